Context: an optimization exercise on an open-source flow, tuned for small area. The choices shown serve that exercise and are no tape-out recipe.
RTL that was checked went through simulation tests only; none was proved equivalent to the original.
Order is by start time. A run may have started before the one above it ended, and the first run may already hold edits.
The series may have gaps, and a smaller design here may also do less where the tests do not look.
Only the layout flow was run in runs 4 to 7; the RTL was not checked for function there.

## flow/config.mk

```make
export PLATFORM = sky130hd
export DESIGN_NAME = configure
export DESIGN_NICKNAME = configure
export VERILOG_FILES = /design/flow/design.v
export SDC_FILE = /design/flow/constraint.sdc
export NUM_CORES = 4
export LEC_CHECK = 0
export CAP_MARGIN = 20
export CORE_MARGIN = 2
export CORE_UTILIZATION = 40
export SLEW_MARGIN = 20
```

## flow/run.sh

```bash
#!/bin/bash
# synth_recipe.tcl (not shown) runs the flow's synth.tcl, then flattens the netlist and writes it again
# the make line also repeats each setting of config.mk as NAME=value (left out here)
make -C /OpenROAD-flow-scripts/flow DESIGN_CONFIG=/design/flow/config.mk WORK_HOME=/design/flow/orfs CLKGATE_MAP_FILE= SYNTH_SCRIPT=/design/flow/synth_recipe.tcl finish
```

## flow/constraint.sdc

```tcl
create_clock -name core_clock -period 5.0 [get_ports {ctrl_s_axi_aclk}]
set_input_delay 1.0000 -clock core_clock [delete_from_list [all_inputs] [get_ports {ctrl_s_axi_aclk}]]
set_output_delay 1.0000 -clock core_clock [all_outputs]
set_load 0.01 [all_outputs]
```

## flow/design.v

```verilog
module    configure #(
		parameter	DEFAULT_SND_BUFFER_SIZE	=	32'd8192 ,
		parameter	DEFAULT_REV_BUFFER_SIZE =   32'd8192 ,
		parameter	DEFAULT_FLIGHT_FLAG_SIZE =	32'd256000,
		parameter	MAX_MSSize	= 32'd8000	,
		parameter	MAX_MEMORY_SIZE	=   32'd1024*1024 ,
		parameter	DEFAULT_INIT_SEQ	=	0	,
		parameter	INIT_STATE	=	32'h0000_0000 ,
		parameter	CONNECTING	=	32'h0000_0001 ,
		parameter	CONNECTED	=	32'h0000_0010 ,
		parameter	CLOSING	=	32'h0000_0100	,
		parameter	CLOSED	=	32'h0000_1000	
)(
	input	ctrl_s_axi_aclk,							 
	input   ctrl_s_axi_aresetn,							 
	input	[31:0]	ctrl_s_axi_awaddr,					 
	input	ctrl_s_axi_awvalid,							 
	output	reg	ctrl_s_axi_awready,						 
	input	[31:0]	ctrl_s_axi_wdata,					 
	input	[3:0]	ctrl_s_axi_wstrb,					 
	input	ctrl_s_axi_wvalid,							 
	output	reg	ctrl_s_axi_wready,						 
	output	reg	[1:0]	ctrl_s_axi_bresp,				 
	output	reg	ctrl_s_axi_bvalid,						 
	input	ctrl_s_axi_bready,							 
	input   [31:0]	ctrl_s_axi_araddr,					 
	input	ctrl_s_axi_arvalid,							 
	output	reg	ctrl_s_axi_arready,							 
	output  reg [31:0]	ctrl_s_axi_rdata,					 
	output	reg [1:0]	ctrl_s_axi_rresp,					 
	output	reg	ctrl_s_axi_rvalid,							 
	input	ctrl_s_axi_rready,							 
	input	[31:0]	udt_state ,							 
	input	state_valid,								 
	output	reg	state_ready,							 
	output	reg	Req_Connect ,							 
	input	Res_Connect ,								 
	output	reg	Req_Close	,							 
	input	Res_Close	,								 
	input	Peer_Req_Close ,						
	output	reg	Peer_Res_Close ,
	output	reg	user_valid	,							 
	input	user_ready	,								 
	output	reg	[31:0]	Snd_Buffer_Size ,					 
	output	reg	[31:0]	Rev_Buffer_Size	,					 
	output	reg [31:0]	 FlightFlagSize ,					 
	output	reg [31:0]	MSSize	,							 
	output	reg	[31:0]	INIT_SEQ							 
);
reg	[31:0]	CTRL_state_reg ; 
reg	[31:0]	REG_address ;
(* mark_debug = "TRUE" *)	integer	CTRL_State  ;
(* mark_debug = "TRUE" *)	integer CTRL_Next_State ;
(* mark_debug = "TRUE" *)	integer	READ_CTRL_State ;
(* mark_debug = "TRUE" *)	integer READ_CTRL_Next_State ;
(* mark_debug = "TRUE" *)	reg		init_paramter ;
localparam  CTRL_IDLE = 0 ,  
	CTRL_INIT = 1 ,	CTRL_SEL = 17 ,
	CTRL_CONNECT = 2 , CTRL_CLOSE  = 3 ,
	CTRL_SND_BUFFER = 4 , CTRL_REV_BUFFER = 5 ,CTRL_FLIGHT_SIZE = 6 , CTRL_MSSIZE = 7 , CTRL_INIT_SEQ = 8 ,
	CTRL_UNKOWN = 9 ,
	WRESP_IDLE = 10 , WRESP_OK = 11 ,WRESP_SLVERR = 12 ,WRESP_DECERR = 13 ,
	CTRL_CLOSE2CORE = 14 ,  CTRL_CONNECT2CORE = 15  ,
	CTRL_UDT_STATE  = 16 ;
localparam	READ_IDLE   =  1  , READ_ADDRESS  = 2 ,  READ_OK  = 3 , READ_SLVERR = 4 , READ_DECERR = 5  , RRESP_IDLE = 6;
(* mark_debug = "TRUE" *)	reg	[7:0]	sel ;
(* mark_debug = "TRUE" *)	reg			sel_en	;
(* mark_debug = "TRUE" *)	reg [31:0]	rd_sel ;
parameter	SEL_SND_PARAMETER	=	8'b0000_0001 ;
parameter	SEL_RCV_PARAMETER	=	8'b0000_0010 ;
parameter	SEL_FIGHT_SIZE		=	8'b0000_0100 ;
parameter	SEL_MSSIZE			=	8'b0000_1000 ;
parameter	SEL_INIT_SEQ		=	8'b0001_0000 ;
parameter	SEL_CONNECT			=	8'b0010_0000 ;
parameter	SEL_CLOSE			=	8'b0100_0000 ;
parameter	SEL_UNKNOW			=	8'b1000_0000 ;
always@(posedge ctrl_s_axi_aclk or negedge ctrl_s_axi_aresetn)
begin
	if(!ctrl_s_axi_aresetn)
	begin
		user_valid <= 0 ;
		Peer_Res_Close <= 0 ;
	end
	else	if(Peer_Req_Close || Res_Close ) begin
		user_valid <= 1 ;
		Peer_Res_Close <= 0 ;
	end
	else	if(user_ready) begin
		user_valid <= 0 ;
		Peer_Res_Close <= 1 ;
	end
end
always@(posedge  ctrl_s_axi_aclk or  negedge ctrl_s_axi_aresetn)
begin
	if(!ctrl_s_axi_aresetn)
		READ_CTRL_State  <= READ_IDLE ;
	else
		READ_CTRL_State  <= READ_CTRL_Next_State ;
end
always@(*)
begin
	case(READ_CTRL_State)
		READ_IDLE:
			if(ctrl_s_axi_arvalid)
				READ_CTRL_Next_State =  READ_ADDRESS ;
			else
				READ_CTRL_Next_State =  READ_IDLE ;
		READ_ADDRESS:
			if(ctrl_s_axi_araddr > 32'h0000_0006)
				READ_CTRL_Next_State	=	READ_DECERR	;
			else
				READ_CTRL_Next_State	=	RRESP_IDLE ;
		RRESP_IDLE:
			if(rd_sel == 32'hffff_ffff)
				READ_CTRL_Next_State	=	READ_SLVERR ;
			else
				READ_CTRL_Next_State	=	READ_OK ;
		READ_DECERR:
			READ_CTRL_Next_State =  READ_IDLE ;
		READ_OK:
			READ_CTRL_Next_State =  READ_IDLE ; 
		READ_SLVERR:
			READ_CTRL_Next_State =  READ_IDLE ; 
		default:
			READ_CTRL_Next_State = READ_IDLE ;
	endcase
end
always@(posedge	ctrl_s_axi_aclk or  negedge  ctrl_s_axi_aresetn)
begin
	if(!ctrl_s_axi_aresetn)
	begin
		ctrl_s_axi_arready <= 0 ;
		ctrl_s_axi_rdata	<= 32'h 0;
		ctrl_s_axi_rresp	<= 2'b0;
		ctrl_s_axi_rvalid	<= 1'b0;
		rd_sel <= 0 ;
	end
	else
	begin
		case(READ_CTRL_Next_State)
			READ_IDLE:
			begin
				ctrl_s_axi_arready 	<= 1 ;
				ctrl_s_axi_rdata	<= 32'h 0;
				ctrl_s_axi_rresp	<= 2'b0;
				ctrl_s_axi_rvalid	<=  0;
				rd_sel <= 0 ;
			end
			READ_ADDRESS:
			begin
				case(ctrl_s_axi_araddr)
					32'h0000_0000:
						rd_sel <= MSSize ;
					32'h0000_0001:
						rd_sel <= Snd_Buffer_Size ;
					32'h0000_0002:
						rd_sel <= Rev_Buffer_Size ;
					32'h0000_0003:
						rd_sel <= FlightFlagSize ;
					32'h0000_0004:
						rd_sel <= INIT_SEQ	;
					32'h0000_0005:
						rd_sel <= CTRL_state_reg ;
					32'h0000_0006:
						rd_sel <= CTRL_state_reg ;
					default:
						rd_sel <= 32'hffff_ffff ;	
				endcase
				ctrl_s_axi_arready <= 0 ;
			end
			READ_OK:
			begin
				ctrl_s_axi_rdata <= rd_sel ;
				ctrl_s_axi_rresp <= 2'b00 ;
				ctrl_s_axi_rvalid <= 1 ;
			end
			READ_DECERR:
			begin
				ctrl_s_axi_rdata <= rd_sel ;
				ctrl_s_axi_rresp <= 2'b01 ;
				ctrl_s_axi_rvalid <= 1  ;
			end
			READ_SLVERR:
			begin
				ctrl_s_axi_rdata <= rd_sel ;
				ctrl_s_axi_rresp <= 2'b11 ;
				ctrl_s_axi_rvalid <= 1 ;
			end
		endcase
	end
end
always@(posedge	ctrl_s_axi_aclk or negedge ctrl_s_axi_aresetn)
begin
	if(!ctrl_s_axi_aresetn)
		CTRL_State	<=	CTRL_IDLE ;
	else
		CTRL_State	<=	CTRL_Next_State	;
end		
always@(*)
begin
	case(CTRL_State)
		CTRL_IDLE:
		if(init_paramter == 0 )
			CTRL_Next_State = CTRL_INIT ;
		else	if(ctrl_s_axi_awvalid)
			CTRL_Next_State = CTRL_SEL ;
		else	if(state_valid)
			CTRL_Next_State = CTRL_UDT_STATE ;
		else
			CTRL_Next_State = CTRL_IDLE ;
		CTRL_SEL:
		begin
			if(sel_en && ctrl_s_axi_wvalid)
			begin
				case(sel)
				SEL_SND_PARAMETER:CTRL_Next_State = CTRL_SND_BUFFER ;
				SEL_RCV_PARAMETER:CTRL_Next_State = CTRL_REV_BUFFER ;
				SEL_FIGHT_SIZE:CTRL_Next_State = CTRL_FLIGHT_SIZE ;
				SEL_MSSIZE:CTRL_Next_State = CTRL_MSSIZE ;
				SEL_INIT_SEQ:CTRL_Next_State = CTRL_INIT_SEQ ;
				SEL_CONNECT:CTRL_Next_State = CTRL_CONNECT ;
				SEL_CLOSE:CTRL_Next_State = CTRL_CLOSE ;
				SEL_UNKNOW:CTRL_Next_State = CTRL_UNKOWN ;
				default:CTRL_Next_State = CTRL_SEL ;
				endcase
			end
			else
				CTRL_Next_State =  CTRL_SEL ;
		end
		CTRL_UDT_STATE:
		begin
			CTRL_Next_State = CTRL_IDLE ;
		end
		CTRL_INIT:
		begin
			CTRL_Next_State	=	CTRL_IDLE	;
		end
		CTRL_CONNECT:
		begin
			CTRL_Next_State =	WRESP_IDLE	;
		end
		CTRL_SND_BUFFER:
		begin
				CTRL_Next_State =	WRESP_IDLE	;
		end
		CTRL_REV_BUFFER:
		begin
				CTRL_Next_State =	WRESP_IDLE	;
		end
		CTRL_FLIGHT_SIZE:
		begin
				CTRL_Next_State =	WRESP_IDLE	;
		end
		CTRL_MSSIZE:
		begin
				CTRL_Next_State =	WRESP_IDLE	;
		end
		CTRL_INIT_SEQ:
		begin
				CTRL_Next_State =	WRESP_IDLE	;
		end
		CTRL_CLOSE:
		begin
				CTRL_Next_State =	WRESP_IDLE	;
		end
		CTRL_UNKOWN:
		begin
				CTRL_Next_State =	WRESP_IDLE	;
		end
		WRESP_IDLE:
		begin
			if(sel <  8'b0010_0000 ) begin
				if(sel == SEL_MSSIZE && MSSize <= MAX_MSSize)
					CTRL_Next_State =	WRESP_OK ;
				else	if(	sel == SEL_SND_PARAMETER && (Snd_Buffer_Size << 3) <= MAX_MEMORY_SIZE)
					CTRL_Next_State =	WRESP_OK ;
				else	if(sel == SEL_RCV_PARAMETER &&  (Rev_Buffer_Size << 3) <= MAX_MEMORY_SIZE)
					CTRL_Next_State =	WRESP_OK ;
				else	if(sel == SEL_FIGHT_SIZE && Rev_Buffer_Size < FlightFlagSize )
					CTRL_Next_State =	WRESP_OK ;
				else	if(sel == SEL_INIT_SEQ )
					CTRL_Next_State =	WRESP_OK ;
				else
					CTRL_Next_State =	WRESP_SLVERR ;
			end  else	if(sel == SEL_CONNECT && (CTRL_state_reg == INIT_STATE || CTRL_state_reg == CLOSED))
				CTRL_Next_State =	WRESP_OK ;
			else	if(sel == SEL_CLOSE &&  CTRL_state_reg == CONNECTED )
				CTRL_Next_State = 	WRESP_OK ;
			else	if(sel == SEL_UNKNOW)
				CTRL_Next_State =	WRESP_DECERR ;
			else
				CTRL_Next_State =  WRESP_SLVERR ;
		end
		WRESP_OK:
		begin
			if( sel == SEL_CONNECT &&  ctrl_s_axi_bready)
				CTRL_Next_State = CTRL_CONNECT2CORE ;
			else	if(sel == SEL_CLOSE && ctrl_s_axi_bready)
				CTRL_Next_State = CTRL_CLOSE2CORE	;
			else	if(ctrl_s_axi_bready)
				CTRL_Next_State = CTRL_IDLE ;
			else
				CTRL_Next_State =  WRESP_OK ;
		end
		WRESP_SLVERR:
		begin
			if(ctrl_s_axi_bready)
				CTRL_Next_State = CTRL_IDLE ;
			else
				CTRL_Next_State =  WRESP_SLVERR ;
		end
		WRESP_DECERR:
		begin
			if(ctrl_s_axi_bready)
				CTRL_Next_State = CTRL_IDLE ;
			else
				CTRL_Next_State =  WRESP_DECERR ;
		end
		CTRL_CLOSE2CORE:
		begin
			if(Res_Close)
				CTRL_Next_State = CTRL_IDLE ;
			else
				CTRL_Next_State = CTRL_CLOSE2CORE ;
		end
		CTRL_CONNECT2CORE:
		begin
			if(Res_Connect)
				CTRL_Next_State = CTRL_IDLE ;
			else
				CTRL_Next_State = CTRL_CONNECT2CORE ;
		end
		default:
			CTRL_Next_State = CTRL_IDLE ;
	endcase
end
always@(posedge	ctrl_s_axi_aclk or negedge	ctrl_s_axi_aresetn)
begin
	if(!ctrl_s_axi_aresetn)
	begin
		init_paramter <= 0;
		ctrl_s_axi_awready <= 0 ;
		ctrl_s_axi_wready  <= 0 ;
		ctrl_s_axi_bresp  <= 2'b00 ;
		ctrl_s_axi_bvalid <= 0 ;
		sel <= 8'b0 ;
		Snd_Buffer_Size  <= 32'h0 ;
		Rev_Buffer_Size	<= 32'h0 ;
		FlightFlagSize <= 32'h0 ;
		MSSize <= 32'h0 ;
		INIT_SEQ <= 32'h0 ;
		CTRL_state_reg	<=	INIT_STATE ;
		Req_Close <= 0 ;
		sel_en <= 0 ;
		state_ready <= 0 ;
		Req_Connect <= 0 ;
	end
	else	begin
		case(CTRL_Next_State)
			CTRL_IDLE:
			begin
				sel <= 8'b0 ;
				state_ready <= 0 ;
				if(init_paramter)
					ctrl_s_axi_awready <= 1 ;
				ctrl_s_axi_wready  <= 0 ;
				ctrl_s_axi_bresp  <= 2'b00 ;
				ctrl_s_axi_bvalid <= 0 ;
				Req_Close <= 0 ;
				sel_en <= 0 ;
				Req_Connect <= 0 ;
			end
			CTRL_INIT:
			begin
				init_paramter <= 1 ;
				Snd_Buffer_Size <= DEFAULT_SND_BUFFER_SIZE ;
				Rev_Buffer_Size <= DEFAULT_REV_BUFFER_SIZE ;
				FlightFlagSize <= DEFAULT_FLIGHT_FLAG_SIZE ;
				INIT_SEQ <=  DEFAULT_INIT_SEQ ;
				MSSize <= MAX_MSSize ;
			end
			CTRL_SEL:
			begin
				ctrl_s_axi_wready <= 1 ;
				REG_address	<= ctrl_s_axi_awaddr ;
				if(!sel_en)begin
				case(ctrl_s_axi_awaddr)
					32'h0000_0000:	sel<=SEL_MSSIZE;
					32'h0000_0001:	sel<=SEL_SND_PARAMETER ;
					32'h0000_0002:	sel<=SEL_RCV_PARAMETER ;
					32'h0000_0003:	sel<=SEL_FIGHT_SIZE ;
					32'h0000_0004:	sel<=SEL_INIT_SEQ ;
					32'h0000_0005:	sel<=SEL_CONNECT ;
					32'h0000_0006:	sel<=SEL_CLOSE	;
					default:
						sel	<= SEL_UNKNOW ;
				endcase
				end
				sel_en	<=	1 ;
			end
			CTRL_UDT_STATE:
			begin
				if(CTRL_state_reg != 32'hffff_ffff)
					CTRL_state_reg	<= udt_state ;
				state_ready <= 1 ;
				ctrl_s_axi_awready <= 0 ;
			end
			CTRL_CONNECT: 
			begin
				ctrl_s_axi_wready  <= 0 ;
				ctrl_s_axi_awready <= 0 ;
				sel <= SEL_CONNECT ;
			end
			CTRL_CLOSE:
			begin
				ctrl_s_axi_wready <= 0 ;
				ctrl_s_axi_awready <= 0 ;
			end
			CTRL_MSSIZE:
			begin
				ctrl_s_axi_wready <= 0 ;
				ctrl_s_axi_awready <= 0 ;
				MSSize[31:24] <= ctrl_s_axi_wdata[31:24] & {8{ctrl_s_axi_wstrb[3]}};
				MSSize[23:16] <= ctrl_s_axi_wdata[23:16] & {8{ctrl_s_axi_wstrb[2]}};
				MSSize[15:8]  <= ctrl_s_axi_wdata[15:8] & {8{ctrl_s_axi_wstrb[1]}};
				MSSize[7:0]   <= ctrl_s_axi_wdata[7:0] & {8{ctrl_s_axi_wstrb[0]}};
			end
			CTRL_FLIGHT_SIZE:
			begin
				ctrl_s_axi_wready <= 0 ;
				ctrl_s_axi_awready <= 0 ;
				FlightFlagSize[31:24] <= ctrl_s_axi_wdata[31:24] & {8{ctrl_s_axi_wstrb[3]}};
				FlightFlagSize[23:16] <= ctrl_s_axi_wdata[23:16] & {8{ctrl_s_axi_wstrb[2]}};
				FlightFlagSize[15:8]  <= ctrl_s_axi_wdata[15:8] & {8{ctrl_s_axi_wstrb[1]}};
				FlightFlagSize[7:0]   <= ctrl_s_axi_wdata[7:0] & {8{ctrl_s_axi_wstrb[0]}};
			end
			CTRL_SND_BUFFER:
			begin
				ctrl_s_axi_wready <=  0 ;
				ctrl_s_axi_awready <= 0 ;
				Snd_Buffer_Size[31:24] <= ctrl_s_axi_wdata[31:24] & {8{ctrl_s_axi_wstrb[3]}};
				Snd_Buffer_Size[23:16] <= ctrl_s_axi_wdata[23:16] & {8{ctrl_s_axi_wstrb[2]}};
				Snd_Buffer_Size[15:8]  <= ctrl_s_axi_wdata[15:8] & {8{ctrl_s_axi_wstrb[1]}};
				Snd_Buffer_Size[7:0]   <= ctrl_s_axi_wdata[7:0] & {8{ctrl_s_axi_wstrb[0]}};
			end
			CTRL_REV_BUFFER:
			begin
				ctrl_s_axi_wready <=  0 ;
				ctrl_s_axi_awready <= 0 ;
				Rev_Buffer_Size[31:24] <= ctrl_s_axi_wdata[31:24] & {8{ctrl_s_axi_wstrb[3]}};
				Rev_Buffer_Size[23:16] <= ctrl_s_axi_wdata[23:16] & {8{ctrl_s_axi_wstrb[2]}};
				Rev_Buffer_Size[15:8]  <= ctrl_s_axi_wdata[15:8] & {8{ctrl_s_axi_wstrb[1]}};
				Rev_Buffer_Size[7:0]   <= ctrl_s_axi_wdata[7:0] & {8{ctrl_s_axi_wstrb[0]}};
			end
			CTRL_INIT_SEQ:
			begin
				ctrl_s_axi_wready <=  0 ;
				ctrl_s_axi_awready <= 0 ;
				INIT_SEQ[31:24] <= ctrl_s_axi_wdata[31:24] & {8{ctrl_s_axi_wstrb[3]}};
				INIT_SEQ[23:16] <= ctrl_s_axi_wdata[23:16] & {8{ctrl_s_axi_wstrb[2]}};
				INIT_SEQ[15:8]  <= ctrl_s_axi_wdata[15:8] & {8{ctrl_s_axi_wstrb[1]}};
				INIT_SEQ[7:0]   <= ctrl_s_axi_wdata[7:0] & {8{ctrl_s_axi_wstrb[0]}};
			end
			WRESP_IDLE:
			begin
				sel_en <= 0 ;
				ctrl_s_axi_wready <= 0 ;
			end
			WRESP_OK:
			begin
				sel_en <= 0 ;
				ctrl_s_axi_bvalid <= 1 ;
				ctrl_s_axi_bresp  <= 2'b00 ;
			end
			WRESP_DECERR:
			begin
				sel_en <= 0 ;
				ctrl_s_axi_bvalid <= 1 ;
				ctrl_s_axi_bresp  <= 2'b11 ;
			end
			WRESP_SLVERR:
			begin
				ctrl_s_axi_bvalid <= 1 ;
				ctrl_s_axi_bresp  <= 2'b11 ;
				case(sel)
					SEL_MSSIZE:
					begin
						MSSize <= 32'hffff_ffff ;
					end
					SEL_SND_PARAMETER:
					begin
						Snd_Buffer_Size <= 32'hffff_ffff ;
					end
					SEL_RCV_PARAMETER:
					begin
						Rev_Buffer_Size  <=32'hffff_ffff ;
					end
					SEL_FIGHT_SIZE:
					begin
						FlightFlagSize <=32'hffff_ffff ;
					end
					SEL_INIT_SEQ:
					begin
						INIT_SEQ <=32'hffff_ffff ;
					end
					SEL_CONNECT:
					begin
						CTRL_state_reg <=32'hffff_ffff ;
					end
					SEL_CLOSE:
					begin
						CTRL_state_reg <=32'hffff_ffff ;
					end
				endcase
			end
			CTRL_CLOSE2CORE:
			begin
				ctrl_s_axi_bvalid <= 0 ;
				Req_Close <= 1 ;
				CTRL_state_reg  <= CLOSING ;
			end
			CTRL_CONNECT2CORE:
			begin
				ctrl_s_axi_bvalid <= 0 ;
				Req_Connect <= 1 ;
				CTRL_state_reg  <= CONNECTING ;
			end
		endcase
	end
end
endmodule
```

==> results of run 1 <==
-- stage by stage --
step / std cells / hold slack, ps / util (%) / instance area [µm²]
final: 2135 / 481 / 54.4 / 19900
after global routing: 2134 / 519 / 54.4 / 19900
after CTS: 2134 / 492 / 54.4 / 19900
after detailed placement: 2073 / 473 / 51.3 / 18700
after global placement: 2073 / 467 / 51.3 / 18700
after floorplan: 1333 / 474 / - / 14800
-- placed cells by master (no fill, tap or decap), types with 38 or more instances in the layout --
cell type,Yosys,layout
a221o_1,55,55
nor4_1,41,41
a2bb2oi_1,39,39
dfrtp_1,286,286
o21ai_0,69,69
inv_1,43,43
o221a_2,115,115
nand2_1,103,103
a22o_1,65,65
buf_4,3,41
clkdlybuf4s50_1,0,346
a21oi_1,38,38
-- area by class of cell --
type,instances,area [µm²],area share [%]
Antenna cell,1,2.50,0.0126
Clock buffer,48,985,4.96
Clock inverter,13,148,0.743
Inverter,45,169,0.850
Multi-Input combinational cell,881,6940,34.9
Sequential cell,287,7180,36.2
Tap cell,468,586,2.95
Timing Repair Buffer,392,3850,19.4
-- layer usage --
metal | GRT usage [%] | vias up | part of all wire, %
met2 | 44.1 | 665 | 44
li1 | - | 5946 | -
met1 | 43.6 | 6819 | 45
met4 | 8.59 | 0 | 2.9
met3 | 6.62 | 102 | 8.8
met5 | 0 | - | 0
-- path summary, 6_finish.rpt --
kind | start | to | slack (ps) | cells after the start
max | sel[5] | INIT_SEQ[0] | 800 | 12
min | Req_Close | Req_Close | 480 | 2
max reg2reg | sel[5] | INIT_SEQ[0] | 800 | 12
min reg2reg | Req_Close | Req_Close | 480 | 2
max in group asynchronous | ctrl_s_axi_aresetn | Rev_Buffer_Size[29] | 3330 | 2
min in group asynchronous | ctrl_s_axi_aresetn | Peer_Res_Close | 570 | 1
-- kinds of logic after synthesis --
family / after synthesis / share of synthesized area (%)
xor+xnor: 6 / 0.356
buf+inv: 165 / 4.87
fa+ha+maj: 31 / 2.63
simple gates: 331 / 12.0
mux: 36 / 3.54
compound gates: 477 / 28.0
flops: 287 / 48.6
-- worst max-delay path: cells and delay by family (launching register included) --
kind / cells / cell delay, ps
compound gates: 6 / 2070
simple gates: 4 / 1130
flops: 1 / 550
buf+inv: 2 / 350
==> notes.md, run 1 <==
Initial Utilization 40.4%; Die ar. 38500 µm²; Distinct cells, synth 77; Post-synth EDFFs 0; WP data arrival between 4000 and 5000 ps; clk buf depth 3; Startpoint Class register; worst-skew pair later-pin latency 530 ps; Die W 196 µm; worst slew pin tran 1020 ps; gr usage total 29.8%; status no timing/DRC/antenna violations; post-synthesis register bit count 287; Initial DRT Pass Iterations 6; layout cells sized above 1 between 10% and 20%; Clock Sink Count 287; Synth area leader dfrtp_1; pre-CTS WS about 380 ps; most frequent cells after synthesis dfrtp_1, o221a_2, nand2_1, o21ai_0, clkbuf_1; post-DP HPWL 42200 µm; Critical Path Sink Type register; Synth area leaders dfrtp_1, o221a_2, a22o_1; final setup violation count 0; clock root cell clkbuf_16; Starting DRT DRC Count 1192; clock edge transition at the registers on the reported setup and hold paths about 60 ps; final worst-path cycle share 84.1%; final hold violation count 0; nets 1817; clock buffer count from CTS 35; H-tree depth 2; Post-DRT Antenna Nets 0; count leader, synth dfrtp_1; GP Congestion 0.943; DR vias/cell about 6.3; CP cell instances nor4_4, nand4b_1, a211o_1, a211oi_2, o21a_1, nor2_1, a21oi_2, inv_2, and4_1, a221oi_4, buf_12, o221a_2; top_reg_cell synth dfrtp_1; Seq/Total Area, Yosys 48.6%; Setup Skew 20.4 ps; chip height 196 µm; initial antenna violation count 1; worst hold path type register to register; row cnt 70; WP data required 5450 ps; drt total wl 58000 µm; Slew Limit Headroom between 30% and 40%; global-route wire length before repair 87100 µm; drt wl/cell 27.2 µm; I/O Pins 350; Post-Syn Instances 1333; vias in the first global route 13400; largest net degree at the start of global routing approximately 130; Avg Inst Size Synth about 11 µm²; filler instances 3196; core area 36500 µm²; CP peak stage delay approximately 680 ps; RSZ-0062 raised after global routing false; share of the synthesized area in the top cell type approximately half; Post-synth ARST share 100%; area growth from synthesis to layout 34.5%; post-CTS sizing 0; type of the worst setup path register to register; CTS tree yes; vias between 10000 and 15000; f_max 0.238 GHz; Slew Viols, Final 0; Mapped Nets 1508; Post-CTS Setup Repair Bufs 0; total number of yosys warnings 1; Fin Setup TNS 0 ps; Final WS setup 796 ps; detailed-route DRC error count 0; CP Max Fanout 25; GRT Residual Overflow 0; Mapped Area 14800 µm²; CP max-delay cell a221oi_4; hold_buf cts 0; number of I/O port buffers 348; Max Cap Viol 0; Tmin final between 4000 and 5000 ps
Power of run 1 is not shown: the default activity estimate is doubtful for this run.
==> inputs of run 2 (changes only) <==
==> flow/design.v (replaced) <==
module configure (
	input             ctrl_s_axi_aclk,
	input             ctrl_s_axi_aresetn,
	input      [31:0] ctrl_s_axi_awaddr,
	input             ctrl_s_axi_awvalid,
	output            ctrl_s_axi_awready,
	input      [31:0] ctrl_s_axi_wdata,
	input      [3:0]  ctrl_s_axi_wstrb,
	input             ctrl_s_axi_wvalid,
	output            ctrl_s_axi_wready,
	output     [1:0]  ctrl_s_axi_bresp,
	output            ctrl_s_axi_bvalid,
	input             ctrl_s_axi_bready,
	input      [31:0] ctrl_s_axi_araddr,
	input             ctrl_s_axi_arvalid,
	output            ctrl_s_axi_arready,
	output     [31:0] ctrl_s_axi_rdata,
	output     [1:0]  ctrl_s_axi_rresp,
	output            ctrl_s_axi_rvalid,
	input             ctrl_s_axi_rready,
	input      [31:0] udt_state,
	input             state_valid,
	output            state_ready,
	output            Req_Connect,
	input             Res_Connect,
	output            Req_Close,
	input             Res_Close,
	input             Peer_Req_Close,
	output reg        Peer_Res_Close,
	output reg        user_valid,
	input             user_ready,
	output reg [31:0] Snd_Buffer_Size,
	output reg [31:0] Rev_Buffer_Size,
	output reg [31:0] FlightFlagSize,
	output reg [31:0] MSSize,
	output reg [31:0] INIT_SEQ
);
localparam [31:0] DEF_SND = 32'd8192, DEF_REV = 32'd8192,
                  DEF_FLT = 32'd256000, DEF_MSS = 32'd8000;
localparam [2:0] S_MSS = 3'd0, S_SND = 3'd1, S_REV = 3'd2, S_FLT = 3'd3,
                 S_SEQ = 3'd4, S_CON = 3'd5, S_CLS = 3'd6, S_UNK = 3'd7;
localparam [3:0] W_RST = 4'd0, W_INIT = 4'd1, W_IDLE = 4'd2, W_UPD = 4'd3,
                 W_SEL = 4'd4, W_WR = 4'd5, W_CHK = 4'd6, W_OK = 4'd7,
                 W_ERR = 4'd8, W_CORE = 4'd9;
localparam [2:0] R_RST = 3'd0, R_IDLE = 3'd1, R_ADDR = 3'd2, R_WAIT = 3'd3,
                 R_VAL = 3'd4, R_DEC = 3'd5;
reg [3:0]  ws;
reg [2:0]  sel;
reg [2:0]  rs;
reg [31:0] st;         
reg [31:0] rd_sel;     
wire [2:0] aw_sel = (|ctrl_s_axi_awaddr[31:3]) ? S_UNK : ctrl_s_axi_awaddr[2:0];
wire [2:0] ar_sel = (|ctrl_s_axi_araddr[31:3]) ? S_UNK : ctrl_s_axi_araddr[2:0];
wire st_ff  = &st;
wire sel_ok =
	(sel == S_MSS) ? (MSSize <= DEF_MSS) :
	(sel == S_SND) ? ((Snd_Buffer_Size << 3) <= 32'd1048576) :
	(sel == S_REV) ? ((Rev_Buffer_Size << 3) <= 32'd1048576) :
	(sel == S_FLT) ? (Rev_Buffer_Size < FlightFlagSize) :
	(sel == S_SEQ) ? 1'b1 :
	(sel == S_CON) ? (st == 32'h0 || st == 32'h1000) :
	(sel == S_CLS) ? (st == 32'h10) : 1'b0;
wire wr_go  = (ws == W_SEL) && ctrl_s_axi_wvalid;
wire err_go = (ws == W_CHK) && !sel_ok;
wire [31:0] mwd = ctrl_s_axi_wdata & {{8{ctrl_s_axi_wstrb[3]}}, {8{ctrl_s_axi_wstrb[2]}},
                                      {8{ctrl_s_axi_wstrb[1]}}, {8{ctrl_s_axi_wstrb[0]}}};
always @(posedge ctrl_s_axi_aclk or negedge ctrl_s_axi_aresetn)
	if (!ctrl_s_axi_aresetn)
		ws <= W_RST;
	else
		case (ws)
			W_RST:  ws <= W_INIT;
			W_INIT: ws <= W_IDLE;
			W_IDLE: ws <= ctrl_s_axi_awvalid ? W_SEL : state_valid ? W_UPD : W_IDLE;
			W_UPD:  ws <= W_IDLE;
			W_SEL:  if (ctrl_s_axi_wvalid) ws <= W_WR;
			W_WR:   ws <= W_CHK;
			W_CHK:  ws <= (sel_ok && sel != S_UNK) ? W_OK : W_ERR;
			W_OK:   if (ctrl_s_axi_bready) ws <= (sel == S_CON || sel == S_CLS) ? W_CORE : W_IDLE;
			W_ERR:  if (ctrl_s_axi_bready) ws <= W_IDLE;
			W_CORE: if (sel == S_CON ? Res_Connect : Res_Close) ws <= W_IDLE;
			default: ws <= W_IDLE;
		endcase
always @(posedge ctrl_s_axi_aclk)
	if (ws == W_IDLE)
		sel <= aw_sel;
assign ctrl_s_axi_awready = (ws == W_IDLE) || (ws == W_SEL) ||
	(sel == S_UNK && (ws == W_WR || ws == W_CHK || ws == W_ERR));
assign ctrl_s_axi_wready  = (ws == W_SEL) || (ws == W_WR && sel == S_UNK);
assign ctrl_s_axi_bvalid  = (ws == W_OK) || (ws == W_ERR);
assign ctrl_s_axi_bresp   = {2{ws == W_ERR}};
assign state_ready        = (ws == W_UPD);
assign Req_Connect        = (ws == W_CORE) && (sel == S_CON);
assign Req_Close          = (ws == W_CORE) && (sel == S_CLS);
always @(posedge ctrl_s_axi_aclk or negedge ctrl_s_axi_aresetn)
	if (!ctrl_s_axi_aresetn) begin
		MSSize          <= 32'h0;
		Snd_Buffer_Size <= 32'h0;
		Rev_Buffer_Size <= 32'h0;
		FlightFlagSize  <= 32'h0;
		INIT_SEQ        <= 32'h0;
	end else if (ws == W_RST) begin
		MSSize          <= MSSize | DEF_MSS;
		Snd_Buffer_Size <= Snd_Buffer_Size | DEF_SND;
		Rev_Buffer_Size <= Rev_Buffer_Size | DEF_REV;
		FlightFlagSize  <= FlightFlagSize | DEF_FLT;
	end else begin
		if (wr_go && sel == S_MSS) MSSize          <= mwd;
		if (wr_go && sel == S_SND) Snd_Buffer_Size <= mwd;
		if (wr_go && sel == S_REV) Rev_Buffer_Size <= mwd;
		if (wr_go && sel == S_FLT) FlightFlagSize  <= mwd;
		if (wr_go && sel == S_SEQ) INIT_SEQ        <= mwd;
		if (err_go && sel == S_MSS) MSSize          <= 32'hffff_ffff;
		if (err_go && sel == S_SND) Snd_Buffer_Size <= 32'hffff_ffff;
		if (err_go && sel == S_REV) Rev_Buffer_Size <= 32'hffff_ffff;
		if (err_go && sel == S_FLT) FlightFlagSize  <= 32'hffff_ffff;
		if (err_go && sel == S_SEQ) INIT_SEQ        <= 32'hffff_ffff;
	end
always @(posedge ctrl_s_axi_aclk or negedge ctrl_s_axi_aresetn)
	if (!ctrl_s_axi_aresetn)
		st <= 32'h0;
	else if (ws == W_IDLE && !ctrl_s_axi_awvalid && state_valid && !st_ff)
		st <= udt_state;
	else if (err_go && (sel == S_CON || sel == S_CLS))
		st <= 32'hffff_ffff;
	else if (ws == W_OK && ctrl_s_axi_bready && sel == S_CON)
		st <= 32'h1;
	else if (ws == W_OK && ctrl_s_axi_bready && sel == S_CLS)
		st <= 32'h100;
always @(posedge ctrl_s_axi_aclk or negedge ctrl_s_axi_aresetn)
	if (!ctrl_s_axi_aresetn)
		rs <= R_RST;
	else
		case (rs)
			R_RST, R_IDLE: rs <= ctrl_s_axi_arvalid ? R_ADDR : R_IDLE;
			R_ADDR:        rs <= (ar_sel == S_UNK) ? R_DEC : R_WAIT;
			R_WAIT:        rs <= R_VAL;
			default:       rs <= R_IDLE;
		endcase
always @(posedge ctrl_s_axi_aclk)
	if (rs == R_RST || rs == R_IDLE)
		case (ar_sel)
			S_MSS:   rd_sel <= MSSize;
			S_SND:   rd_sel <= Snd_Buffer_Size;
			S_REV:   rd_sel <= Rev_Buffer_Size;
			S_FLT:   rd_sel <= FlightFlagSize;
			S_SEQ:   rd_sel <= INIT_SEQ;
			S_CON,
			S_CLS:   rd_sel <= st;
			default: rd_sel <= 32'hffff_ffff;
		endcase
assign ctrl_s_axi_arready = (rs == R_IDLE);
assign ctrl_s_axi_rvalid  = (rs == R_VAL) || (rs == R_DEC);
assign ctrl_s_axi_rdata   = ctrl_s_axi_rvalid ? rd_sel : 32'h0;
assign ctrl_s_axi_rresp   = (rs == R_DEC) ? 2'b01 : (rs == R_VAL && &rd_sel) ? 2'b11 : 2'b00;
always @(posedge ctrl_s_axi_aclk or negedge ctrl_s_axi_aresetn)
	if (!ctrl_s_axi_aresetn) begin
		user_valid     <= 1'b0;
		Peer_Res_Close <= 1'b0;
	end else if (Peer_Req_Close || Res_Close) begin
		user_valid     <= 1'b1;
		Peer_Res_Close <= 1'b0;
	end else if (user_ready) begin
		user_valid     <= 1'b0;
		Peer_Res_Close <= 1'b1;
	end
endmodule
--- a/flow/config.mk
+++ b/flow/config.mk
@@ -5,7 +5,8 @@
 export SDC_FILE = /design/flow/constraint.sdc
 export NUM_CORES = 4
 export LEC_CHECK = 0
+export ABC_AREA = 1
 export CAP_MARGIN = 20
 export CORE_MARGIN = 2
-export CORE_UTILIZATION = 40
+export CORE_UTILIZATION = 60
 export SLEW_MARGIN = 20
==> notes.md, run 2 <==
vias in the first global route 14100 (+4.9%); drt total wl 52100 µm (-10%); H-tree depth 1 (-1); vias 14900 (+9.9%); Post-synth EDFFs 35 (+35); CP Capture Point ctrl_s_axi_rresp[0]; count leader, synth nand2_1; Max Cap Viol 0 (unchanged); I/O Pins 350 (unchanged); Clock Sink Count 236 (-18%); Post-DRT Antenna Nets 0 (unchanged); fin util 80.8% (+26 points); R2R cell count 16 (+4); post-DP HPWL 37700 µm (-11%); Post-CTS Setup Repair Bufs 0 (unchanged); nets 2251 (+24%); Fin Setup TNS 0 ps (unchanged); clk buf depth 3 (unchanged); hold_buf cts 0 (unchanged); Starting DRT DRC Count 2164 (+82%); DR vias/cell 6.26 (-1.2%); Initial DRT Pass Iterations 6 (unchanged); chip height 153 µm (-22%); gr usage total 43.7% (+14 points); Mapped Nets 1953 (+30%); worst slew pin tran 988 ps (-27.1 ps); reg-to-reg endpoint FlightFlagSize[12]; commonest non-fill, non-tap cells in the layout nand2_1, clkdlybuf4s50_1, dfrtp_1; Initial Utilization 61.2% (+21 points); Post-synth ARST share 85.2% (-15 points); final worst-path cycle share 74.5% (-9.6 points); worst-skew pair later-pin latency 540 ps (about the same); most frequent cells after synthesis nand2_1, dfrtp_1, inv_1, nand3_1, nor2_1; Tmin final 3720 ps (-481 ps); top_reg_cell synth dfrtp_1; GP Congestion 1.01 (+7.2%); Slew Viols, Final 0 (unchanged); FF-to-FF Start FlightFlagSize[11]; WP data arrival 2720 ps (-1930 ps); Post-Syn Instances 1778 (+33%); final setup violation count 0 (unchanged); Startpoint Class register; post-synthesis register bit count 236 (-18%); area growth from synthesis to layout 32.1%; post-CTS sizing 0 (unchanged); clock root cell clkbuf_16; clock edge transition at the registers on the reported setup and hold paths 60 ps (about the same); CP Max Fanout 33 (+32%); CTS tree yes; type of the worst setup path register to output port; worst hold path type register to register; Synth area leaders dfrtp_1, nand2_1, edfxtp_1; pre-CTS WS 1100 ps (+716 ps); core area 21900 µm² (-40%); Critical Path Sink Type output port; final hold violation count 0 (unchanged); HP Start Peer_Res_Close; Die W 153 µm (-22%); CP startpoint rs[2]; setup slack, reg-to-reg 1470 ps (+670 ps); detailed-route DRC error count 0 (unchanged); commonest non-fill, non-tap cell in the layout nand2_1; Final WS setup 1280 ps (+481 ps); WP data required 4000 ps (-1450 ps); layout cells sized above 1 4.49% (-11 points); GRT Residual Overflow 0 (unchanged); Distinct cells, synth 44 (-43%); share of the synthesized area in the top cell type 37.6% (-11 points); Mapped Area 13400 µm² (-9.3%); clock buffer count from CTS 25 (-29%); worst hold path cell count 1 (-1); row cnt 54 (-23%); Seq/Total Area, Yosys 45.4% (-3.2 points); Synth area leader dfrtp_1; largest net degree at the start of global routing 115 (-8.0%); Setup Skew 11.4 ps (-9.06 ps); Avg Inst Size Synth 7.53 µm² (-32%); Die ar. 23500 µm² (-39%); RSZ-0062 raised after global routing false; f_max 0.269 GHz (+13%); number of I/O port buffers 348 (unchanged); initial antenna violation count 1 (unchanged); total number of yosys warnings 1 (unchanged); global-route wire length before repair 80400 µm (-7.6%); Slew Limit Headroom 34.1% (+1.8 points); status no timing/DRC/antenna violations; drt wl/cell 21.9 µm (-19%)
==> run 2: worst min path at each step <==
stage                endpoint  slack, ps
6_report       Peer_Res_Close        480
3_5_place_dp   Peer_Res_Close        480
5_1_grt        Peer_Res_Close        520
3_3_place_gp   Peer_Res_Close        470
4_1_cts        Peer_Res_Close        480
2_1_floorplan           st[0]        510
==> run 2: cells by family (layout without fill, tap and decap cells) <==
group	Yosys count	count (layout)	synth area share, %
and+or+nand+nor	993	993	32.5
buffers and inverters	305	620	9.43
DFF	236	236	45.4
AOI/OAI and AO/OA	213	213	9.73
adders and majority gates	31	31	2.90
other	0	1	0
==> run 2: metrics by stage <==
| step | area [µm²] | std cells | hold WS (ps) |
|---|---|---|---|
| after floorplan | 13400 | 1778 | 506 |
| after global placement | 16900 | 2329 | 467 |
| after detailed placement | 16900 | 2329 | 478 |
| after CTS | 17700 | 2373 | 480 |
| after global routing | 17700 | 2374 | 520 |
| final | 17700 | 2374 | 476 |
==> run 2: area by class of cell <==
class | count | area (µm²)
Clock inverter | 10 | 76.3
Inverter | 208 | 781
Tap cell | 280 | 350
Fill cell | 1449 | 4200
Sequential cell | 236 | 6080
Timing Repair Buffer | 368 | 3650
Antenna cell | 1 | 2.50
Multi-Input combinational cell | 1237 | 6060
Clock buffer | 34 | 691
==> run 2: layer usage <==
layer	vias to the layer above	GRT usage (%)	routed length, µm
li1	6463	-	-
met1	6813	60.3	19000
met2	1409	65.0	22400
met3	181	14.3	8520
met4	0	16.2	2130
met5	-	0	0
==> run 2: worst max-delay path, cell delays in order, from the launching register on <==
cell,delay (ps)
dfrtp_1,380
inv_1,80
nor2_1,140
inv_1,430
nor2_1,320
nand3_1,130
o22ai_1,160
clkdlybuf4s50_1,570
Power of run 2 is not shown: the default activity estimate is doubtful for this run.
==> inputs of run 3 (changes only) <==
==> flow/flow/run.sh (new file) <==
#!/bin/bash
set -euo pipefail
export BUFFER_PORTS_ARGS="-buffer_cell sky130_fd_sc_hd__buf_1"
bash standard.sh > standard.log 2>&1
==> flow/standard.sh (new file) <==
#!/bin/bash
# synth_recipe.tcl (not shown) runs the flow's synth.tcl, then flattens the netlist and writes it again
# the make line also repeats each setting of config.mk as NAME=value (left out here)
make -C /OpenROAD-flow-scripts/flow DESIGN_CONFIG=/design/flow/config.mk WORK_HOME=/design/flow/orfs CLKGATE_MAP_FILE= SYNTH_SCRIPT=/design/flow/synth_recipe.tcl "${@:-finish}"
removed: flow/run.sh
==> notes.md, run 3 <==
area growth from synthesis to layout 16.8%; nets 2251 (unchanged); WP data required 4000 ps (about the same); total number of yosys warnings 1 (unchanged); Clock Sink Count 236 (unchanged); Max Cap Viol 0 (unchanged); CP cell instances inv_1, nor4_1, nand3_1, o22ai_1, buf_1; DR vias/cell 6.07 (-3.0%); top_reg_cell synth dfrtp_1; count leader, synth nand2_1; Seq/Total Area, Yosys 45.4% (unchanged); Synth area leader dfrtp_1; H-tree depth 1 (unchanged); commonest non-fill, non-tap cells in the layout nand2_1, buf_1, dfrtp_1; Slew Viols, Final 0 (unchanged); initial antenna violation count 1 (unchanged); chip height 153 µm (unchanged); worst slew pin tran 976 ps (-12.6 ps); CTS tree yes; worst hold path type register to register; final worst-path cycle share 66.9% (-7.5 points); Post-synth ARST share 85.2% (unchanged); layout cells sized above 1 4.87% (+0.38 points); Post-DRT Antenna Nets 0 (unchanged); share of the synthesized area in the top cell type 37.6% (unchanged); drt total wl 49600 µm (-4.8%); Top Family by Delay on Critical Path simple AND/OR/NAND/NOR gates; drt wl/cell 20.9 µm (-4.9%); clock edge transition at the registers on the reported setup and hold paths 60 ps (about the same); worst-skew pair later-pin latency 540 ps (about the same); Initial Utilization 61.2% (unchanged); vias 14400 (-2.9%); Post-synth EDFFs 35 (unchanged); Die ar. 23500 µm² (unchanged); Avg Inst Size Synth 7.53 µm² (unchanged); WP data arrival 2350 ps (-370 ps); worst hold path cell count 1 (unchanged); largest net degree at the start of global routing 77 (-33%); status no timing/DRC/antenna violations; Distinct cells, synth 44 (unchanged); R2R cell count 15 (-1); core area 21900 µm² (unchanged); filler instances 1871 (+29%); Post-Syn Instances 1778 (unchanged); Die W 153 µm (unchanged); Slew Limit Headroom 34.9% (+0.77 points); Startpoint Class register; row cnt 54 (unchanged); CP max-delay cell nor4_1; Worst Hold Path EP Peer_Res_Close; type of the worst setup path register to output port; CP Max Fanout 2 (-94%); GP Congestion 1.03 (+1.9%); reg-to-reg endpoint MSSize[0]; Initial DRT Pass Iterations 6 (unchanged); I/O Pins 350 (unchanged); commonest non-fill, non-tap cell in the layout nand2_1; Crit path buffers/inverters 2 (-1); post-synthesis register bit count 236 (unchanged); number of I/O port buffers 348 (unchanged); Mapped Nets 1953 (unchanged); post-CTS sizing 0 (unchanged); most frequent cells after synthesis nand2_1, dfrtp_1, inv_1, nand3_1, nor2_1; final hold violation count 0 (unchanged); Mapped Area 13400 µm² (unchanged); gr usage total 41.3% (-2.4 points); f_max 0.299 GHz (+11%); GRT Residual Overflow 0 (unchanged); Post-CTS Setup Repair Bufs 0 (unchanged); vias in the first global route 13200 (-5.9%); clock buffer count from CTS 26 (+4.0%); CP peak stage delay 700 ps (+130 ps); Setup Skew 17.3 ps (+5.96 ps); RSZ-0062 raised after global routing false; Synth area leaders dfrtp_1, nand2_1, edfxtp_1; hold_buf cts 0 (unchanged); Fin Setup TNS 0 ps (unchanged); Critical Path Sink Type output port; setup slack, reg-to-reg 1780 ps (+310 ps); global-route wire length before repair 75600 µm (-6.0%); HP Start Peer_Res_Close; post-DP HPWL 36300 µm (-3.6%); clock root cell clkbuf_16; clk buf depth 3 (unchanged); detailed-route DRC error count 0 (unchanged); Tmin final 3350 ps (-376 ps); FF-to-FF Start Rev_Buffer_Size[11]; final setup violation count 0 (unchanged); diode count 0 (-1); Starting DRT DRC Count 2017 (-6.8%)
[run 3: how the worst max path moves through the flow]
stage | startpoint | end | slack (ps) | depth (start not counted)
after floorplan | ctrl_s_axi_araddr[11] | rd_sel[13] | 2430 | 9
after global placement | ctrl_s_axi_araddr[11] | rd_sel[6] | 1400 | 10
after detailed placement | ctrl_s_axi_araddr[3] | rd_sel[0] | 1290 | 10
after CTS | ws[1] | ctrl_s_axi_awready | 1710 | 5
after global routing | rs[2] | ctrl_s_axi_rresp[0] | 1470 | 7
final | rd_sel[2] | ctrl_s_axi_rresp[0] | 1650 | 5
[run 3: cells by family after synthesis]
| logic type | count (synthesis) | synth area share, % |
|---|---|---|
| and+or+nand+nor | 993 | 32.5 |
| buffers and inverters | 305 | 9.43 |
| DFF | 236 | 45.4 |
| AOI/OAI and AO/OA | 213 | 9.73 |
| adders and majority gates | 31 | 2.90 |
[run 3: worst register-to-register path: cells and delay by family, from the launching register on]
kind	cells	cell delay, ps
buffers and inverters	1	80
adder cells (fa/ha/maj)	1	360
AO/OA/AOI/OAI	1	160
AND/OR/NAND/NOR	12	2060
flip-flops	1	500
[run 3: final cells by class]
class | count | area (µm²) | area share [%]
sequential | 236 | 6080 | 38.9
multi-input combinational | 1237 | 6060 | 38.7
timing repair buffer | 367 | 1480 | 9.45
clock buffer | 40 | 826 | 5.28
inverter | 208 | 781 | 4.99
tap | 280 | 350 | 2.24
clock inverter | 8 | 68.8 | 0.440
[run 3: per-layer routing]
layer / routed length, µm / part of all wire, % / GRT usage, %
met5: 11 / 0.022 / 0
met3: 7480 / 15 / 12.3
met2: 21000 / 42 / 61.3
met1: 19200 / 39 / 59.0
met4: 1910 / 3.9 / 12.8
[run 3: per-stage QoR]
step / hold WS, ps / instance area (µm²) / worst slack, ps / cells / utilization (%)
2_1_floorplan: 506 / 13400 / 2430 / 1778 / -
3_3_place_gp: 464 / 14700 / 1400 / 2328 / 67.4
3_5_place_dp: 478 / 14700 / 1290 / 2328 / 67.4
4_1_cts: 491 / 15600 / 1710 / 2376 / 71.4
5_1_grt: 516 / 15600 / 1470 / 2376 / 71.4
6_report: 489 / 15600 / 1650 / 2376 / 71.4
Power of run 3 is not shown: the default activity estimate is doubtful for this run.
==> inputs of run 4 (changes only) <==
--- a/flow/design.v
+++ b/flow/design.v
@@ -49,14 +49,27 @@
 reg [2:0]  rs;
 reg [31:0] st;         
 reg [31:0] rd_sel;     
+function lt32;
+	input [31:0] a, b;
+	integer i;
+	begin
+		lt32 = 1'b0;
+		for (i = 0; i < 32; i = i + 1)
+			lt32 = (~a[i] & b[i]) | (~a[i] & lt32) | (b[i] & lt32);
+	end
+endfunction
 wire [2:0] aw_sel = (|ctrl_s_axi_awaddr[31:3]) ? S_UNK : ctrl_s_axi_awaddr[2:0];
 wire [2:0] ar_sel = (|ctrl_s_axi_araddr[31:3]) ? S_UNK : ctrl_s_axi_araddr[2:0];
 wire st_ff  = &st;
+wire mss_ok = ~lt32(DEF_MSS, MSSize);
+wire snd_ok = ~lt32(32'd1048576, Snd_Buffer_Size << 3);
+wire rev_ok = ~lt32(32'd1048576, Rev_Buffer_Size << 3);
+wire flt_ok = lt32(Rev_Buffer_Size, FlightFlagSize);
 wire sel_ok =
-	(sel == S_MSS) ? (MSSize <= DEF_MSS) :
-	(sel == S_SND) ? ((Snd_Buffer_Size << 3) <= 32'd1048576) :
-	(sel == S_REV) ? ((Rev_Buffer_Size << 3) <= 32'd1048576) :
-	(sel == S_FLT) ? (Rev_Buffer_Size < FlightFlagSize) :
+	(sel == S_MSS) ? mss_ok :
+	(sel == S_SND) ? snd_ok :
+	(sel == S_REV) ? rev_ok :
+	(sel == S_FLT) ? flt_ok :
 	(sel == S_SEQ) ? 1'b1 :
 	(sel == S_CON) ? (st == 32'h0 || st == 32'h1000) :
 	(sel == S_CLS) ? (st == 32'h10) : 1'b0;
@@ -92,6 +105,8 @@
 assign state_ready        = (ws == W_UPD);
 assign Req_Connect        = (ws == W_CORE) && (sel == S_CON);
 assign Req_Close          = (ws == W_CORE) && (sel == S_CLS);
+wire [31:0] pv = mwd | {32{ws == W_CHK}};
+wire        pl = wr_go || err_go;
 always @(posedge ctrl_s_axi_aclk or negedge ctrl_s_axi_aresetn)
 	if (!ctrl_s_axi_aresetn) begin
 		MSSize          <= 32'h0;
@@ -104,17 +119,12 @@
 		Snd_Buffer_Size <= Snd_Buffer_Size | DEF_SND;
 		Rev_Buffer_Size <= Rev_Buffer_Size | DEF_REV;
 		FlightFlagSize  <= FlightFlagSize | DEF_FLT;
-	end else begin
-		if (wr_go && sel == S_MSS) MSSize          <= mwd;
-		if (wr_go && sel == S_SND) Snd_Buffer_Size <= mwd;
-		if (wr_go && sel == S_REV) Rev_Buffer_Size <= mwd;
-		if (wr_go && sel == S_FLT) FlightFlagSize  <= mwd;
-		if (wr_go && sel == S_SEQ) INIT_SEQ        <= mwd;
-		if (err_go && sel == S_MSS) MSSize          <= 32'hffff_ffff;
-		if (err_go && sel == S_SND) Snd_Buffer_Size <= 32'hffff_ffff;
-		if (err_go && sel == S_REV) Rev_Buffer_Size <= 32'hffff_ffff;
-		if (err_go && sel == S_FLT) FlightFlagSize  <= 32'hffff_ffff;
-		if (err_go && sel == S_SEQ) INIT_SEQ        <= 32'hffff_ffff;
+	end else if (pl) begin
+		if (sel == S_MSS) MSSize          <= pv;
+		if (sel == S_SND) Snd_Buffer_Size <= pv;
+		if (sel == S_REV) Rev_Buffer_Size <= pv;
+		if (sel == S_FLT) FlightFlagSize  <= pv;
+		if (sel == S_SEQ) INIT_SEQ        <= pv;
 	end
 always @(posedge ctrl_s_axi_aclk or negedge ctrl_s_axi_aresetn)
 	if (!ctrl_s_axi_aresetn)
--- a/flow/config.mk
+++ b/flow/config.mk
@@ -5,8 +5,7 @@
 export SDC_FILE = /design/flow/constraint.sdc
 export NUM_CORES = 4
 export LEC_CHECK = 0
-export ABC_AREA = 1
 export CAP_MARGIN = 20
 export CORE_MARGIN = 2
-export CORE_UTILIZATION = 60
+export CORE_UTILIZATION = 40
 export SLEW_MARGIN = 20
==> notes.md, run 4 <==
status no timing/DRC/antenna violations; nets 1574 (-30%); diode count 0 (unchanged); post-CTS sizing 0 (unchanged); layout cells sized above 1 5.66% (+0.80 points); CP cell instances nand3b_1, buf_4, a211oi_1, nor3_1, o21bai_4, a21oi_2, buf_4, o22a_1; WP data arrival 4070 ps (+1720 ps); multi-input logic area 5050 µm² (-17%); CP max-delay cell a21oi_2; Mapped Area 11600 µm² (-13%); Startpoint Class register; post-synthesis register bit count 236 (unchanged); Max Cap Viol 0 (unchanged); Post-Syn Instances 1124 (-37%); clk buf depth 3 (unchanged); initial antenna violation count 1 (unchanged); Post-synth ARST share 85.2% (unchanged); post-DP HPWL 33600 µm (-7.7%); core area 28600 µm² (+31%); Register Area 6080 µm² (unchanged); Worst path most repeated cell buf_4; count leader, synth dfrtp_1; worst hold path cell count 1 (unchanged); clock root cell clkbuf_16; Seq/Total Area, Yosys 52.5% (+7.1 points); hold_buf cts 0 (unchanged); worst slew pin tran 1050 ps (+72.9 ps); most frequent cells after synthesis dfrtp_1, nand2_1, o22a_1, clkbuf_1, nand3_1; final worst-path cycle share 72.5% (+5.5 points); drt wl/cell 24.9 µm (+20%); RSZ-0062 raised after global routing false; drt total wl 45700 µm (-7.8%); final hold violation count 0 (unchanged); share of the synthesized area in the top cell type 43.4% (+5.9 points); type of the worst setup path register to register; Distinct cells, synth 63 (+43%); Die ar. 30300 µm² (+29%); Critical Path Sink Type register; top_reg_cell synth dfrtp_1; Post-DRT Antenna Nets 0 (unchanged); CTS tree yes; detailed-route DRC error count 0 (unchanged); GRT Residual Overflow 0 (unchanged); Initial Utilization 40.5% (-21 points); WP data required 5450 ps (+1450 ps); GP Congestion 0.931 (-9.7%); Avg Inst Size Synth 10.3 µm² (+37%); Post-CTS Setup Repair Bufs 0 (unchanged); commonest non-fill, non-tap cell in the layout buf_1; row cnt 62 (+15%); f_max 0.276 GHz (-7.6%); H-tree depth 1 (unchanged); Synth area leaders dfrtp_1, o22a_1, edfxtp_1; worst-skew pair later-pin latency 530 ps (about the same); Tmin final 3620 ps (+277 ps); Fin Setup TNS 0 ps (unchanged); Slew Viols, Final 0 (unchanged); Post-synth EDFFs 35 (unchanged); clock buffer count from CTS 27 (+3.8%); I/O Pins 350 (unchanged); filler instances 2819 (+51%); CP peak stage delay 700 ps (about the same); Synth area leader dfrtp_1; Mapped Nets 1268 (-35%); clock edge transition at the registers on the reported setup and hold paths 60 ps (about the same); chip height 174 µm (+14%); Clock Sink Count 236 (unchanged); vias 11300 (-22%); global-route wire length before repair 67100 µm (-11%); Initial DRT Pass Iterations 9 (+3); CP Max Fanout 34 (+32); Die W 174 µm (+14%); largest net degree at the start of global routing 80 (+3.9%); final setup violation count 0 (unchanged); DR vias/cell 6.15 (+1.3%); Starting DRT DRC Count 1352 (-33%); worst hold path type register to register; commonest non-fill, non-tap cells in the layout buf_1, dfrtp_1, nand2_1; Setup Skew 20.6 ps (+3.26 ps); area growth from synthesis to layout 21.0%; number of I/O port buffers 348 (unchanged); total number of yosys warnings 1 (unchanged); vias in the first global route 10600 (-20%); R2R cell count 8 (-7); Slew Limit Headroom 30.0% (-4.9 points); gr usage total 29.0% (-12 points)
[run 4: cell types whose count changed after synthesis, sizes merged, moves of 30 or more]
cell    delta
o22a     +145
nand2    -386
o211ai    +34
a21oi     -49
and2      +34
a221oi    +32
o311ai    -30
nor2     -120
o21ai     -48
inv      -179
ha        -31
nand3    -144
[run 4: metrics by stage]
stage | setup WS (ps) | utilization, % | area [µm²] | std cells | hold slack, ps
after floorplan | 1880 | - | 11600 | 1124 | 456
after global placement | 1310 | 46.2 | 13200 | 1785 | 463
after detailed placement | 1270 | 46.2 | 13200 | 1785 | 492
after CTS | 1430 | 48.9 | 14000 | 1832 | 506
after global routing | 1260 | 49.0 | 14000 | 1832 | 516
final | 1380 | 49.0 | 14000 | 1832 | 495
[run 4: layout make-up]
class	count	share of cell area, %
Clock buffer	40	5.38
Clock inverter	7	0.295
Inverter	28	0.750
Multi-Input combinational cell	767	36.1
Sequential cell	236	43.4
Tap cell	384	3.43
Timing Repair Buffer	370	10.7
[run 4: worst paths after layout]
check                              startpoint                 end  slack [ps]
max in group asynchronous  ctrl_s_axi_aresetn  Snd_Buffer_Size[7]        3440
min in group asynchronous  ctrl_s_axi_aresetn          user_valid         610
hold / removal                 Peer_Res_Close      Peer_Res_Close         500
setup / recovery                       sel[2]   FlightFlagSize[7]        1380
hold reg to reg                Peer_Res_Close      Peer_Res_Close         500
setup reg to reg                       sel[2]   FlightFlagSize[7]        1380
[run 4: routing by layer]
layer  vias to the layer above  share of wire (%)  track usage (%)
met5                         -                  0                0
met4                         0                2.7             8.44
met3                        65                 10             6.04
met2                       660                 45             44.9
met1                      5607                 42             41.2
li1                       4938                  -                -
[run 4: worst max-delay path: cells and delay by family, from the launching register on]
kind / cells / cell delay, ps
AOI/OAI and AO/OA: 4 / 1200
buffers and inverters: 2 / 870
DFF: 1 / 630
and+or+nand+nor: 2 / 830
[run 4: cell families (layout without fill, tap and decap cells)]
logic type      after synthesis  in the layout  share of synthesized area [%]
simple gates                419            419                           17.9
compound gates              342            342                           24.8
fa+ha+maj                     2              2                          0.173
mux                           3              3                          0.259
xor+xnor                      1              1                         0.0756
buf+inv                     121            445                           4.21
flops                       236            236                           52.5
Power of run 4 is not shown: the default activity estimate is doubtful for this run.
==> inputs of run 5 (changes only) <==
--- a/flow/config.mk
+++ b/flow/config.mk
@@ -8,4 +8,5 @@
 export CAP_MARGIN = 20
 export CORE_MARGIN = 2
 export CORE_UTILIZATION = 40
+export CTS_BUF_LIST = sky130_fd_sc_hd__clkbuf_4
 export SLEW_MARGIN = 20
==> notes.md, run 5 <==
Post-DRT Antenna Nets 0 (unchanged); Setup Skew 48.1 ps (+27.5 ps); gr usage total 29.5% (+0.53 points); count leader, synth dfrtp_1; Initial DRT Pass Iterations 9 (unchanged); commonest non-fill, non-tap cell in the layout buf_1; status no timing/DRC/antenna violations; post-CTS sizing 0 (unchanged); Mapped Nets 1268 (unchanged); Initial Utilization 40.5% (unchanged); nets 1615 (+2.6%); I/O Pins 350 (unchanged); Die ar. 30300 µm² (unchanged); Slew Limit Headroom 28.5% (-1.5 points); Post-Syn Instances 1124 (unchanged); clock root cell clkbuf_4; DR vias/cell 6.05 (-1.7%); vias in the first global route 11000 (+3.1%); Synth area leader dfrtp_1; hold_buf cts 0 (unchanged); Clock Sink Count 236 (unchanged); f_max 0.273 GHz (-0.91%); setup slack, reg-to-reg 1340 ps (-30 ps); clk buf depth 3 (unchanged); Post-DP Area 13200 µm² (unchanged); share of the synthesized area in the top cell type 43.4% (unchanged); final setup violation count 0 (unchanged); Mapped Area 11600 µm² (unchanged); Avg Inst Size Synth 10.3 µm² (unchanged); chip height 174 µm (unchanged); worst hold path type input pin to asynchronous set/reset pin; clock edge transition at the registers on the reported setup and hold paths 60 ps (about the same); type of the worst setup path register to register; worst slew pin tran 1070 ps (+22.5 ps); row cnt 62 (unchanged); Seq/Total Area, Yosys 52.5% (unchanged); global-route wire length before repair 67800 µm (+1.1%); R2R cell count 8 (unchanged); Slew Viols, Final 0 (unchanged); filler instances 2864 (+1.6%); RSZ-0062 raised after global routing false; Critical Path Sink Type register; top_reg_cell synth dfrtp_1; clock buffer count from CTS 68 (+150%); area growth from synthesis to layout 22.0%; CP Max Fanout 34 (unchanged); vias 11500 (+2.3%); Startpoint Class register; H-tree depth 3 (+2); drt wl/cell 24.1 µm (-3.3%); post-synthesis register bit count 236 (unchanged); Max Cap Viol 0 (unchanged); Post-CTS Setup Repair Bufs 0 (unchanged); Post-synth ARST share 85.2% (unchanged); total number of yosys warnings 1 (unchanged); GRT Residual Overflow 0 (unchanged); largest net degree at the start of global routing 80 (unchanged); Starting DRT DRC Count 1271 (-6.0%); Synth area leaders dfrtp_1, o22a_1, edfxtp_1; multi-input logic area 5050 µm² (unchanged); detailed-route DRC error count 0 (unchanged); reg-to-reg endpoint FlightFlagSize[19]; Tmin final 3660 ps (+33.2 ps); WP data required 5570 ps (+120 ps); commonest non-fill, non-tap cells in the layout buf_1, dfrtp_1, nand2_1; FF-to-FF Start sel[2]; post-DP HPWL 33600 µm (unchanged); worst-skew pair later-pin latency 670 ps (+140 ps); final worst-path cycle share 73.1% (+0.66 points); final hold violation count 0 (unchanged); CTS tree yes; number of I/O port buffers 348 (unchanged); layout cells sized above 1 10.6% (+4.9 points); initial antenna violation count 2 (+1); Fin Setup TNS 0 ps (unchanged); core area 28600 µm² (unchanged); drt total wl 46000 µm (+0.69%); most frequent cells after synthesis dfrtp_1, nand2_1, o22a_1, clkbuf_1, nand3_1; Distinct cells, synth 63 (unchanged); Post-synth EDFFs 35 (unchanged); Die W 174 µm (unchanged); fin area 14100 µm² (+0.81%); Register Area 6080 µm² (unchanged); WP data arrival 4230 ps (+160 ps); GP Congestion 0.931 (unchanged)
run 5: worst max-delay path, stage by stage (launching register included):
cell,delay [ps]
edfxtp_1,640
nand3b_1,250
buf_4,460
a211oi_1,150
nor3_1,580
o21bai_4,170
a21oi_2,700
buf_4,420
o22a_1,200
run 5: area by class of cell:
type	count	share of cell area [%]
clock inverters	13	0.629
inverters	28	0.744
well taps	384	3.40
repair buffers	370	10.6
multi-input cells	767	35.8
clock buffers	109	5.79
flip-flops and latches	236	43.0
diodes	1	0.0177
run 5: metrics by stage:
step	worst slack (ps)	instances	hold WS [ps]	util (%)
2_1_floorplan	1880	1124	456	-
3_3_place_gp	1310	1785	463	46.2
3_5_place_dp	1270	1785	492	46.2
4_1_cts	1430	1907	455	49.3
5_1_grt	1280	1908	510	49.4
6_report	1340	1908	479	49.4
run 5: logic make-up after synthesis:
group / share of synthesized area (%)
AND/OR/NAND/NOR: 17.9
AO/OA/AOI/OAI: 24.8
flip-flops: 52.5
buffers and inverters: 4.21
multiplexers: 0.259
adder cells (fa/ha/maj): 0.173
XOR/XNOR: 0.0756
run 5: worst max-delay path by stage:
stage	slack [ps]	to	start
after CTS	1430	FlightFlagSize[19]	sel[2]
after floorplan	1880	ctrl_s_axi_arready	rs[2]
after detailed placement	1270	rd_sel[12]	ctrl_s_axi_araddr[6]
final	1340	FlightFlagSize[19]	sel[2]
after global placement	1310	rd_sel[6]	ctrl_s_axi_araddr[6]
after global routing	1280	FlightFlagSize[17]	sel[2]
run 5: layer usage:
metal / up-vias / GRT usage [%] / part of all wire (%)
li1: 5066 / - / -
met1: 5683 / 40.7 / 41
met2: 700 / 45.0 / 45
met4: 0 / 10.7 / 3.0
met5: - / 0 / 0
met3: 85 / 7.76 / 11
Power of run 5 is not shown: the default activity estimate is doubtful for this run.
==> inputs of run 6 (changes only) <==
--- a/flow/config.mk
+++ b/flow/config.mk
@@ -8,5 +8,6 @@
 export CAP_MARGIN = 20
 export CORE_MARGIN = 2
 export CORE_UTILIZATION = 40
-export CTS_BUF_LIST = sky130_fd_sc_hd__clkbuf_4
+export CTS_CLUSTER_DIAMETER = 60
+export CTS_CLUSTER_SIZE = 20
 export SLEW_MARGIN = 20
==> notes.md, run 6 <==
status no timing/DRC/antenna violations; Avg Inst Size Synth 10.3 µm² (unchanged); type of the worst setup path register to register; Die ar. 30300 µm² (unchanged); Slew Viols, Final 0 (unchanged); diode count 0 (-1); initial antenna violation count 1 (-1); Worst Hold Path EP Peer_Res_Close; GRT Residual Overflow 0 (unchanged); Post-DRT Antenna Nets 0 (unchanged); final worst-path cycle share 72.6% (-0.54 points); post-DP HPWL 33600 µm (unchanged); Synth area leaders dfrtp_1, o22a_1, edfxtp_1; WP data required 5450 ps (-120 ps); Initial Utilization 40.5% (unchanged); Mapped Area 11600 µm² (unchanged); layout cells sized above 1 5.42% (-5.1 points); Fin Setup TNS 0 ps (unchanged); Critical Path Sink Type register; post-synthesis register bit count 236 (unchanged); worst-skew pair later-pin latency 530 ps (-140 ps); FF-to-FF Start sel[2]; core area 28600 µm² (unchanged); most frequent cells after synthesis dfrtp_1, nand2_1, o22a_1, clkbuf_1, nand3_1; drt wl/cell 25.0 µm (+3.8%); total number of yosys warnings 1 (unchanged); commonest non-fill, non-tap cell in the layout buf_1; top_reg_cell synth dfrtp_1; fin area 13900 µm² (-1.3%); gr usage total 29.0% (-0.53 points); Post-synth ARST share 85.2% (unchanged); commonest non-fill, non-tap cells in the layout buf_1, dfrtp_1, nand2_1; R2R cell count 8 (unchanged); clock root cell clkbuf_16; Mapped Nets 1268 (unchanged); Clock Sink Count 236 (unchanged); Startpoint Class register; hold_buf cts 0 (unchanged); Post-CTS Setup Repair Bufs 0 (unchanged); vias in the first global route 10500 (-4.0%); Slew Limit Headroom 30.2% (+1.7 points); share of the synthesized area in the top cell type 43.4% (unchanged); Distinct cells, synth 63 (unchanged); DR vias/cell 6.17 (+2.0%); clock buffer count from CTS 21 (-69%); Tmin final 3630 ps (-26.8 ps); CP Max Fanout 34 (unchanged); Post-Syn Instances 1124 (unchanged); drt total wl 45600 µm (-0.85%); GP Congestion 0.931 (unchanged); worst slew pin tran 1050 ps (-25.8 ps); vias 11200 (-2.6%); f_max 0.275 GHz (+0.74%); worst hold path type register to register; Setup Skew 26.9 ps (-21.2 ps); setup slack, reg-to-reg 1370 ps (+30 ps); reg-to-reg endpoint FlightFlagSize[5]; Starting DRT DRC Count 1202 (-5.4%); row cnt 62 (unchanged); final setup violation count 0 (unchanged); cell count after placement 1785 (unchanged); chip height 174 µm (unchanged); filler instances 2838 (-0.91%); number of I/O port buffers 348 (unchanged); RSZ-0062 raised after global routing false; area growth from synthesis to layout 20.4%; global-route wire length before repair 66900 µm (-1.4%); Die W 174 µm (unchanged); Seq/Total Area, Yosys 52.5% (unchanged); HP Start Peer_Res_Close; final hold violation count 0 (unchanged); Layout Cells excl Fill 1822 (-4.5%); CTS tree yes; Initial DRT Pass Iterations 6 (-3); count leader, synth dfrtp_1; H-tree depth 1 (-2); detailed-route DRC error count 0 (unchanged); post-CTS sizing 0 (unchanged); Post-synth EDFFs 35 (unchanged); clock edge transition at the registers on the reported setup and hold paths 70 ps (about the same); largest net degree at the start of global routing 80 (unchanged); worst hold path cell count 1; clk buf depth 3 (unchanged); nets 1568 (-2.9%); I/O Pins 350 (unchanged); Post-DP Area 13200 µm² (unchanged); WP data arrival 4080 ps (-150 ps); Synth area leader dfrtp_1; WHS 497 ps (+17.8 ps); Max Cap Viol 0 (unchanged)
==> run 6: cell counts after synthesis <==
Identical to the previous run, type by type.
==> run 6: how the worst max path moves through the flow <==
stage	cells past startpoint	from	endpoint	slack, ps
detailed placement	9	ctrl_s_axi_araddr[6]	rd_sel[12]	1270
floorplan	2	rs[2]	ctrl_s_axi_arready	1880
CTS	8	sel[2]	FlightFlagSize[4]	1430
finish	8	sel[2]	FlightFlagSize[5]	1370
global route	8	sel[2]	FlightFlagSize[7]	1240
global placement	9	ctrl_s_axi_araddr[6]	rd_sel[6]	1310
==> run 6: metal layers <==
metal  GRT usage, %  up-vias  share of wire, %
met2           44.9      614                45
met3           6.19       75               9.9
met1           41.1     5622                42
met5              0        -                 0
li1               -     4924                 -
met4           8.40        0               2.8
==> run 6: metrics by stage <==
step	setup WS [ps]	util [%]
floorplan	1880	-
global placement	1310	46.2
detailed placement	1270	46.2
CTS	1430	48.7
global route	1240	48.7
finish	1370	48.7
==> run 6: layout make-up <==
| cell class | count | area (µm²) | share of cell area (%) |
|---|---|---|---|
| repair buffers | 370 | 1500 | 10.8 |
| clock buffers | 24 | 537 | 3.85 |
| well taps | 384 | 480 | 3.45 |
| multi-input cells | 767 | 5050 | 36.2 |
| flip-flops and latches | 236 | 6080 | 43.6 |
| clock inverters | 13 | 186 | 1.34 |
| inverters | 28 | 105 | 0.754 |
==> run 6: logic make-up after synthesis <==
group           after synthesis  synth area share, %
compound gates              342                 24.8
xor+xnor                      1               0.0756
fa+ha+maj                     2                0.173
buf+inv                     121                 4.21
flops                       236                 52.5
mux                           3                0.259
simple gates                419                 17.9
==> run 6: critical path, stage by stage, from the launching register on <==
cell      delay, ps
edfxtp_1        630
nand3b_1        260
buf_4           460
a211oi_1        140
nor3_1          560
o21bai_4        170
a21oi_2         710
buf_4           420
o22a_1          190
Power of run 6 is not shown: the default activity estimate is doubtful for this run.
==> inputs of run 7 (changes only) <==
--- a/flow/config.mk
+++ b/flow/config.mk
@@ -7,7 +7,7 @@
 export LEC_CHECK = 0
 export CAP_MARGIN = 20
 export CORE_MARGIN = 2
-export CORE_UTILIZATION = 40
+export CORE_UTILIZATION = 65
 export CTS_CLUSTER_DIAMETER = 60
-export CTS_CLUSTER_SIZE = 20
+export CTS_CLUSTER_SIZE = 30
 export SLEW_MARGIN = 20
==> notes.md, run 7 <==
status no timing/DRC/antenna violations; count leader, synth dfrtp_1; I/O Pins 350 (unchanged); clock buffer count from CTS 16 (-24%); cell count after placement 1626 (-8.9%); Die W 137 µm (-21%); Clock Sink Count 236 (unchanged); row cnt 48 (-23%); Distinct cells, synth 63 (unchanged); commonest non-fill, non-tap cell in the layout buf_1; CTS tree yes; commonest non-fill, non-tap cells in the layout buf_1, dfrtp_1, nand2_1; Seq/Total Area, Yosys 52.5% (unchanged); worst-skew pair later-pin latency 500 ps (-30 ps); number of I/O port buffers 348 (unchanged); CP Max Fanout 34 (unchanged); Post-CTS Setup Repair Bufs 0 (unchanged); Die ar. 18900 µm² (-38%); worst hold path type register to register; WHS 479 ps (-17.4 ps); Post-DP Area 13000 µm² (-1.6%); top_reg_cell synth dfrtp_1; global-route wire length before repair 59700 µm (-11%); Avg Inst Size Synth 10.3 µm² (unchanged); CP max-delay cell a21oi_2; drt total wl 40100 µm (-12%); post-CTS sizing 0 (unchanged); Initial Utilization 66.7% (+26 points); R2R cell count 8 (unchanged); vias in the first global route 10300 (-1.9%); most frequent cells after synthesis dfrtp_1, nand2_1, o22a_1, clkbuf_1, nand3_1; Post-Syn Instances 1124 (unchanged); Post-synth EDFFs 35 (unchanged); Synth area leader dfrtp_1; Post-DRT Antenna Nets 0 (unchanged); total number of yosys warnings 1 (unchanged); Mapped Area 11600 µm² (unchanged); final worst-path cycle share 69.7% (-2.9 points); initial antenna violation count 2 (+1); Startpoint Class register; area growth from synthesis to layout 17.3%; Setup Skew 26.4 ps (-0.581 ps); post-synthesis register bit count 236 (unchanged); clock edge transition at the registers on the reported setup and hold paths 80 ps (about the same); WP data required 5430 ps (-20 ps); final hold violation count 0 (unchanged); setup slack, reg-to-reg 1520 ps (+150 ps); f_max 0.287 GHz (+4.2%); layout cells sized above 1 5.03% (-0.39 points); gr usage total 42.0% (+13 points); detailed-route DRC error count 0 (unchanged); core area 17400 µm² (-39%); Fin Setup TNS 0 ps (unchanged); Layout Cells excl Fill 1657 (-9.1%); fin area 13600 µm² (-2.6%); post-DP HPWL 29100 µm (-13%); type of the worst setup path register to register; vias 11600 (+2.8%); Post-synth ARST share 85.2% (unchanged); GRT Residual Overflow 0 (unchanged); Starting DRT DRC Count 1631 (+36%); worst slew pin tran 1070 ps (+27.1 ps); hold_buf cts 0 (unchanged); clock root cell clkbuf_16; Initial DRT Pass Iterations 8 (+2); Slew Limit Headroom 28.4% (-1.8 points); DR vias/cell 6.97 (+13%); Worst path most repeated cell buf_4; share of the synthesized area in the top cell type 43.4% (unchanged); largest net degree at the start of global routing 92 (+15%); GP Congestion 1.02 (+9.1%); final setup violation count 0 (unchanged); RSZ-0062 raised after global routing false; clk buf depth 3 (unchanged); CP peak stage delay 810 ps (+100 ps); Slew Viols, Final 0 (unchanged); Critical Path Sink Type register; CP cell instances nand3b_1, buf_4, a211oi_1, nor3_1, o21bai_4, a21oi_2, buf_4, o22a_1; Tmin final 3480 ps (-147 ps); worst hold path cell count 1 (unchanged); H-tree depth 1 (unchanged); Mapped Nets 1268 (unchanged); Synth area leaders dfrtp_1, o22a_1, edfxtp_1; Max Cap Viol 0 (unchanged); WP data arrival 3910 ps (-170 ps); drt wl/cell 24.2 µm (-3.2%); chip height 137 µm (-21%); nets 1565 (-0.19%)
## run 7: worst paths after layout
path,start,to
max in group asynchronous,ctrl_s_axi_aresetn,MSSize[24]
worst max register to register,sel[2],MSSize[7]
worst min register to register,Peer_Res_Close,Peer_Res_Close
min in group asynchronous,ctrl_s_axi_aresetn,st[21]
worst min-delay path,Peer_Res_Close,Peer_Res_Close
worst max-delay path,sel[2],MSSize[7]
## run 7: kinds of logic (layout without fill, tap and decap cells)
kind of cell | Yosys count | in the layout | share of synthesized area, %
buf+inv | 121 | 428 | 4.21
compound gates | 342 | 342 | 24.8
fa+ha+maj | 2 | 2 | 0.173
simple gates | 419 | 419 | 17.9
xor+xnor | 1 | 1 | 0.0756
mux | 3 | 3 | 0.259
other cells | 0 | 1 | 0
flops | 236 | 236 | 52.5
## run 7: layout make-up
cell class	instances	area [µm²]
Sequential cell	236	6080
Fill cell	1196	3770
Inverter	28	105
Antenna cell	1	2.50
Timing Repair Buffer	372	1510
Multi-Input combinational cell	767	5040
Tap cell	225	282
Clock inverter	7	92.6
Clock buffer	21	470
## run 7: worst max-delay path, delay by kind of cell (launching register included)
| kind | cells | cell delay, ps |
|---|---|---|
| AO/OA/AOI/OAI | 4 | 1280 |
| buffers and inverters | 2 | 760 |
| flip-flops | 1 | 620 |
| AND/OR/NAND/NOR | 2 | 760 |
## run 7: stage by stage
stage                     util, %  setup slack [ps]
after floorplan                 -              1880
after global placement       74.9              1400
final                        78.3              1520
after detailed placement     74.9              1370
after CTS                    78.1              1580
after global routing         78.3              1360
## run 7: routing by layer
layer / vias to the layer above / routed length (µm) / global-route usage, %
li1: 4926 / - / -
met1: 5546 / 14600 / 58.1
met2: 933 / 18200 / 63.9
met3: 146 / 5710 / 12.4
met4: 2 / 1610 / 14.3
met5: - / 13 / 0
Power of run 7 is not shown: the default activity estimate is doubtful for this run.
==> inputs of run 8 (changes only) <==
--- a/flow/design.v
+++ b/flow/design.v
@@ -126,17 +126,17 @@
 		if (sel == S_FLT) FlightFlagSize  <= pv;
 		if (sel == S_SEQ) INIT_SEQ        <= pv;
 	end
+wire st_upd = (ws == W_IDLE) && !ctrl_s_axi_awvalid && state_valid && !st_ff;
+wire st_err = err_go && (sel == S_CON || sel == S_CLS);
+wire st_con = (ws == W_OK) && ctrl_s_axi_bready && (sel == S_CON);
+wire st_cls = (ws == W_OK) && ctrl_s_axi_bready && (sel == S_CLS);
+wire st_ld  = st_upd || st_err || st_con || st_cls;
 always @(posedge ctrl_s_axi_aclk or negedge ctrl_s_axi_aresetn)
 	if (!ctrl_s_axi_aresetn)
 		st <= 32'h0;
-	else if (ws == W_IDLE && !ctrl_s_axi_awvalid && state_valid && !st_ff)
-		st <= udt_state;
-	else if (err_go && (sel == S_CON || sel == S_CLS))
-		st <= 32'hffff_ffff;
-	else if (ws == W_OK && ctrl_s_axi_bready && sel == S_CON)
-		st <= 32'h1;
-	else if (ws == W_OK && ctrl_s_axi_bready && sel == S_CLS)
-		st <= 32'h100;
+	else
+		st <= ({32{st_upd}} & udt_state) | {32{st_err}} |
+		      {23'h0, st_cls, 7'h0, st_con} | ({32{!st_ld}} & st);
 always @(posedge ctrl_s_axi_aclk or negedge ctrl_s_axi_aresetn)
 	if (!ctrl_s_axi_aresetn)
 		rs <= R_RST;
==> flow/flow/run.sh (replaced) <==
#!/bin/bash
set -euo pipefail
export BUFFER_PORTS_ARGS="-buffer_cell sky130_fd_sc_hd__buf_1"
export CTS_ARGS="-sink_clustering_enable -repair_clock_nets -dont_use_dummy_load -sink_clustering_size 20 -sink_clustering_max_diameter 60"
bash standard.sh > standard.log 2>&1
--- a/flow/config.mk
+++ b/flow/config.mk
@@ -7,7 +7,5 @@
 export LEC_CHECK = 0
 export CAP_MARGIN = 20
 export CORE_MARGIN = 2
-export CORE_UTILIZATION = 65
-export CTS_CLUSTER_DIAMETER = 60
-export CTS_CLUSTER_SIZE = 30
+export CORE_UTILIZATION = 40
 export SLEW_MARGIN = 20
==> notes.md, run 8 <==
status no timing/DRC/antenna violations; post-DP HPWL 34200 µm (+18%); CP Max Fanout 22 (-35%); CTS tree yes; final setup violation count 0 (unchanged); most frequent cells after synthesis dfrtp_1, a2bb2oi_1, a22oi_1, clkbuf_1, nand2_1; final worst-path cycle share 76.8% (+7.1 points); Fin Setup TNS 0 ps (unchanged); top_reg_cell synth dfrtp_1; Seq/Total Area, Yosys 53.2% (+0.74 points); largest net degree at the start of global routing 125 (+36%); WP data arrival 4240 ps (+330 ps); Distinct cells, synth 60 (-4.8%); count leader, synth dfrtp_1; gr usage total 30.4% (-12 points); worst hold path type input pin to asynchronous set/reset pin; Max Cap Viol 0 (unchanged); initial antenna violation count 0 (-2); CP max-delay cell a21boi_2; clock edge transition at the registers on the reported setup and hold paths 70 ps (about the same); Avg Inst Size Synth 10.8 µm² (+4.7%); DR WL met2 21200 µm (+16%); diode count 0 (-1); drt wl/cell 26.7 µm (+10%); layout cells sized above 1 5.38% (+0.35 points); Starting DRT DRC Count 1136 (-30%); commonest non-fill, non-tap cell in the layout buf_1; Post-DRT Antenna Nets 0 (unchanged); Post-CTS Setup Repair Bufs 0 (unchanged); Post-Syn Instances 1059 (-5.8%); Mapped Area 11400 µm² (-1.4%); Post-synth ARST share 85.2% (unchanged); Startpoint Class register; clk buf depth 3 (unchanged); chip height 173 µm (+26%); post-synthesis register bit count 236 (unchanged); highest metal used met4; Top Family by Delay on Critical Path compound AO/OA/AOI/OAI gates; type of the worst setup path register to register; f_max 0.260 GHz (-9.2%); Crit path buffers/inverters 1 (-1); core area 27900 µm² (+61%); worst slew pin tran 1100 ps (+24.6 ps); clock root cell clkbuf_16; I/O Pins 350 (unchanged); WP data required 5410 ps (-20 ps); share of the synthesized area in the top cell type 44.0% (+0.61 points); vias in the first global route 10500 (+1.8%); GRT Residual Overflow 0 (unchanged); drt total wl 46900 µm (+17%); final hold violation count 0 (unchanged); row cnt 61 (+27%); Initial Utilization 40.9% (-26 points); Die ar. 29900 µm² (+58%); Tmin final 3840 ps (+355 ps); CP cell instances nor2b_1, a2111oi_0, o2111ai_1, a211oi_1, o311a_1, nand3_2, a21boi_2, buf_4, a2bb2oi_1; total number of yosys warnings 1 (unchanged); Initial DRT Pass Iterations 7 (-1); global-route wire length before repair 69700 µm (+17%); clock buffer count from CTS 21 (+5); wl on met1 19300 µm (+32%); GP Congestion 0.918 (-9.6%); post-CTS sizing 0 (unchanged); fin util 49.1% (-29 points); nets 1522 (-2.7%); Synth area leaders dfrtp_1, edfxtp_1, a2bb2oi_1; Slew Limit Headroom 26.6% (-1.8 points); Slew Viols, Final 0 (unchanged); Critical Path Sink Type register; Setup Skew 32.4 ps (+6.01 ps); number of I/O port buffers 348 (unchanged); Synth area leader dfrtp_1; CP peak stage delay 680 ps (-130 ps); Mapped Nets 1203 (-5.1%); vias 11100 (-3.8%); worst-skew pair later-pin latency 520 ps (+20 ps); Clock Sink Count 236 (unchanged); Die W 173 µm (+26%); Post-synth EDFFs 35 (unchanged); H-tree depth 1 (unchanged); detailed-route DRC error count 0 (unchanged); DR vias/cell 6.34 (-9.1%); area growth from synthesis to layout 20.1%; RSZ-0062 raised after global routing false; hold_buf cts 0 (unchanged); commonest non-fill, non-tap cells in the layout buf_1, dfrtp_1, a2bb2oi_1; Met3 Wirelength 5060 µm (-11%)
==> run 8: per-stage QoR <==
stage	hold slack [ps]	area, µm²	std cells	setup WS (ps)
floorplan	456	11400	1059	1880
global route	388	13700	1754	987
global placement	468	13200	1733	1260
CTS	382	13700	1754	1240
detailed placement	475	13200	1733	1250
finish	384	13700	1754	1160
==> run 8: metal layers <==
metal	vias up	track usage, %
li1	4787	-
met1	5555	43.1
met2	679	47.6
met3	93	6.79
met4	0	7.49
met5	-	0
==> run 8: cells by family after synthesis <==
| group | after synthesis | synth area share (%) |
|---|---|---|
| and+or+nand+nor | 346 | 16.3 |
| xor gates and xnor gates | 1 | 0.0767 |
| adders and majority gates | 5 | 0.438 |
| buffers and inverters | 104 | 3.60 |
| muxes | 2 | 0.197 |
| DFF | 236 | 53.2 |
| AOI/OAI and AO/OA | 365 | 26.1 |
==> run 8: area by class of cell <==
cell class	count	area [µm²]
fill	2739	14200
inverter	25	93.8
clock buffer	21	526
timing repair buffer	375	1540
multi-input combinational	719	5010
tap	378	473
sequential	236	6080
==> run 8: final timing paths <==
check	endpoint	startpoint	cells past startpoint	slack [ps]
setup / recovery	INIT_SEQ[11]	FlightFlagSize[11]	9	1160
max in group asynchronous	MSSize[25]	ctrl_s_axi_aresetn	2	3640
hold reg to reg	Peer_Res_Close	Peer_Res_Close	1	490
setup reg to reg	INIT_SEQ[11]	FlightFlagSize[11]	9	1160
min in group core_clock	Peer_Res_Close	Peer_Res_Close	1	490
hold / removal	Snd_Buffer_Size[13]	ctrl_s_axi_aresetn	1	380
Power of run 8 is not shown: the default activity estimate is doubtful for this run.
==> inputs of run 9 (changes only) <==
==> flow/flow/run.sh (replaced) <==
#!/bin/bash
set -euo pipefail
export BUFFER_PORTS_ARGS="-buffer_cell sky130_fd_sc_hd__buf_1"
export CTS_ARGS="-sink_clustering_enable -repair_clock_nets -dont_use_dummy_load -sink_clustering_size 16 -sink_clustering_max_diameter 40 -buf_list sky130_fd_sc_hd__clkbuf_8"
bash standard.sh > standard.log 2>&1
--- a/flow/config.mk
+++ b/flow/config.mk
@@ -7,5 +7,5 @@
 export LEC_CHECK = 0
 export CAP_MARGIN = 20
 export CORE_MARGIN = 2
-export CORE_UTILIZATION = 40
+export CORE_UTILIZATION = 65
 export SLEW_MARGIN = 20
==> notes.md, run 9 <==
diode count 0 (unchanged); Distinct cells, synth 60 (unchanged); setup slack, reg-to-reg 900 ps (-260 ps); H-tree depth 2 (+1); core area 17200 µm² (-38%); initial antenna violation count 0 (unchanged); global-route wire length before repair 61900 µm (-11%); Starting DRT DRC Count 1808 (+59%); clock edge transition at the registers on the reported setup and hold paths 70 ps (about the same); R2R cell count 9 (unchanged); detailed-route DRC error count 0 (unchanged); Post-DRT Antenna Nets 0 (unchanged); Post-Syn Instances 1059 (unchanged); row cnt 48 (-21%); area growth from synthesis to layout 17.9%; worst-skew pair later-pin latency 540 ps (+20 ps); Fin Setup TNS 0 ps (unchanged); FF-to-FF Start FlightFlagSize[22]; fin util 78.1% (+29 points); CP Capture Point FlightFlagSize[5]; Synth area leaders dfrtp_1, edfxtp_1, a2bb2oi_1; Max Cap Viol 0 (unchanged); layout cells sized above 1 6.39% (+1.0 points); final worst-path cycle share 81.9% (+5.2 points); most frequent cells after synthesis dfrtp_1, a2bb2oi_1, a22oi_1, clkbuf_1, nand2_1; count leader, synth dfrtp_1; top_reg_cell synth dfrtp_1; drt total wl 42200 µm (-10%); final setup violation count 0 (unchanged); Die W 137 µm (-21%); f_max 0.244 GHz (-6.3%); GP Congestion 0.984 (+7.2%); hold_buf cts 0 (unchanged); WP data arrival 4530 ps (+290 ps); Clock Sink Count 236 (unchanged); reg-to-reg endpoint FlightFlagSize[5]; Slew Viols, Final 0 (unchanged); worst hold path type register to register; Mapped Nets 1203 (unchanged); DR vias/cell 7.16 (+13%); post-CTS sizing 0 (unchanged); nets 1538 (+1.1%); pre-CTS WS 1120 ps (-131 ps); Seq/Total Area, Yosys 53.2% (unchanged); CP Max Fanout 18 (-18%); Slew Limit Headroom 25.5% (-1.1 points); Initial Utilization 66.3% (+25 points); post-DP HPWL 30200 µm (-12%); commonest non-fill, non-tap cells in the layout buf_1, dfrtp_1, a2bb2oi_1; gr usage total 44.9% (+14 points); Tmin final 4100 ps (+258 ps); Post-CTS Setup Repair Bufs 0 (unchanged); clock root cell clkbuf_8; final hold violation count 0 (unchanged); vias in the first global route 10500 (-0.019%); largest net degree at the start of global routing 68 (-46%); chip height 137 µm (-21%); total number of yosys warnings 1 (unchanged); GRT Residual Overflow 0 (unchanged); CTS tree yes; WP data required 5430 ps (+20 ps); Die ar. 18700 µm² (-38%); Mapped Area 11400 µm² (unchanged); share of the synthesized area in the top cell type 44.0% (unchanged); post-synthesis register bit count 236 (unchanged); commonest non-fill, non-tap cell in the layout buf_1; Post-synth EDFFs 35 (unchanged); status no timing/DRC/antenna violations; drt wl/cell 26.1 µm (-2.4%); Initial DRT Pass Iterations 6 (-1); vias 11600 (+4.2%); Post-synth ARST share 85.2% (unchanged); clock buffer count from CTS 35 (+67%); Setup Skew 55.7 ps (+23.3 ps); I/O Pins 350 (unchanged); CP startpoint FlightFlagSize[22]; Avg Inst Size Synth 10.8 µm² (unchanged); type of the worst setup path register to register; clk buf depth 3 (unchanged); Final WS setup 903 ps (-258 ps); Synth area leader dfrtp_1; number of I/O port buffers 348 (unchanged); Startpoint Class register; filler instances 1176 (-57%); Critical Path Sink Type register; worst slew pin tran 1110 ps (+15.9 ps); RSZ-0062 raised after global routing false
-- run 9: cell counts after synthesis --
Identical to the previous run, type by type.
-- run 9: metal layers --
layer,global-route usage [%],vias to the layer above,wire length (µm)
met5,0,-,0
met4,20.4,0,2280
met3,12.9,208,6470
met2,67.3,1126,18800
met1,61.0,5426,14600
li1,-,4816,-
-- run 9: logic make-up (layout without fill, tap and decap cells) --
kind of cell,after synthesis,after routing,synth area share [%]
mux,2,2,0.197
fa+ha+maj,5,5,0.438
simple gates,346,346,16.3
buf+inv,104,437,3.60
compound gates,365,365,26.1
xor+xnor,1,1,0.0767
flops,236,236,53.2
-- run 9: worst min-delay path by stage --
| stage | startpoint | end | slack, ps | cells past startpoint |
|---|---|---|---|---|
| 2_1_floorplan | rs[2] | rs[1] | 460 | 1 |
| 6_report | Peer_Res_Close | Peer_Res_Close | 490 | 1 |
| 3_5_place_dp | Peer_Res_Close | Peer_Res_Close | 480 | 1 |
| 3_3_place_gp | Peer_Res_Close | Peer_Res_Close | 470 | 1 |
| 4_1_cts | Peer_Res_Close | Peer_Res_Close | 490 | 1 |
| 5_1_grt | Peer_Res_Close | Peer_Res_Close | 520 | 1 |
-- run 9: final cells by class --
| cell class | instances | area [µm²] | share of cell area [%] |
|---|---|---|---|
| Sequential cell | 236 | 6080 | 45.2 |
| Timing Repair Buffer | 377 | 1530 | 11.3 |
| Multi-Input combinational cell | 719 | 5000 | 37.1 |
| Inverter | 25 | 93.8 | 0.697 |
| Clock buffer | 35 | 482 | 3.58 |
| Tap cell | 225 | 282 | 2.09 |
-- run 9: worst max-delay path, cell delays in order (launching register included) --
cell and delay [ps]:
dfrtp_1 430, nor2b_1 170, a2111oi_0 710, o221ai_1 250
o211ai_1 300, a31o_2 250, nand3_2 310, a21oi_2 930
buf_4 430, a2bb2oi_1 200
-- run 9: per-stage QoR --
stage / std cells / area, µm² / hold WS (ps)
2_1_floorplan: 1059 / 11400 / 456
3_5_place_dp: 1582 / 13000 / 484
4_1_cts: 1617 / 13500 / 492
6_report: 1617 / 13500 / 487
3_3_place_gp: 1582 / 13000 / 474
5_1_grt: 1617 / 13500 / 524
Power of run 9 is not shown: the default activity estimate is doubtful for this run.
==> inputs of run 10 (changes only) <==
==> flow/flow/run.sh (replaced) <==
#!/bin/bash
# The standard layout with these changes:
#  - after the standard synthesis, the combinational cells are re-mapped for
#    area (flow/reopt.sh); the flip-flops stay exactly as synthesis made them
#  - the port buffers are the smallest buffer cell
#  - clock tree synthesis inserts no dummy loads and uses larger sink clusters
set -euo pipefail
export BUFFER_PORTS_ARGS="-buffer_cell sky130_fd_sc_hd__buf_1"
export CTS_ARGS="-sink_clustering_enable -repair_clock_nets -dont_use_dummy_load -sink_clustering_size 30 -sink_clustering_max_diameter 50"
R=orfs/results/sky130hd/configure/base
bash standard.sh synth > synth.log 2>&1
cp $R/1_2_yosys.v standard_1_2_yosys.v
bash flow/reopt.sh "$PWD/standard_1_2_yosys.v" "$PWD/reopt_1_2_yosys.v" "$PWD/reopt.log"
cp reopt_1_2_yosys.v $R/1_2_yosys.v
rm -f $R/1_synth.odb $R/1_synth.sdc
bash standard.sh > standard.log 2>&1
==> flow/flow/reopt.sh (new file) <==
#!/bin/bash
# reopt.sh IN.v OUT.v LOG
# Re-maps the combinational cells of a mapped netlist for area with ABC, keeping
# every flip-flop instance (its name and cell type) exactly as it is.
set -euo pipefail
IN=$1; OUT=$2; LOG=$3
PLAT=$FLOW_HOME/platforms/sky130hd
LIB=$PLAT/lib/sky130_fd_sc_hd__tt_025C_1v80.lib
DU=$(sed -n '/^export DONT_USE_CELLS/,/^$/p' $PLAT/config.mk | grep -o 'sky130_fd_sc_hd__[a-z0-9_]*' | sed 's/^/-dont_use /' | tr '\n' ' ')
FLOPS=$(grep -o 'sky130_fd_sc_hd__[a-z0-9_]*' $IN | sort -u | grep -E '__(df|edf|sdf|sedf|dl)' | tr '\n' ' ')
W=$(dirname $OUT)
cat > $W/reopt_abc.script <<EOS
&get -n
&st
&syn2
&dch -f
&nf -a -R 1000
&syn2
&dch -f
&nf -a -R 1000
&put
EOS
cat > $W/reopt.ys <<EOS
read_liberty -ignore_miss_func $LIB
read_verilog $IN
hierarchy -top configure
setattr -mod -set keep_hierarchy 1 $FLOPS
flatten
select configure
opt_clean -purge
abc -liberty $LIB $DU -script $W/reopt_abc.script
opt_clean -purge
hilomap -singleton -hicell sky130_fd_sc_hd__conb_1 HI -locell sky130_fd_sc_hd__conb_1 LO
splitnets
opt_clean -purge
stat -liberty $LIB
write_verilog -noattr -nohex -nodec -selected $OUT
EOS
yosys -l $LOG $W/reopt.ys > /dev/null
--- a/flow/config.mk
+++ b/flow/config.mk
@@ -7,5 +7,5 @@
 export LEC_CHECK = 0
 export CAP_MARGIN = 20
 export CORE_MARGIN = 2
-export CORE_UTILIZATION = 65
+export CORE_UTILIZATION = 50
 export SLEW_MARGIN = 20
==> notes.md, run 10 <==
Post-DRT Antenna Nets 0 (unchanged); WP data arrival 4920 ps (+390 ps); initial antenna violation count 1 (+1); R2R cell count 14 (+5); layout cells sized above 1 4.72% (-1.7 points); Die W 151 µm (+11%); detailed-route DRC error count 0 (unchanged); Mapped Nets 1267 (+5.3%); Clock Sink Count 236 (unchanged); Initial Utilization 51.3% (-15 points); row cnt 53 (+10%); fin area 13400 µm² (-0.17%); clock edge transition at the registers on the reported setup and hold paths 50 ps (-20 ps); post-CTS sizing 0 (unchanged); Tmin final 4500 ps (+408 ps); fin util 63.5% (-15 points); reg-to-reg endpoint FlightFlagSize[22]; status no timing/DRC/antenna violations; nets 1672 (+8.7%); commonest non-fill, non-tap cells in the layout buf_1, dfrtp_1, nand2_1; WP data required 5420 ps (about the same); Die ar. 22900 µm² (+23%); worst-skew pair later-pin latency 560 ps (+20 ps); final hold violation count 0 (unchanged); Slew Limit Headroom 30.9% (+5.4 points); Post-CTS Setup Repair Bufs 0 (unchanged); final setup violation count 0 (unchanged); final worst-path cycle share 90.1% (+8.2 points); worst slew pin tran 1040 ps (-77.6 ps); Initial DRT Pass Iterations 10 (+4); CP startpoint FlightFlagSize[0]; drt total wl 44700 µm (+6.2%); RSZ-0062 raised after global routing false; gr usage total 38.4% (-6.5 points); filler instances 1903 (+62%); Startpoint Class register; Mapped Area 10800 µm² (-5.1%); post-DP HPWL 31900 µm (+5.4%); vias 11600 (-0.078%); drt wl/cell 24.8 µm (-4.7%); Max Cap Viol 0 (unchanged); commonest non-fill, non-tap cell in the layout buf_1; chip height 151 µm (+11%); H-tree depth 1 (-1); Setup Skew 66.6 ps (+10.9 ps); Post-DP Area 12800 µm² (-1.5%); total number of yosys warnings 1 (unchanged); global-route wire length before repair 65200 µm (+5.2%); clk buf depth 3 (unchanged); vias in the first global route 10700 (+1.9%); clock buffer count from CTS 26 (-26%); Post-Syn Instances 1123 (+6.0%); worst hold path type register to register; type of the worst setup path register to register; clock root cell clkbuf_16; Critical Path Sink Type register; DR vias/cell 6.42 (-10%); Starting DRT DRC Count 1376 (-24%); CP Max Fanout 10 (-8); I/O Pins 350 (unchanged); largest net degree at the start of global routing 103 (+51%); hold_buf cts 0 (unchanged); HP Start rs[2]; setup slack, reg-to-reg 500 ps (-410 ps); CTS tree yes; GRT Residual Overflow 0 (unchanged); core area 21200 µm² (+23%); GP Congestion 0.936 (-4.9%); number of I/O port buffers 348 (unchanged); Fin Setup TNS 0 ps (unchanged); area growth from synthesis to layout 24.0%; Slew Viols, Final 0 (unchanged); f_max 0.222 GHz (-9.1%); Avg Inst Size Synth 9.65 µm² (-11%); FF-to-FF Start FlightFlagSize[0]; CP Capture Point FlightFlagSize[22]
run 10: how the worst min path moves through the flow:
stage,slack [ps],to,depth (start not counted)
finish,490,rs[2],1
global route,520,Peer_Res_Close,1
CTS,490,rs[2],1
detailed placement,480,rs[2],1
global placement,470,Peer_Res_Close,1
floorplan,440,rs[2],1
run 10: final cells by class:
| class | instances | area (µm²) | area share (%) |
|---|---|---|---|
| Antenna cell | 1 | 2.50 | 0.0186 |
| Sequential cell | 236 | 6080 | 45.2 |
| Multi-Input combinational cell | 849 | 4680 | 34.8 |
| Clock buffer | 26 | 651 | 4.84 |
| Tap cell | 275 | 344 | 2.56 |
| Timing Repair Buffer | 377 | 1540 | 11.5 |
| Inverter | 38 | 143 | 1.06 |
run 10: routing by layer:
layer | GRT usage [%] | routed length (µm) | vias up
li1 | - | - | 5066
met1 | 52.7 | 17100 | 5536
met2 | 58.3 | 20100 | 828
met3 | 10.4 | 5810 | 137
met4 | 15.0 | 1720 | 0
met5 | 0 | 0 | -
run 10: worst max-delay path: stages (launching register included):
cell and delay (ps):
dfrtp_1 400, nor2b_1 150, maj3_1 380, a21oi_1 150
nor3_1 120, a2111oi_0 490, a21oi_1 140, o21ai_0 270
nor3b_1 520, nand4_1 220, and2_0 410, nor2_2 640
buf_4 300, nor2_1 50, a21oi_1 130
run 10: stage by stage:
step	hold slack (ps)	worst slack, ps	cells
5_1_grt	517	354	1802
2_1_floorplan	440	636	1123
6_report	491	495	1802
3_5_place_dp	481	663	1775
3_3_place_gp	474	740	1775
4_1_cts	492	643	1801
Power of run 10 is not shown: the default activity estimate is doubtful for this run.
==> inputs of run 11 (changes only) <==
--- a/flow/config.mk
+++ b/flow/config.mk
@@ -5,7 +5,7 @@
 export SDC_FILE = /design/flow/constraint.sdc
 export NUM_CORES = 4
 export LEC_CHECK = 0
-export CAP_MARGIN = 20
+export CAP_MARGIN = 0
 export CORE_MARGIN = 2
 export CORE_UTILIZATION = 50
-export SLEW_MARGIN = 20
+export SLEW_MARGIN = 0
==> notes.md, run 11 <==
FF-to-FF Start FlightFlagSize[0]; HP Start rs[2]; nets 1672 (unchanged); WP data required 5420 ps (about the same); clock edge transition at the registers on the reported setup and hold paths 50 ps (about the same); core area 21200 µm² (unchanged); final hold violation count 0 (unchanged); type of the worst setup path register to register; chip height 151 µm (unchanged); drt wl/cell 24.8 µm (-0.19%); WP data arrival 4920 ps (about the same); vias in the first global route 10700 (unchanged); Tmin final 4500 ps (-9.06 ps); commonest non-fill, non-tap cells in the layout buf_1, dfrtp_1, nand2_1; number of I/O port buffers 348 (unchanged); post-DP HPWL 31900 µm (unchanged); worst slew pin tran 1170 ps (+138 ps); final setup violation count 0 (unchanged); worst-skew pair later-pin latency 560 ps (about the same); detailed-route DRC error count 0 (unchanged); gr usage total 38.4% (unchanged); initial antenna violation count 1 (unchanged); status no timing/DRC/antenna violations; GP Congestion 0.936 (unchanged); Die ar. 22900 µm² (unchanged); fin util 63.5% (about the same); Post-CTS Setup Repair Bufs 0 (unchanged); vias 11600 (+0.069%); commonest non-fill, non-tap cell in the layout buf_1; CTS tree yes; global-route wire length before repair 65200 µm (unchanged); largest net degree at the start of global routing 103 (unchanged); layout cells sized above 1 4.65% (-0.066 points); area growth from synthesis to layout 23.9% (about the same); Critical Path Sink Type register; Avg Inst Size Synth 9.65 µm² (unchanged); Fin Setup TNS 0 ps (unchanged); Initial Utilization 51.3% (unchanged); Starting DRT DRC Count 1384 (+0.58%); Mapped Area 10800 µm² (unchanged); row cnt 53 (unchanged); WHS 491 ps (-0.422 ps); Max Cap Viol 0 (unchanged); f_max 0.222 GHz (+0.20%); RSZ-0062 raised after global routing false; Setup Skew 63.7 ps (-2.90 ps); Post-DRT Antenna Nets 0 (unchanged); Clock Sink Count 236 (unchanged); H-tree depth 1 (unchanged); drt total wl 44700 µm (-0.19%); clk buf depth 3 (unchanged); Post-Syn Instances 1123 (unchanged); CP startpoint FlightFlagSize[0]; Slew Limit Headroom 21.8% (-9.1 points); final worst-path cycle share 89.9% (-0.18 points); DR vias/cell 6.42 (about the same); clock root cell clkbuf_16; total number of yosys warnings 1 (unchanged); Die W 151 µm (unchanged); I/O Pins 350 (unchanged); CP Max Fanout 10 (unchanged); worst hold path type register to register; post-CTS sizing 0 (unchanged); GRT Residual Overflow 0 (unchanged); Slew Viols, Final 0 (unchanged); Final WS setup 505 ps (+9.06 ps); pre-CTS WS 663 ps (unchanged); Mapped Nets 1267 (unchanged); hold_buf cts 0 (unchanged); Initial DRT Pass Iterations 8 (-2); clock buffer count from CTS 26 (unchanged); Startpoint Class register
run 11: path summary, 6_finish.rpt:
path	to	slack (ps)	depth (start not counted)
setup reg to reg	FlightFlagSize[22]	500	14
setup / recovery	FlightFlagSize[22]	500	14
max in group asynchronous	Rev_Buffer_Size[28]	3310	2
hold / removal	rs[2]	490	1
min in group asynchronous	INIT_SEQ[4]	560	1
hold reg to reg	rs[2]	490	1
run 11: area by class of cell:
| type | count | area, µm² |
|---|---|---|
| Tap cell | 275 | 344 |
| Multi-Input combinational cell | 849 | 4680 |
| Inverter | 38 | 143 |
| Clock buffer | 26 | 651 |
| Timing Repair Buffer | 377 | 1540 |
| Sequential cell | 236 | 6080 |
| Fill cell | 1904 | 7720 |
| Antenna cell | 1 | 2.50 |
run 11: metal layers:
layer  global-route usage (%)  vias to the layer above  wire length [µm]  share of wire, %
li1                         -                     5062                 -                 -
met1                     52.7                     5548             17100                38
met2                     58.3                      837             20100                45
met3                     10.4                      128              5740                13
met4                     15.0                        0              1730               3.9
met5                        0                        -                 0                 0
run 11: stage by stage:
step / instances / area, µm²
2_1_floorplan: 1123 / 10800
3_3_place_gp: 1775 / 12800
3_5_place_dp: 1775 / 12800
4_1_cts: 1801 / 13400
5_1_grt: 1802 / 13400
6_report: 1802 / 13400
run 11: critical path: stages, from the launching register on:
cell and delay [ps]:
dfrtp_1 400, nor2b_1 150, maj3_1 380, a21oi_1 150
nor3_1 120, a2111oi_0 510, a21oi_1 140, o21ai_0 270
nor3b_1 520, nand4_1 230, and2_0 410, nor2_2 620
buf_4 300, nor2_1 50, a21oi_1 120
Power of run 11 is not shown: the default activity estimate is doubtful for this run.
==> inputs of run 12 (changes only) <==
--- a/flow/design.v
+++ b/flow/design.v
@@ -39,9 +39,7 @@
                   DEF_FLT = 32'd256000, DEF_MSS = 32'd8000;
 localparam [2:0] S_MSS = 3'd0, S_SND = 3'd1, S_REV = 3'd2, S_FLT = 3'd3,
                  S_SEQ = 3'd4, S_CON = 3'd5, S_CLS = 3'd6, S_UNK = 3'd7;
-localparam [3:0] W_RST = 4'd0, W_INIT = 4'd1, W_IDLE = 4'd2, W_UPD = 4'd3,
-                 W_SEL = 4'd4, W_WR = 4'd5, W_CHK = 4'd6, W_OK = 4'd7,
-                 W_ERR = 4'd8, W_CORE = 4'd9;
+localparam [3:0] W_RST = 4'd0, W_INIT = 4'd1, W_IDLE = 4'd3, W_UPD = 4'd2, W_SEL = 4'd6, W_WR = 4'd7, W_CHK = 4'd5, W_OK = 4'd4, W_ERR = 4'd12, W_CORE = 4'd8;
 localparam [2:0] R_RST = 3'd0, R_IDLE = 3'd1, R_ADDR = 3'd2, R_WAIT = 3'd3,
                  R_VAL = 3'd4, R_DEC = 3'd5;
 reg [3:0]  ws;
--- a/flow/flow/run.sh
+++ b/flow/flow/run.sh
@@ -6,7 +6,7 @@
 #  - clock tree synthesis inserts no dummy loads and uses larger sink clusters
 set -euo pipefail
 export BUFFER_PORTS_ARGS="-buffer_cell sky130_fd_sc_hd__buf_1"
-export CTS_ARGS="-sink_clustering_enable -repair_clock_nets -dont_use_dummy_load -sink_clustering_size 30 -sink_clustering_max_diameter 50"
+export CTS_ARGS="-sink_clustering_enable -repair_clock_nets -dont_use_dummy_load -sink_clustering_size 30 -sink_clustering_max_diameter 80"
 R=orfs/results/sky130hd/configure/base
 bash standard.sh synth > synth.log 2>&1
 cp $R/1_2_yosys.v standard_1_2_yosys.v
==> flow/config.mk (replaced) <==
export PLATFORM = sky130hd
export DESIGN_NAME = configure
export DESIGN_NICKNAME = configure
export VERILOG_FILES = /design/flow/design.v
export SDC_FILE = /design/flow/constraint.sdc
export NUM_CORES = 4
export LEC_CHECK = 0
export CAP_MARGIN = 20
export CORE_AREA = 2.3 2.72 149.04 146.88
export DIE_AREA = 0 0 151.25 151.25
export SLEW_MARGIN = 20
==> notes.md, run 12 <==
Worst path most repeated cell o21ai_0; H-tree depth 1 (unchanged); clock buffer count from CTS 13 (-50%); cell count after placement 1718 (-3.2%); HP Start Peer_Res_Close; Crit path buffers/inverters 1 (unchanged); fin area 13000 µm² (-3.6%); number of I/O port buffers 348 (unchanged); worst slew pin tran 1120 ps (-51.9 ps); Clock Sink Count 236 (unchanged); Slew Limit Headroom 25.1% (+3.3 points); post-DP HPWL 30500 µm (-4.3%); CP startpoint Rev_Buffer_Size[18]; Critical Path Sink Type register; post-CTS sizing 0 (unchanged); commonest non-fill, non-tap cells in the layout buf_1, dfrtp_1, a21oi_1; final worst-path cycle share 75.7% (-14 points); row cnt 53 (unchanged); drt wl/cell 24.5 µm (-0.96%); WP data required 5360 ps (-60 ps); Slew Viols, Final 0 (unchanged); Tmin final 3780 ps (-712 ps); Starting DRT DRC Count 1560 (+13%); RSZ-0062 raised after global routing false; chip height 151 µm (unchanged); f_max 0.264 GHz (+19%); Initial Utilization 50.6% (-0.69 points); gr usage total 36.6% (-1.8 points); Die ar. 22900 µm² (unchanged); Post-Syn Instances 1071 (-4.6%); vias 11000 (-4.7%); I/O Pins 350 (unchanged); GRT Residual Overflow 0 (unchanged); commonest non-fill, non-tap cell in the layout buf_1; Initial DRT Pass Iterations 6 (-2); clock edge transition at the registers on the reported setup and hold paths 110 ps (+60 ps); CTS tree yes; CP max-delay cell a2111oi_0; type of the worst setup path register to register; detailed-route DRC error count 0 (unchanged); CP cell instances nand2b_1, o221ai_1, a2111oi_0, o21ai_0, nand3b_1, nand3_1, a21oi_1, o2111ai_4, buf_12, o21ai_0; hold_buf cts 0 (unchanged); Layout Cells excl Fill 1731 (-3.9%); Die W 151 µm (unchanged); GP Congestion 0.929 (-0.66%); global-route wire length before repair 61700 µm (-5.3%); Avg Inst Size Synth 9.99 µm² (+3.5%); Startpoint Class register; final hold violation count 0 (unchanged); diode count 0 (-1); worst hold path type register to register; layout cells sized above 1 3.64% (-1.0 points); CP Max Fanout 38 (+28); initial antenna violation count 0 (-1); status no timing/DRC/antenna violations; core area 21200 µm² (unchanged); vias in the first global route 9828 (-8.2%); worst-skew pair later-pin latency 500 ps (-60 ps); clk buf depth 3 (unchanged); Post-DP Area 12600 µm² (-1.2%); clock root cell clkbuf_16; largest net degree at the start of global routing 73 (-29%); Top Family by Delay on Critical Path compound AO/OA/AOI/OAI gates; Post-CTS Setup Repair Bufs 0 (unchanged); area growth from synthesis to layout 21.1%; final setup violation count 0 (unchanged); Setup Skew 48.2 ps (-15.5 ps); drt total wl 42500 µm (-4.9%); Fin Setup TNS 0 ps (unchanged); CP peak stage delay 750 ps (+130 ps); nets 1602 (-4.2%); DR vias/cell 6.37 (-0.78%); Mapped Nets 1215 (-4.1%); Max Cap Viol 0 (unchanged); Mapped Area 10700 µm² (-1.3%); Post-DRT Antenna Nets 0 (unchanged); WP data arrival 4140 ps (-780 ps); FF-to-FF Start Rev_Buffer_Size[18]; total number of yosys warnings 1 (unchanged)
[run 12: final timing paths]
kind	depth (start not counted)	to	slack, ps
setup / recovery	10	INIT_SEQ[9]	1220
max in group asynchronous	2	Rev_Buffer_Size[13]	3500
min in group asynchronous	1	Rev_Buffer_Size[7]	550
hold reg to reg	1	Peer_Res_Close	510
hold / removal	1	Peer_Res_Close	510
setup reg to reg	10	INIT_SEQ[9]	1220
[run 12: per-stage QoR]
stage / utilization (%) / setup WS, ps / hold slack [ps]
5_1_grt: 61.3 / 1170 / 535
4_1_cts: 61.3 / 1330 / 508
3_3_place_gp: 59.7 / 1270 / 477
3_5_place_dp: 59.7 / 1250 / 484
6_report: 61.3 / 1220 / 512
2_1_floorplan: - / 47.9 / 440
[run 12: per-layer routing]
metal | part of all wire, % | routed length, µm | vias up | GRT usage, %
li1 | - | - | 4894 | -
met1 | 40 | 17200 | 5292 | 53.3
met2 | 45 | 19000 | 759 | 55.5
met3 | 12 | 5070 | 87 | 8.52
met4 | 2.8 | 1190 | 0 | 9.44
met5 | 0 | 0 | - | 1.14
[run 12: cell type report]
| class | count | area (µm²) |
|---|---|---|
| fill | 1893 | 8200 |
| clock buffer | 13 | 325 |
| timing repair buffer | 372 | 1520 |
| multi-input combinational | 799 | 4560 |
| inverter | 36 | 135 |
| sequential | 236 | 6080 |
| tap | 275 | 344 |
[run 12: worst register-to-register path: cells and delay by family (launching register included)]
| family | cells | cell delay [ps] |
|---|---|---|
| AOI/OAI and AO/OA | 6 | 2350 |
| and+or+nand+nor | 3 | 550 |
| DFF | 1 | 470 |
| buffers and inverters | 1 | 300 |
Power of run 12 is not shown: the default activity estimate is doubtful for this run.
==> inputs of run 13 (changes only) <==
--- a/flow/flow/run.sh
+++ b/flow/flow/run.sh
@@ -6,6 +6,7 @@
 #  - clock tree synthesis inserts no dummy loads and uses larger sink clusters
 set -euo pipefail
 export BUFFER_PORTS_ARGS="-buffer_cell sky130_fd_sc_hd__buf_1"
+export RECOVER_POWER=100
 export CTS_ARGS="-sink_clustering_enable -repair_clock_nets -dont_use_dummy_load -sink_clustering_size 30 -sink_clustering_max_diameter 80"
 R=orfs/results/sky130hd/configure/base
 bash standard.sh synth > synth.log 2>&1
==> notes.md, run 13 <==
status failed layout checks; layout check failures max-capacitance violations, max-slew violations; final worst-path cycle share 86.1% (+10 points); WP data required 5300 ps (-60 ps); met3 usage 8.52% (unchanged); Clock Sink Count 236 (unchanged); final setup violation count 0 (unchanged); Worst path most repeated cell o21ai_0; GRT Residual Overflow 0 (unchanged); worst-skew pair later-pin latency 500 ps (about the same); CP Max Fanout 20 (-47%); post-CTS sizing 0 (unchanged); Mapped Area 10700 µm² (unchanged); CP cell instances nand2b_1, o221ai_1, a2111oi_0, o21ai_0, nand3b_1, nand3_1, a21oi_1, o21ai_4, clkbuf_1, o21ai_0; hold_buf cts 0 (unchanged); Slew Limit Headroom -74.9% (-100 points); filler instances 1906 (+0.69%); DR vias/cell 6.31 (-1.0%); clock root cell clkbuf_16; GP Congestion 0.929 (unchanged); type of the worst setup path register to register; CTS tree yes; vias in the first global route 9828 (unchanged); drt total wl 42500 µm (about the same); layout cells sized above 1 2.75% (-0.89 points); Avg Inst Size Synth 9.99 µm² (unchanged); Starting DRT DRC Count 1429 (-8.4%); detailed-route DRC error count 0 (unchanged); Mapped Nets 1215 (unchanged); CP max-delay cell a2111oi_0; WP data arrival 4610 ps (+470 ps); vias 10900 (-1.0%); initial antenna violation count 0 (unchanged); diode count 0 (unchanged); number of I/O port buffers 348 (unchanged); clock edge transition at the registers on the reported setup and hold paths 100 ps (about the same); Fin Setup TNS 0 ps (unchanged); H-tree depth 1 (unchanged); commonest non-fill, non-tap cell in the layout buf_1; area growth from synthesis to layout 20.6%; met1 usage 53.3% (unchanged); RSZ-0062 raised after global routing false; drt wl/cell 24.6 µm (about the same); Startpoint Class register; commonest non-fill, non-tap cells in the layout buf_1, dfrtp_1, a21oi_1; largest net degree at the start of global routing 73 (unchanged); chip height 151 µm (unchanged); GR peak layer met2; Die W 151 µm (unchanged); nets 1602 (unchanged); global-route wire length before repair 61700 µm (unchanged); Post-Syn Instances 1071 (unchanged); gr usage total 36.6% (unchanged); Die ar. 22900 µm² (unchanged); M2 GR Usage 55.5% (unchanged); Initial Utilization 50.6% (unchanged); Setup Skew 50.2 ps (+1.95 ps); final hold violation count 0 (unchanged); Critical Path Sink Type register; Post-DRT Antenna Nets 0 (unchanged); post-DP HPWL 30500 µm (unchanged); total number of yosys warnings 1 (unchanged); f_max 0.232 GHz (-12%); Max Cap Viol 4 (+4); clk buf depth 3 (unchanged); Initial DRT Pass Iterations 6 (unchanged); R2R cell count 10 (unchanged); worst hold path cell count 1 (unchanged); I/O Pins 350 (unchanged); fin util 61.0% (-0.28 points); worst slew pin tran 2620 ps (+1500 ps); Tmin final 4300 ps (+520 ps); clock buffer count from CTS 13 (unchanged); core area 21200 µm² (unchanged); row cnt 53 (unchanged); Post-CTS Setup Repair Bufs 0 (unchanged); CP peak stage delay 890 ps (+140 ps); Slew Viols, Final 140 (+140); worst hold path type register to register
run 13: cell type report:
type,count,area [µm²],area share [%]
Sequential cell,236,6080,47.1
Multi-Input combinational cell,799,4540,35.2
Timing Repair Buffer,372,1480,11.5
Tap cell,275,344,2.67
Clock buffer,13,325,2.52
Inverter,36,135,1.05
run 13: final timing paths:
check | endpoint | from | slack (ps)
max | FlightFlagSize[18] | Rev_Buffer_Size[18] | 700
min | Peer_Res_Close | Peer_Res_Close | 510
max reg2reg | FlightFlagSize[18] | Rev_Buffer_Size[18] | 700
min reg2reg | Peer_Res_Close | Peer_Res_Close | 510
max in group asynchronous | Snd_Buffer_Size[26] | ctrl_s_axi_aresetn | 1500
min in group asynchronous | Rev_Buffer_Size[7] | ctrl_s_axi_aresetn | 1320
run 13: metal layers:
layer	up-vias	part of all wire, %
met5	-	0
met1	5215	41
met2	724	45
met4	0	2.9
li1	4892	-
met3	88	12
run 13: per-stage QoR:
| stage | hold slack, ps | cell area, µm² | std cells | setup slack (ps) |
|---|---|---|---|---|
| 3_5_place_dp | 484 | 12600 | 1718 | 1250 |
| 2_1_floorplan | 440 | 10700 | 1071 | 47.9 |
| 4_1_cts | 508 | 13000 | 1731 | 1330 |
| 6_report | 512 | 12900 | 1731 | 696 |
| 5_1_grt | 535 | 12900 | 1731 | 624 |
| 3_3_place_gp | 477 | 12600 | 1718 | 1270 |
run 13: critical path, delay by kind of cell (launching register included):
family,cells,cell delay (ps)
compound gates,6,2400
buf+inv,1,710
simple gates,3,560
flops,1,470
Power of run 13 is not shown: the default activity estimate is doubtful for this run.
==> inputs of run 14 (changes only) <==
--- a/flow/flow/run.sh
+++ b/flow/flow/run.sh
@@ -6,7 +6,6 @@
 #  - clock tree synthesis inserts no dummy loads and uses larger sink clusters
 set -euo pipefail
 export BUFFER_PORTS_ARGS="-buffer_cell sky130_fd_sc_hd__buf_1"
-export RECOVER_POWER=100
 export CTS_ARGS="-sink_clustering_enable -repair_clock_nets -dont_use_dummy_load -sink_clustering_size 30 -sink_clustering_max_diameter 80"
 R=orfs/results/sky130hd/configure/base
 bash standard.sh synth > synth.log 2>&1
--- a/flow/config.mk
+++ b/flow/config.mk
@@ -8,4 +8,5 @@
 export CAP_MARGIN = 20
 export CORE_AREA = 2.3 2.72 149.04 146.88
 export DIE_AREA = 0 0 151.25 151.25
+export PLACE_DENSITY = 0.8
 export SLEW_MARGIN = 20
==> notes.md, run 14 <==
chip height 151 µm (unchanged); area growth from synthesis to layout 20.7%; CTS tree yes; fin area 12900 µm² (+0.11%); clock root cell clkbuf_16; Fin Setup TNS 0 ps (unchanged); Post-CTS Setup Repair Bufs 0 (unchanged); CP Max Fanout 42 (+110%); drt total wl 41800 µm (-1.6%); layout cells sized above 1 3.44% (+0.70 points); Post-DRT Antenna Nets 0 (unchanged); initial antenna violation count 1 (+1); Critical Path Sink Type register; worst slew pin tran 1090 ps (-1540 ps); post-DP HPWL 30100 µm (-1.2%); GP Congestion 0.967 (+4.0%); Max Cap Viol 0 (-4); vias in the first global route 10400 (+5.5%); GRT Residual Overflow 0 (unchanged); number of I/O port buffers 348 (unchanged); worst-skew pair later-pin latency 490 ps (about the same); WHS 501 ps (-10.7 ps); f_max 0.272 GHz (+17%); global-route wire length before repair 61000 µm (-1.1%); WP data required 5410 ps (+110 ps); Die ar. 22900 µm² (unchanged); WP data arrival 4080 ps (-530 ps); core area 21200 µm² (unchanged); DR vias/cell 6.46 (+2.4%); Slew Limit Headroom 27.6% (+100 points); commonest non-fill, non-tap cells in the layout buf_1, dfrtp_1, a21oi_1; clock buffer count from CTS 12 (-1); Setup Skew 38.7 ps (-11.5 ps); gr usage total 35.4% (-1.2 points); commonest non-fill, non-tap cell in the layout buf_1; Mapped Nets 1215 (unchanged); Initial DRT Pass Iterations 12 (+6); detailed-route DRC error count 0 (unchanged); Initial Utilization 50.6% (unchanged); final hold violation count 0 (unchanged); Starting DRT DRC Count 1508 (+5.5%); Tmin final 3670 ps (-634 ps); clock edge transition at the registers on the reported setup and hold paths 110 ps (about the same); worst hold path type register to register; RSZ-0062 raised after global routing false; status no timing/DRC/antenna violations; row cnt 53 (unchanged); H-tree depth 1 (unchanged); drt wl/cell 24.2 µm (-1.5%); Clock Sink Count 236 (unchanged); I/O Pins 350 (unchanged); type of the worst setup path register to register; nets 1598 (-0.25%); final setup violation count 0 (unchanged); largest net degree at the start of global routing 103 (+41%); vias 11200 (+2.2%); final worst-path cycle share 73.4% (-13 points); Die W 151 µm (unchanged); clk buf depth 3 (unchanged); hold_buf cts 0 (unchanged); Startpoint Class register; fin util 61.0% (+0.065 points); Mapped Area 10700 µm² (unchanged); Avg Inst Size Synth 9.99 µm² (unchanged); filler instances 1876 (-1.6%); Slew Viols, Final 0 (-100%); Post-DP Area 12600 µm² (-0.22%); post-CTS sizing 0 (unchanged); Post-Syn Instances 1071 (unchanged); total number of yosys warnings 1 (unchanged)
==> run 14: per-layer routing <==
layer	part of all wire (%)	track usage [%]
met5	0	0.909
met4	4.9	14.6
met3	13	9.46
met2	46	55.9
met1	36	46.6
==> run 14: per-stage QoR <==
| step | worst slack (ps) | std cells |
|---|---|---|
| after global routing | 1200 | 1728 |
| final | 1330 | 1728 |
| after CTS | 1470 | 1727 |
| after floorplan | 47.9 | 1071 |
| after detailed placement | 1150 | 1715 |
| after global placement | 1230 | 1715 |
==> run 14: critical path, stage by stage, from the launching register on <==
cell and delay, ps:
dfrtp_1 480, or4_1 560, o31a_1 280, o2111ai_1 420
nand4_1 150, nand3_1 130, a21oi_1 140, o21ai_4 610
buf_4 520, o21ai_0 160, o21ai_0 110
==> run 14: cell type report <==
class                   count  area [µm²]  area share, %
repair buffers            369        1490           11.6
inverters                  36         135           1.05
flip-flops and latches    236        6080           47.1
multi-input cells         799        4560           35.3
diodes                      1        2.50         0.0194
clock buffers              12         300           2.33
well taps                 275         344           2.66
==> run 14: worst paths after layout <==
path / startpoint / endpoint / slack (ps) / cells past startpoint
max in group asynchronous: ctrl_s_axi_aresetn / Snd_Buffer_Size[29] / 3260 / 2
worst max register to register: MSSize[5] / FlightFlagSize[13] / 1330 / 10
worst min register to register: Peer_Res_Close / Peer_Res_Close / 500 / 1
worst min-delay path: Peer_Res_Close / Peer_Res_Close / 500 / 1
min in group asynchronous: ctrl_s_axi_aresetn / MSSize[22] / 610 / 1
worst max-delay path: MSSize[5] / FlightFlagSize[13] / 1330 / 10
Power of run 14 is not shown: the default activity estimate is doubtful for this run.
==> inputs of run 15 (changes only) <==
--- a/flow/flow/run.sh
+++ b/flow/flow/run.sh
@@ -6,7 +6,7 @@
 #  - clock tree synthesis inserts no dummy loads and uses larger sink clusters
 set -euo pipefail
 export BUFFER_PORTS_ARGS="-buffer_cell sky130_fd_sc_hd__buf_1"
-export CTS_ARGS="-sink_clustering_enable -repair_clock_nets -dont_use_dummy_load -sink_clustering_size 30 -sink_clustering_max_diameter 80"
+export CTS_ARGS="-sink_clustering_enable -repair_clock_nets -dont_use_dummy_load -sink_clustering_size 24 -sink_clustering_max_diameter 70"
 R=orfs/results/sky130hd/configure/base
 bash standard.sh synth > synth.log 2>&1
 cp $R/1_2_yosys.v standard_1_2_yosys.v
--- a/flow/config.mk
+++ b/flow/config.mk
@@ -8,5 +8,4 @@
 export CAP_MARGIN = 20
 export CORE_AREA = 2.3 2.72 149.04 146.88
 export DIE_AREA = 0 0 151.25 151.25
-export PLACE_DENSITY = 0.8
 export SLEW_MARGIN = 20
==> notes.md, run 15 <==
Slew Limit Headroom 25.9% (-1.7 points); vias in the first global route 9899 (-4.5%); detailed-route DRC error count 0 (unchanged); Register Area 6080 µm² (unchanged); commonest non-fill, non-tap cell in the layout buf_1; Tmin final 3890 ps (+220 ps); Post-DP Area 12600 µm² (+0.22%); status no timing/DRC/antenna violations; worst-skew pair later-pin latency 490 ps (about the same); total number of yosys warnings 1 (unchanged); largest net degree at the start of global routing 73 (-29%); WP data required 5350 ps (-60 ps); CP Max Fanout 38 (-9.5%); WP data arrival 4240 ps (+160 ps); Critical Path Sink Type register; CTS tree yes; Initial DRT Pass Iterations 7 (-5); DR vias/cell 6.36 (-1.5%); vias 11000 (-1.1%); Die ar. 22900 µm² (unchanged); H-tree depth 1 (unchanged); worst slew pin tran 1110 ps (+23.4 ps); Startpoint Class register; area growth from synthesis to layout 21.6%; Avg Inst Size Synth 9.99 µm² (unchanged); GP Congestion 0.929 (-3.9%); post-DP HPWL 30500 µm (+1.2%); chip height 151 µm (unchanged); global-route wire length before repair 61700 µm (+1.1%); filler instances 1892 (+0.85%); Die W 151 µm (unchanged); core area 21200 µm² (unchanged); Post-Syn Instances 1071 (unchanged); gr usage total 36.6% (+1.2 points); Slew Viols, Final 0 (unchanged); commonest non-fill, non-tap cells in the layout buf_1, dfrtp_1, a21oi_1; multi-input logic area 4560 µm² (about the same); post-CTS sizing 0 (unchanged); Max Cap Viol 0 (unchanged); Setup Skew 22.7 ps (-16.0 ps); fin area 13000 µm² (+0.77%); type of the worst setup path register to register; drt total wl 42600 µm (+1.9%); initial antenna violation count 1 (unchanged); Mapped Nets 1215 (unchanged); final setup violation count 0 (unchanged); Fin Setup TNS 0 ps (unchanged); layout cells sized above 1 3.77% (+0.33 points); Starting DRT DRC Count 1277 (-15%); drt wl/cell 24.6 µm (+1.6%); number of I/O port buffers 348 (unchanged); Post-DRT Antenna Nets 0 (unchanged); hold_buf cts 0 (unchanged); clock root cell clkbuf_16; Post-CTS Setup Repair Bufs 0 (unchanged); Initial Utilization 50.6% (unchanged); clock buffer count from CTS 15 (+3); f_max 0.257 GHz (-5.6%); clk buf depth 3 (unchanged); clock edge transition at the registers on the reported setup and hold paths 90 ps (-20 ps); RSZ-0062 raised after global routing false; GRT Residual Overflow 0 (unchanged); row cnt 53 (unchanged); final hold violation count 0 (unchanged); I/O Pins 350 (unchanged); worst hold path type register to register; final worst-path cycle share 77.8% (+4.4 points); Mapped Area 10700 µm² (unchanged); nets 1604 (+0.38%); Clock Sink Count 236 (unchanged)
-- run 15: changes by cell type in the layout (fill, tap and decap cells not counted) --
cell | before | now
o21ai_2 | 1 | 0
nor2_4 | 0 | 1
o21ai_1 | 0 | 1
nor2_2 | 2 | 1
clkbuf_16 | 12 | 15
buf_4 | 19 | 22
-- run 15: worst paths after layout --
kind / startpoint / endpoint / slack, ps / depth (start not counted)
hold / removal: Peer_Res_Close / Peer_Res_Close / 500 / 1
setup / recovery: Rev_Buffer_Size[18] / INIT_SEQ[9] / 1110 / 10
max in group asynchronous: ctrl_s_axi_aresetn / Snd_Buffer_Size[1] / 3470 / 2
setup reg to reg: Rev_Buffer_Size[18] / INIT_SEQ[9] / 1110 / 10
hold reg to reg: Peer_Res_Close / Peer_Res_Close / 500 / 1
min in group asynchronous: ctrl_s_axi_aresetn / INIT_SEQ[8] / 560 / 1
-- run 15: through the flow --
step / hold WS [ps] / std cells / setup slack [ps] / utilization, %
finish: 504 / 1734 / 1110 / 61.5
CTS: 501 / 1733 / 1320 / 61.5
global route: 527 / 1734 / 1140 / 61.5
global placement: 477 / 1718 / 1270 / 59.7
detailed placement: 484 / 1718 / 1250 / 59.7
floorplan: 440 / 1071 / 47.9 / -
-- run 15: final cells by class --
class / instances / share of cell area, %
Multi-Input combinational cell: 799 / 35.0
Antenna cell: 1 / 0.0192
Inverter: 36 / 1.04
Clock buffer: 15 / 2.88
Tap cell: 275 / 2.64
Sequential cell: 236 / 46.7
Timing Repair Buffer: 372 / 11.6
-- run 15: routing by layer --
metal | share of wire, % | global-route usage [%] | wire, µm
met4 | 3.4 | 10.7 | 1440
met3 | 12 | 8.92 | 4990
met5 | 0 | 1.14 | 0
met1 | 40 | 52.4 | 17100
met2 | 45 | 55.5 | 19100
-- run 15: worst max-delay path: stages (launching register included) --
cell	delay, ps
dfrtp_1	470
nand2b_1	180
o221ai_1	170
a2111oi_0	810
o21ai_0	380
nand3b_1	270
nand3_1	110
a21oi_1	200
o2111ai_4	720
buf_12	290
o21ai_0	140
Power of run 15 is not shown: the default activity estimate is doubtful for this run.
==> inputs of run 16 (changes only) <==
--- a/flow/flow/run.sh
+++ b/flow/flow/run.sh
@@ -6,7 +6,7 @@
 #  - clock tree synthesis inserts no dummy loads and uses larger sink clusters
 set -euo pipefail
 export BUFFER_PORTS_ARGS="-buffer_cell sky130_fd_sc_hd__buf_1"
-export CTS_ARGS="-sink_clustering_enable -repair_clock_nets -dont_use_dummy_load -sink_clustering_size 24 -sink_clustering_max_diameter 70"
+export CTS_ARGS="-sink_clustering_enable -repair_clock_nets -dont_use_dummy_load -sink_clustering_size 30 -sink_clustering_max_diameter 80"
 R=orfs/results/sky130hd/configure/base
 bash standard.sh synth > synth.log 2>&1
 cp $R/1_2_yosys.v standard_1_2_yosys.v
--- a/flow/config.mk
+++ b/flow/config.mk
@@ -6,6 +6,7 @@
 export NUM_CORES = 4
 export LEC_CHECK = 0
 export CAP_MARGIN = 20
-export CORE_AREA = 2.3 2.72 149.04 146.88
-export DIE_AREA = 0 0 151.25 151.25
+export CORE_AREA = 2.3 2.72 139.84 138.72
+export DIE_AREA = 0 0 142.14 142.14
+export PLACE_DENSITY = 0.8
 export SLEW_MARGIN = 20
==> notes.md, run 16 <==
drt wl/cell 24.5 µm (-0.43%); global-route wire length before repair 61200 µm (-0.73%); Setup Skew 59.9 ps (+37.2 ps); Initial DRT Pass Iterations 9 (+2); initial antenna violation count 0 (-1); nets 1597 (-0.44%); commonest non-fill, non-tap cell in the layout buf_1; Tmin final 3760 ps (-128 ps); Mapped Nets 1215 (unchanged); worst slew pin tran 941 ps (-168 ps); WP data required 5400 ps (+50 ps); status no timing/DRC/antenna violations; Slew Viols, Final 0 (unchanged); Slew Limit Headroom 37.3% (+11 points); worst hold path type register to register; GRT Residual Overflow 0 (unchanged); area growth from synthesis to layout 20.1%; post-DP HPWL 29300 µm (-4.0%); Fin Setup TNS 0 ps (unchanged); f_max 0.266 GHz (+3.4%); RSZ-0062 raised after global routing false; clock root cell clkbuf_16; final worst-path cycle share 75.2% (-2.6 points); CTS tree yes; post-CTS sizing 0 (unchanged); worst-skew pair later-pin latency 500 ps (about the same); Mapped Area 10700 µm² (unchanged); number of I/O port buffers 348 (unchanged); largest net degree at the start of global routing 110 (+51%); DR vias/cell 6.79 (+6.6%); Die ar. 20200 µm² (-12%); Post-CTS Setup Repair Bufs 0 (unchanged); FF-to-FF Start Rev_Buffer_Size[16]; hold_buf cts 0 (unchanged); row cnt 50 (-5.7%); layout cells sized above 1 3.38% (-0.40 points); gr usage total 40.2% (+3.5 points); Post-Syn Instances 1071 (unchanged); Avg Inst Size Synth 9.99 µm² (unchanged); detailed-route DRC error count 0 (unchanged); CP Max Fanout 36 (-5.3%); HP Start Peer_Res_Close; Critical Path Sink Type register; Initial Utilization 57.2% (+6.6 points); Starting DRT DRC Count 1679 (+31%); Clock Sink Count 236 (unchanged); GP Congestion 0.948 (+2.0%); vias in the first global route 10400 (+5.5%); I/O Pins 350 (unchanged); Die W 142 µm (-6.0%); WP data arrival 4160 ps (-80 ps); type of the worst setup path register to register; clock edge transition at the registers on the reported setup and hold paths 110 ps (+20 ps); clk buf depth 3 (unchanged); clock buffer count from CTS 12 (-3); Post-DRT Antenna Nets 0 (unchanged); CP startpoint Rev_Buffer_Size[16]; total number of yosys warnings 1 (unchanged); chip height 142 µm (-6.0%); final hold violation count 0 (unchanged); Startpoint Class register; H-tree depth 1 (unchanged); core area 18700 µm² (-12%); Max Cap Viol 0 (unchanged); commonest non-fill, non-tap cells in the layout buf_1, dfrtp_1, a21oi_1; final setup violation count 0 (unchanged); drt total wl 41300 µm (-3.2%); vias 11400 (+3.7%)
## run 16: cell count changes in the layout (fill, tap and decap cells not counted)
| cell | delta |
|---|---|
| and2_1 | -1 |
| and2_2 | +1 |
| buf_4 | -4 |
| clkbuf_16 | -3 |
| nor2_2 | +1 |
| nor2_4 | -1 |
## run 16: per-layer routing
| layer | part of all wire, % | wire (µm) | GRT usage, % | up-vias |
|---|---|---|---|---|
| li1 | - | - | - | 4881 |
| met2 | 45 | 18700 | 62.9 | 979 |
| met3 | 13 | 5420 | 7.74 | 164 |
| met1 | 37 | 15200 | 56.5 | 5416 |
| met4 | 4.7 | 1940 | 14.7 | 0 |
| met5 | 0 | 0 | 0 | - |
## run 16: final timing paths
kind                            slack, ps                  to  cells past startpoint
min in group asynchronous             540              st[28]                      1
max in group asynchronous            3310          MSSize[21]                      2
worst max register to register       1240  FlightFlagSize[17]                     11
worst min-delay path                  500      Peer_Res_Close                      1
worst max-delay path                 1240  FlightFlagSize[17]                     11
worst min register to register        500      Peer_Res_Close                      1
## run 16: layout make-up
class	instances	area (µm²)
inverter	36	135
sequential	236	6080
clock buffer	12	300
tap	234	293
antenna	1	2.50
timing repair buffer	368	1490
fill	1501	5850
multi-input combinational	799	4550
## run 16: stage by stage
stage / cells / utilization [%] / setup WS (ps) / hold WS [ps] / instance area (µm²)
after floorplan: 1071 / - / 47.9 / 440 / 10700
after global placement: 1673 / 67.1 / 1370 / 477 / 12500
after detailed placement: 1673 / 67.1 / 1260 / 480 / 12500
after CTS: 1685 / 68.7 / 1390 / 501 / 12800
after global routing: 1685 / 68.7 / 1040 / 514 / 12800
final: 1686 / 68.7 / 1240 / 499 / 12900
## run 16: worst max-delay path, stage by stage, from the launching register on
cell and delay, ps:
dfrtp_1 480, clkinv_1 110, o221ai_1 170, a2111oi_0 660, o21ai_0 300, nand3b_1 240
nand3_1 100, a21oi_1 190, o21ai_4 660, buf_4 480, o21ai_0 140, o21ai_0 110
Power of run 16 is not shown: the default activity estimate is doubtful for this run.

==> afterwards: timing with drivers on the ports <==
In the flow no input, the clock included, has a driving cell. The finished layouts below were timed again as built, in two steps. Step 1, drivers: a clkbuf_16 drives ctrl_s_axi_aclk and a buf_2 each remaining input, both assumed. Step 2, shift: input delay + t, output delay - t, t = (earliest + latest rising clock arrival at the registers) / 2. This alone moves slack from input paths to output paths. a / b / c = ideal / step 1 / step 2; a / b = the first two.
run	shift t [ns]	slack for setup (ns)	hold WS [ns]	slew at the worst register clock pin (ns)	cell pins on the clock port's net
run 1	0.570	0.796 / 0.796 / 0.352	0.481 / 0.481 / 0.481	0.06 / 0.06	1
run 2	0.582	1.277 / 1.228 / 0.942	0.476 / 0.476 / 0.476	0.06 / 0.06	1
run 3	0.583	1.653 / 1.604 / 1.123	0.489 / 0.489 / 0.489	0.07 / 0.07	1
run 4	0.570	1.376 / 1.376 / 1.149	0.495 / 0.495 / 0.495	0.06 / 0.06	1
run 5	0.693	1.343 / 1.343 / 1.164	0.479 / 0.451 / 0.495	0.07 / 0.07	1
run 6	0.561	1.369 / 1.369 / 1.143	0.497 / 0.497 / 0.497	0.08 / 0.08	1
run 7	0.532	1.516 / 1.516 / 1.277	0.479 / 0.479 / 0.479	0.10 / 0.10	1
run 8	0.550	1.161 / 1.161 / 1.161	0.384 / 0.367 / 0.488	0.08 / 0.08	1
run 9	0.555	0.903 / 0.903 / 0.903	0.487 / 0.487 / 0.487	0.09 / 0.09	1
run 10	0.570	0.495 / 0.495 / 0.495	0.491 / 0.491 / 0.491	0.08 / 0.08	1
run 11	0.570	0.505 / 0.505 / 0.505	0.491 / 0.491 / 0.491	0.08 / 0.08	1
run 12	0.530	1.216 / 1.216 / 0.973	0.512 / 0.512 / 0.512	0.12 / 0.12	1
run 13	0.526	0.696 / 0.696 / 0.289	0.512 / 0.512 / 0.512	0.12 / 0.12	1
run 14	0.518	1.330 / 1.330 / 1.063	0.501 / 0.501 / 0.501	0.12 / 0.12	1
run 15	0.530	1.110 / 1.110 / 0.944	0.504 / 0.504 / 0.504	0.10 / 0.10	1
run 16	0.514	1.238 / 1.238 / 1.166	0.499 / 0.499 / 0.499	0.12 / 0.12	1
For run 3, which loses most, drivers alone change the setup slack by -0.049 ns; drivers and shift together by -0.530 ns.
